From an optimization exercise on the open Yosys and OpenROAD flow, aimed at small area; shortcuts taken in it are not production practice.
In this exercise RTL edits were held to simulation tests only and were not proved equivalent to the original.
The runs stand in the order in which they began. Some may have run side by side, so a run need not build on the results above it, and the first need not be the original design.
Some runs may be left out. An edit can pass the tests and still lose a function that they never use.

$ cat flow/constraint.sdc
create_clock -name core_clock -period 240.0 [get_ports {clk}]
set_input_delay 48.0000 -clock core_clock [delete_from_list [all_inputs] [get_ports {clk}]]
set_output_delay 48.0000 -clock core_clock [all_outputs]
set_load 0.01 [all_outputs]
$ cat flow/run.sh
#!/bin/bash
# synth_recipe.tcl (not shown) runs the flow's synth.tcl, then flattens the netlist and writes it again
# the make line also repeats each setting of config.mk as NAME=value (left out here)
make -C /OpenROAD-flow-scripts/flow DESIGN_CONFIG=/design/flow/config.mk WORK_HOME=/design/flow/orfs CLKGATE_MAP_FILE= SYNTH_SCRIPT=/design/flow/synth_recipe.tcl finish
$ cat flow/design.v
module diff_word #(
    parameter N = 100   
)(
	input clk,
	input rst,
    input  [2*N-1:0] word_in,   
    output logic [2*N-1:0] word_out   
);
	logic [2*N-1:0] word_tmp;
    integer i;
	always_ff @(posedge clk or posedge rst) begin
		if (rst) begin 
			word_out <=0;
		end
		else begin 
			word_out <=word_tmp;
		end
	end
    always_comb begin 
        word_tmp[2*N-1 -: 2] = word_in[2*N-1 -: 2];   
        for (i = N-2; i >=0 ; i -= 1) begin : diff_loop
            word_tmp[2*i +: 2] = mod4_subtract(word_in[2*i +: 2], word_in[2*(i+1) +: 2]);
		end
    end
    function [1:0] mod4_subtract;
        input [1:0] current;
        input [1:0] previous;
        logic [2:0] diff;
        begin
            diff = {1'b0, current} - {1'b0, previous};   
            case (diff)
                3'b001, 3'b101: mod4_subtract = 2'b01;   
                3'b010, 3'b110: mod4_subtract = 2'b10;   
                3'b011, 3'b111: mod4_subtract = 2'b11;   
                default:        mod4_subtract = 2'b00;   
            endcase
        end
    endfunction
endmodule
module inv_syn #(
    parameter N = 6   
)(
	input clk,
	input rst,
    input  [2*N-1:0] word_in,   
    output logic [13:0] sum_out   
);
	logic [13:0] sum;
    integer i;
	always_ff @(posedge clk or posedge rst) begin
		if (rst) begin 
			sum_out <=0;
		end
		else begin 
			sum_out <=sum;
		end
	end
    always_comb begin 
        sum = 0;   
        for (i = 0; i < N; i = i + 1) begin
			if (word_in[2*i +: 2]==2'b00) begin
				sum = sum + (4 * (i+1));   
			end
			else begin
				sum = sum + (word_in[2*i +: 2] * (i+1));   
			end 
        end
    end
endmodule
module word_sum #(
    parameter N = 4   
)(
	input clk,
	input rst,
    input  [2*N-1:0] word_in,   
    output logic [9:0] sum_out    
);
	logic [9:0] sum;
    integer i;
	always_ff @(posedge clk or posedge rst) begin
		if (rst) sum_out <=0;
		else sum_out <=sum;
	end
    always_comb begin 
        sum = 0;
        for (i = 0; i < N; i++) begin
            if (!word_in[2*i +: 2]) sum=sum+4;
			else sum = sum + word_in[2*i +: 2];
        end
    end
endmodule
module find_index #(
    parameter N=100,
    parameter A=30,
    parameter B=27
)(
    input clk,
    input rst,
    input [2*(N-1)-1:0] word_in,
    input [2*(N-1)-1:0] diff_word,
    input [9:0] diff_word_sum,
    input [13:0] inv_syn,
    input logic reverse_needed,
    output logic [6:0] missing_index,
    output logic [1:0] missing_digit
);
    logic [9:0] sum_yd;
    logic [8:0] deltaj;
    logic [6:0] j;
    logic signed [13:0] delta;
    logic [2:0] gamma;
    integer a, t1, t2, t3, t4, t6, t7, i;
    logic done;
    logic [1:0] diff_val, word_val;
    always_ff @(posedge clk or posedge rst) begin
        if (rst) begin
            missing_index <= 7'b0;
            missing_digit <= 2'b00;
        end 
        else begin
            missing_index <= j;
            missing_digit <= gamma[1:0];
        end
    end
    always_comb begin
        sum_yd = 0;
        deltaj = 0;
        a = 0;
        t4 = 0;
        t6 = 0;
        i = 0;
        done = 0;
        diff_val = 0;
        word_val = 0;
        if (reverse_needed) begin
            t1 = (B - inv_syn) % 4;
            t2 = (B - inv_syn);
            t3 = (t2 % (4*N)) + (4*N);
        end
        else begin
            t1 = (A - inv_syn) % 4;
            t2 = (A - inv_syn);
            t3 = (t2 % (4*N)) + (4*N);
        end
        gamma = t1;
        delta = t3;
        if (gamma == 0) gamma = 3'b100;  
        if (delta < diff_word_sum) begin
            j = N - 2;
            sum_yd = 0;
            done = 0;
            for (int k = 0; k < N; k++) begin
                if (sum_yd >= delta) done = 1;
                if (!done) begin
                diff_val = (k <= N-2) ? ((diff_word >> (2*(N-2-k))) & 2'b11) : 2'b00;
                if (diff_val == 0) 
                    sum_yd = sum_yd + 4;
                else 
                    sum_yd = sum_yd + diff_val;
                j--;
                end
            end
            j = N - j - 3;
        end 
        else if (delta >= diff_word_sum + 4) begin
            sum_yd = diff_word_sum;
            i = N;
            j = 0;
            done = 0;
            for (int k = 0; k < N; k++) begin
                if (i < 2) done = 1;
                if (!done) begin
                word_val = (word_in >> (2*k)) & 2'b11;
                if (word_val == 0) 
                    a = gamma - 4;
                else 
                    a = gamma - word_val;
                if (a <= 0) a += 4;
                t4 = k * 4;
                diff_val = (diff_word >> (2*k)) & 2'b11;
                if (diff_val == 0) 
                    t6 = 4;
                else 
                    t6 = diff_val;
                deltaj = a + sum_yd + t4;
                if (delta == deltaj) done = 1;
                end
                if (!done) begin
                sum_yd -= t6;
                j++;
                i--;
                end
            end
            j = N - j - 1;
        end 
        else begin
            j = N - 1;
        end
    end
endmodule
module insert_digit #(
    parameter N = 6   
)(
	input clk,
	input rst,
    input [2*(N-1)-1:0] word_in,   
    input [6:0] missing_index_ltr,
	input [1:0] missing_digit,
	output logic  [2*N-1:0] word_out  
);
	logic [2*N-1:0] word;
	logic [6:0] missing_index_rtl;
	logic [2*N-1:0] word_up, word_same;
	assign word_up = {word_in, 2'b00};
	assign word_same = {2'b00, word_in};
	integer i;
	always_ff @(posedge clk or posedge rst) begin
		if (rst) 
			word_out <=0;
		else 
			word_out <=word;
	end
	always_comb begin
		missing_index_rtl=N-missing_index_ltr-1;
		for (i=0; i<N; i++) begin
			if (i == missing_index_rtl)
				word[2*i +: 2]=missing_digit;
			else if (i > missing_index_rtl || i == N-1)
				word[2*i +: 2]=word_up[2*i +: 2];
			else
				word[2*i +: 2]=word_same[2*i +: 2];
		end
	end
endmodule
module deletion_restore #(
    parameter N = 98,
	parameter A = 30,	 
	parameter B = 27	 
)(
	input clk,
	input rst,
    input [2*(N-1)-1:0] word_in,
	input reverse_needed,
    output logic [2*N-1:0] word_out
);
	logic [9:0] diff_word_sum;
	logic [2*(N-1)-1:0] diff_word;
	logic [13:0] inv_syn;
	logic [6:0] missing_index;
	logic [1:0] missing_digit;
	logic [2*N-1:0] word;
		diff_word #(.N(N-1)) diff_word0 (
			.clk(clk),
			.rst(rst),
			.word_in(word_in),
			.word_out(diff_word)
		);
		inv_syn #(.N(N-1)) inv_syn0 (
			.clk(clk),
			.rst(rst),
			.word_in(diff_word),
			.sum_out(inv_syn)
		);
		word_sum #(.N(N-1)) word_sum0 (
			.clk(clk),
			.rst(rst),
			.word_in(diff_word),
			.sum_out(diff_word_sum)
		);
		find_index #(.N(N),.A(A),.B(B)) find_index0 (
			.clk(clk),
			.rst(rst),
			.word_in(word_in),
			.diff_word(diff_word),
			.diff_word_sum(diff_word_sum),
			.inv_syn(inv_syn),
			.reverse_needed(reverse_needed),
			.missing_index(missing_index),
			.missing_digit(missing_digit)
		);
		insert_digit #(.N(N)) insert_digit0 (
			.clk(clk),
			.rst(rst),
			.word_in(word_in),
			.missing_digit(missing_digit),
			.missing_index_ltr(missing_index),
			.word_out(word)
		);
		always_ff @(posedge clk or posedge rst) begin
			if (rst) word_out <=0;
			else begin 
				word_out <=word;
			end
		end
endmodule
module dna_deletion_decoder (
	input clk,
	input rst,
	input [61:0] word_in,
	input reverse_needed,
	output [63:0] word_out
);
	deletion_restore #(.N(32),.A(30),.B(50)) deletion_restore0 (
		.clk(clk),
		.rst(rst),
		.word_in(word_in),
		.reverse_needed(reverse_needed),
		.word_out(word_out)
	);
endmodule
$ cat flow/config.mk
export PLATFORM = sky130hd
export DESIGN_NAME = dna_deletion_decoder
export DESIGN_NICKNAME = dna_deletion_decoder
export VERILOG_FILES = /design/flow/design.v
export SDC_FILE = /design/flow/constraint.sdc
export NUM_CORES = 4
export LEC_CHECK = 0
export CAP_MARGIN = 20
export CORE_MARGIN = 2
export CORE_UTILIZATION = 40
export SLEW_MARGIN = 20
==> out/results.tsv, run 1 <==
stage	metric	value	unit
timing	worst_pin_slew	1.123	ns
logic_synthesis	yosys.cell_count.top_type	ha_1	
worst_setup_path	r2r_slack	123.75	ns
clock_network	clkTransAtPathRegs	0.08	ns
floorplanning	io_pins	129	
detailed_routing	vias	82000	
worst_setup_path	crit_path_end	deletion_restore0.find_index0.missing_index[6]$_DFF_PP0_	
worst_setup_path	r2r_end	deletion_restore0.find_index0.missing_index[6]$_DFF_PP0_	
floorplanning	row_count	169	
detailed_routing	wl	312800	um
grt	antenna_found_initial	12	
clock_network	cts_tree	built	
clock_network	root_buffer	clkbuf_16	
timing	clock_skew	0.03487	ns
clock_network	cts_made_buffers	28	
clock_network	cts_resized	0	
logic_synthesis	ys_types	149	
logic_synthesis	yosys.area.top_type_share	0.2081	
worst_setup_path	worstPathMaxFanout	24	
logic_synthesis	synth-async-reset-ratio	1.000	
floorplanning	start_util	0.4028	
timing	setup_violations	0	
worst_setup_path	cp.arrival	163.37	ns
worst_setup_path	startpoint	word_in[1]	
worst_setup_path	r2r_start	deletion_restore0.inv_syn0.sum_out[0]$_DFF_PP0_	
floorplanning	core	0.2121	mm^2
worst_setup_path	cp_common_cell	a21oi_1	
hold_path	hold_class	register to register	
logic_synthesis	yosys.area.top_type	ha_1	
worst_setup_path	r2r.worst_path.cells	489	
timing	hold_viol_final	0	
hold_path	min_from	deletion_restore0.insert_digit0.word_out[57]$_DFF_PP0_	
timing	fmax	0.006141	GHz
worst_setup_path	cp.depth	492	
floorplanning	die_h	466.1	um
logic_synthesis	netlist_instances	11360	
detailed_routing	avgViaCountPerCell	5.783	
clock_network	cts.sink_count	223	
timing	setup_tns	0	ns
status	status	finished clean	
logic_synthesis	ys_seq_elements	223	
timing	maxSlewViolCount	0	
detailed_routing	drc	0	
clock_network	worstSkewPairLatency	0.66	ns
worst_setup_path	cp-start-kind	input pin	
logic_synthesis	yosysWarnings	6	
logic_synthesis	syn_area	0.08542	mm^2
timing	max_slew_margin	0.2321	
detailed_routing	drt-initial-drc-count	6425	
worst_setup_path	crit_buf_inv	43	
detailed_routing	firstDrtPassIters	7	
grt	grt_pass1_wl	476100	um
place	place_hpwl	259300	um
grt	first_global_vias	79140	
hold_path	min_path_cells	0	
timing	finalCriticalPeriod	162.85	ns
logic_synthesis	synth_area_leaders	ha_1 21%, xnor2_1 11%, dfrtp_1 6.5%	
worst_setup_path	crit_family	compound AO/OA/AOI/OAI gates	
place	gp_congestion	0.9532	
layout	syn2layout_area_growth	6.586	%
layout	drive_gt1_frac	0.05462	
worst_setup_path	critPathSlowestCell	nor4_1	
logic_synthesis	synth-edff-count	0	
layout	finalNetCount	13020	
worst_setup_path	cp-end-kind	register	
detailed_routing	wl_per_cell	22.06	um
detailed_routing	postRouteAntennaNets	0	
logic_synthesis	synth_seq_area_share	0.06533	
floorplanning	fp.dieW	466.1	um
timing	rsz0062_at_grt	no	
run	cap_viol_max_count	0	
clock_network	cts_hold_repair.buffers	0	
grt	grt_max_degree	74	
logic_synthesis	ys.flop_type	dfrtp_1	
clock_network	post_cts_buffers	0	
hold_path	min_to	deletion_restore0.word_out[57]$_DFF_PP0_	
logic_synthesis	avgSynthCellArea	7.519	um^2
clock_network	clk_path_buf_depth	3	
logic_synthesis	ys_top_cells_by_count	1421 x ha_1, 1212 x inv_1, 1106 x xnor2_1	
clock_network	htree_num_levels	1	
grt	grt-ovfl-total	0	
floorplanning	die_area	0.2173	mm^2
timing	finalCritPeriodShare	0.6785	
worst_setup_path	criticalPathCategory	input pin to register	
grt	grtUsageTotal	0.2794	
place	io_buffers	128	
worst_setup_path	critPathRequiredTime	240.52	ns
worst_setup_path	max_stage_delay	0.84	ns
layer usage:
metal,vias up,GRT usage,wire (um),share of wire
met5,-,0,0,0
met4,0,0.1047,12540,0.040
met3,434,0.02284,17130,0.055
met2,2410,0.4504,138800,0.44
met1,39420,0.3863,144300,0.46
li1,39730,-,-,-
state kept, by name (all words and copies together), names as in the netlist:
| name | cells |
|---|---|
| deletion_restore0.inv_syn0.sum_out | 14 |
| deletion_restore0.diff_word0.word_out | 62 |
| deletion_restore0.insert_digit0.word_out | 64 |
| deletion_restore0.word_out | 64 |
| deletion_restore0.find_index0.missing_digit | 2 |
| deletion_restore0.find_index0.missing_index | 7 |
| deletion_restore0.word_sum0.sum_out | 10 |
logic make-up (layout without fill, tap and decap cells):
group | after synthesis | count (layout) | share of synthesized area
AND/OR/NAND/NOR | 3505 | 3505 | 0.2042
AO/OA/AOI/OAI | 2586 | 2586 | 0.2003
adder cells (fa/ha/maj) | 1641 | 1641 | 0.2578
buffers and inverters | 1559 | 1546 | 0.06985
XOR/XNOR | 1558 | 1558 | 0.1662
multiplexers | 286 | 286 | 0.03627
flip-flops | 223 | 223 | 0.06533
other | 2 | 12 | 0.00008792
through the flow:
stage | instance area, um^2 | hold slack (ns) | utilization | setup slack [ns] | cells
after floorplan | 85440 | 0.3312 | - | 90.41 | 11360
after global placement | 90030 | 0.3330 | 0.4245 | 80.98 | 14120
final | 91050 | 0.3306 | 0.4293 | 77.15 | 14180
after CTS | 91000 | 0.3349 | 0.4291 | 78.11 | 14170
after detailed placement | 90040 | 0.3347 | 0.4245 | 77.82 | 14120
after global routing | 91040 | 0.3520 | 0.4293 | 67.21 | 14180
worst max-delay path by stage:
stage / depth (start not counted) / slack, ns / end / start
2_1_floorplan: 542 / 90.41 / deletion_restore0.find_index0.missing_index[6]$_DFF_PP0_ / word_in[1]
3_3_place_gp: 485 / 80.98 / deletion_restore0.find_index0.missing_index[6]$_DFF_PP0_ / word_in[1]
3_5_place_dp: 496 / 77.82 / deletion_restore0.find_index0.missing_index[6]$_DFF_PP0_ / word_in[1]
cells in the final DEF (no fill, tap or decap), drive strengths merged, types with 96 or more instances in the layout:
cell type      count
xor2             415
inv             1232
ha              1421
dfrtp            223
and2             103
fa               204
mux2i            107
nor3             220
nor2             840
clkdlybuf4s50    128
and3              96
nor4             113
nor2b            208
nand4            114
a21o             221
nand3            228
mux2             178
a31oi            102
nand2           1007
nand2b           199
xnor2           1116
o21ai            590
a21oi            798
buf              129
cell type report:
type | count | area [um^2]
fill | 21490 | 121000
tap | 2821 | 3530
timing repair buffer | 257 | 2275
inverter | 1238 | 4661
clock inverter | 16 | 202.7
sequential | 223 | 5584
clock buffer | 35 | 758.2
multi-input combinational | 9582 | 74020
antenna | 6 | 15.01
Power of run 1 is not shown: the default activity estimate is doubtful for this run.
==> run 2: too many edits to list; what changed since run 1 <==
flow/design.v: 310 -> 7253 lines; modules unchanged: 0
  cell_a211oi_1: new, 35 lines
  cell_a21o_1: new, 15 lines
  cell_a21oi_1: new, 25 lines
  cell_a221o_1: new, 23 lines
  cell_a221oi_1: new, 61 lines
  cell_a22o_1: new, 19 lines
  cell_a22oi_1: new, 43 lines
  cell_a311oi_1: new, 49 lines
  cell_a31oi_1: new, 35 lines
  cell_a32oi_1: new, 61 lines
  cell_and2_0: new, 11 lines
  cell_and3_1: new, 15 lines
  cell_clkinv_1: new, 9 lines
  cell_fa_1: new, 58 lines
  cell_nand2_1: new, 15 lines
  cell_nand2b_1: new, 13 lines
  cell_nand3_1: new, 21 lines
  cell_nand4_1: new, 27 lines
  cell_nor2_1: new, 15 lines
  cell_nor2b_1: new, 13 lines
  cell_nor3_1: new, 21 lines
  cell_nor3b_1: new, 19 lines
  cell_nor4b_1: new, 25 lines
  cell_o211ai_1: new, 27 lines
  cell_o21a_1: new, 17 lines
  cell_o21ai_0: new, 21 lines
  cell_o21bai_1: new, 19 lines
  cell_o221ai_1: new, 33 lines
  cell_o22a_1: new, 27 lines
  cell_o22ai_1: new, 27 lines
  dna_deletion_decoder: edited, 15 -> 6260 lines, shown in part
  and 8 more new or edited modules, 8 of them shown
  removed: diff_word, inv_syn, word_sum, find_index, insert_digit, deletion_restore
==> module cell_a211oi_1 as of run 2 <==
module cell_a211oi_1(A1, A2, B1, Y, C1);
  input A1;
  wire A1;
  input A2;
  wire A2;
  input B1;
  wire B1;
  output Y;
  wire Y;
  input C1;
  wire C1;
  wire _00_;
  wire _01_;
  wire _02_;
  wire _03_;
  wire _04_;
  wire _05_;
  wire _06_;
  wire _07_;
  wire _08_;
  wire _09_;
  wire _10_;
  assign _06_ = _00_ & _01_;
  assign _07_ = _06_ & _02_;
  assign _08_ = _03_ & _04_;
  assign _09_ = _08_ & _05_;
  assign _10_ = _07_ | _09_;
  assign _00_ = ~A1;
  assign _01_ = ~B1;
  assign _02_ = ~C1;
  assign _03_ = ~A2;
  assign _04_ = ~B1;
  assign _05_ = ~C1;
  assign Y = _10_;
endmodule
==> module cell_a21o_1 as of run 2 <==
module cell_a21o_1(A1, A2, B1, X);
  input A1;
  wire A1;
  input A2;
  wire A2;
  input B1;
  wire B1;
  output X;
  wire X;
  wire _0_;
  wire _1_;
  assign _0_ = A1 & A2;
  assign _1_ = _0_ | B1;
  assign X = _1_;
endmodule
==> module cell_a21oi_1 as of run 2 <==
module cell_a21oi_1(A1, A2, B1, Y);
  input A1;
  wire A1;
  input A2;
  wire A2;
  input B1;
  wire B1;
  output Y;
  wire Y;
  wire _00_;
  wire _01_;
  wire _02_;
  wire _03_;
  wire _04_;
  wire _05_;
  wire _06_;
  assign _04_ = _00_ & _01_;
  assign _05_ = _02_ & _03_;
  assign _06_ = _04_ | _05_;
  assign _00_ = ~A1;
  assign _01_ = ~B1;
  assign _02_ = ~A2;
  assign _03_ = ~B1;
  assign Y = _06_;
endmodule
==> module cell_a221o_1 as of run 2 <==
module cell_a221o_1(A1, A2, B1, B2, X, C1);
  input A1;
  wire A1;
  input A2;
  wire A2;
  input B1;
  wire B1;
  input B2;
  wire B2;
  output X;
  wire X;
  input C1;
  wire C1;
  wire _0_;
  wire _1_;
  wire _2_;
  wire _3_;
  assign _0_ = B1 & B2;
  assign _1_ = A1 & A2;
  assign _2_ = _0_ | _1_;
  assign _3_ = _2_ | C1;
  assign X = _3_;
endmodule
==> module cell_a221oi_1 as of run 2 <==
module cell_a221oi_1(A1, A2, B1, B2, Y, C1);
  input A1;
  wire A1;
  input A2;
  wire A2;
  input B1;
  wire B1;
  input B2;
  wire B2;
  output Y;
  wire Y;
  input C1;
  wire C1;
  wire _00_;
  wire _01_;
  wire _02_;
  wire _03_;
  wire _04_;
  wire _05_;
  wire _06_;
  wire _07_;
  wire _08_;
  wire _09_;
  wire _10_;
  wire _11_;
  wire _12_;
  wire _13_;
  wire _14_;
  wire _15_;
  wire _16_;
  wire _17_;
  wire _18_;
  wire _19_;
  wire _20_;
  wire _21_;
  wire _22_;
  assign _12_ = _00_ & _01_;
  assign _13_ = _12_ & _02_;
  assign _14_ = _03_ & _04_;
  assign _15_ = _14_ & _05_;
  assign _16_ = _06_ & _07_;
  assign _17_ = _16_ & _08_;
  assign _18_ = _09_ & _10_;
  assign _19_ = _18_ & _11_;
  assign _20_ = _13_ | _15_;
  assign _21_ = _20_ | _17_;
  assign _22_ = _21_ | _19_;
  assign _00_ = ~A1;
  assign _01_ = ~B1;
  assign _02_ = ~C1;
  assign _03_ = ~A1;
  assign _04_ = ~B2;
  assign _05_ = ~C1;
  assign _06_ = ~A2;
  assign _07_ = ~B1;
  assign _08_ = ~C1;
  assign _09_ = ~A2;
  assign _10_ = ~B2;
  assign _11_ = ~C1;
  assign Y = _22_;
endmodule
==> module cell_a22o_1 as of run 2 <==
module cell_a22o_1(A1, A2, B1, B2, X);
  input A1;
  wire A1;
  input A2;
  wire A2;
  input B1;
  wire B1;
  input B2;
  wire B2;
  output X;
  wire X;
  wire _0_;
  wire _1_;
  wire _2_;
  assign _0_ = B1 & B2;
  assign _1_ = A1 & A2;
  assign _2_ = _0_ | _1_;
  assign X = _2_;
endmodule
==> module cell_a22oi_1 as of run 2 <==
module cell_a22oi_1(A1, A2, B1, B2, Y);
  input A1;
  wire A1;
  input A2;
  wire A2;
  input B1;
  wire B1;
  input B2;
  wire B2;
  output Y;
  wire Y;
  wire _00_;
  wire _01_;
  wire _02_;
  wire _03_;
  wire _04_;
  wire _05_;
  wire _06_;
  wire _07_;
  wire _08_;
  wire _09_;
  wire _10_;
  wire _11_;
  wire _12_;
  wire _13_;
  wire _14_;
  assign _08_ = _00_ & _01_;
  assign _09_ = _02_ & _03_;
  assign _10_ = _04_ & _05_;
  assign _11_ = _06_ & _07_;
  assign _12_ = _08_ | _09_;
  assign _13_ = _12_ | _10_;
  assign _14_ = _13_ | _11_;
  assign _00_ = ~A1;
  assign _01_ = ~B1;
  assign _02_ = ~A1;
  assign _03_ = ~B2;
  assign _04_ = ~A2;
  assign _05_ = ~B1;
  assign _06_ = ~A2;
  assign _07_ = ~B2;
  assign Y = _14_;
endmodule
==> module cell_a311oi_1 as of run 2 <==
module cell_a311oi_1(A1, A2, A3, B1, Y, C1);
  input A1;
  wire A1;
  input A2;
  wire A2;
  input A3;
  wire A3;
  input B1;
  wire B1;
  output Y;
  wire Y;
  input C1;
  wire C1;
  wire _00_;
  wire _01_;
  wire _02_;
  wire _03_;
  wire _04_;
  wire _05_;
  wire _06_;
  wire _07_;
  wire _08_;
  wire _09_;
  wire _10_;
  wire _11_;
  wire _12_;
  wire _13_;
  wire _14_;
  wire _15_;
  wire _16_;
  assign _09_ = _00_ & _01_;
  assign _10_ = _09_ & _02_;
  assign _11_ = _03_ & _04_;
  assign _12_ = _11_ & _05_;
  assign _13_ = _06_ & _07_;
  assign _14_ = _13_ & _08_;
  assign _15_ = _10_ | _12_;
  assign _16_ = _15_ | _14_;
  assign _00_ = ~A1;
  assign _01_ = ~B1;
  assign _02_ = ~C1;
  assign _03_ = ~A2;
  assign _04_ = ~B1;
  assign _05_ = ~C1;
  assign _06_ = ~A3;
  assign _07_ = ~B1;
  assign _08_ = ~C1;
  assign Y = _16_;
endmodule
==> module cell_a31oi_1 as of run 2 <==
module cell_a31oi_1(A1, A2, A3, B1, Y);
  input A1;
  wire A1;
  input A2;
  wire A2;
  input A3;
  wire A3;
  input B1;
  wire B1;
  output Y;
  wire Y;
  wire _00_;
  wire _01_;
  wire _02_;
  wire _03_;
  wire _04_;
  wire _05_;
  wire _06_;
  wire _07_;
  wire _08_;
  wire _09_;
  wire _10_;
  assign _06_ = _00_ & _01_;
  assign _07_ = _02_ & _03_;
  assign _08_ = _04_ & _05_;
  assign _09_ = _06_ | _07_;
  assign _10_ = _09_ | _08_;
  assign _00_ = ~A1;
  assign _01_ = ~B1;
  assign _02_ = ~A2;
  assign _03_ = ~B1;
  assign _04_ = ~A3;
  assign _05_ = ~B1;
  assign Y = _10_;
endmodule
==> module cell_a32oi_1 as of run 2 <==
module cell_a32oi_1(A1, A2, A3, B1, B2, Y);
  input A1;
  wire A1;
  input A2;
  wire A2;
  input A3;
  wire A3;
  input B1;
  wire B1;
  input B2;
  wire B2;
  output Y;
  wire Y;
  wire _00_;
  wire _01_;
  wire _02_;
  wire _03_;
  wire _04_;
  wire _05_;
  wire _06_;
  wire _07_;
  wire _08_;
  wire _09_;
  wire _10_;
  wire _11_;
  wire _12_;
  wire _13_;
  wire _14_;
  wire _15_;
  wire _16_;
  wire _17_;
  wire _18_;
  wire _19_;
  wire _20_;
  wire _21_;
  wire _22_;
  assign _12_ = _00_ & _01_;
  assign _13_ = _02_ & _03_;
  assign _14_ = _04_ & _05_;
  assign _15_ = _06_ & _07_;
  assign _16_ = _08_ & _09_;
  assign _17_ = _10_ & _11_;
  assign _18_ = _12_ | _13_;
  assign _19_ = _18_ | _14_;
  assign _20_ = _19_ | _15_;
  assign _21_ = _20_ | _16_;
  assign _22_ = _21_ | _17_;
  assign _00_ = ~A1;
  assign _01_ = ~B1;
  assign _02_ = ~A1;
  assign _03_ = ~B2;
  assign _04_ = ~A2;
  assign _05_ = ~B1;
  assign _06_ = ~A3;
  assign _07_ = ~B1;
  assign _08_ = ~A2;
  assign _09_ = ~B2;
  assign _10_ = ~A3;
  assign _11_ = ~B2;
  assign Y = _22_;
endmodule
==> module cell_and2_0 as of run 2 <==
module cell_and2_0(A, B, X);
  input A;
  wire A;
  input B;
  wire B;
  output X;
  wire X;
  wire _0_;
  assign _0_ = A & B;
  assign X = _0_;
endmodule
==> module cell_and3_1 as of run 2 <==
module cell_and3_1(A, B, C, X);
  input A;
  wire A;
  input B;
  wire B;
  input C;
  wire C;
  output X;
  wire X;
  wire _0_;
  wire _1_;
  assign _0_ = A & B;
  assign _1_ = _0_ & C;
  assign X = _1_;
endmodule
==> module cell_clkinv_1 as of run 2 <==
module cell_clkinv_1(A, Y);
  input A;
  wire A;
  output Y;
  wire Y;
  wire _0_;
  assign _0_ = ~A;
  assign Y = _0_;
endmodule
==> module cell_fa_1 as of run 2 <==
module cell_fa_1(A, B, CIN, COUT, SUM);
  input A;
  wire A;
  input B;
  wire B;
  input CIN;
  wire CIN;
  output COUT;
  wire COUT;
  output SUM;
  wire SUM;
  wire _00_;
  wire _01_;
  wire _02_;
  wire _03_;
  wire _04_;
  wire _05_;
  wire _06_;
  wire _07_;
  wire _08_;
  wire _09_;
  wire _10_;
  wire _11_;
  wire _12_;
  wire _13_;
  wire _14_;
  wire _15_;
  wire _16_;
  wire _17_;
  wire _18_;
  wire _19_;
  wire _20_;
  wire _21_;
  assign _06_ = A & B;
  assign _07_ = A & CIN;
  assign _08_ = B & CIN;
  assign _09_ = A & _00_;
  assign _10_ = _09_ & _01_;
  assign _11_ = _02_ & B;
  assign _12_ = _11_ & _03_;
  assign _13_ = _04_ & _05_;
  assign _14_ = _13_ & CIN;
  assign _15_ = A & B;
  assign _16_ = _15_ & CIN;
  assign _17_ = _06_ | _07_;
  assign _18_ = _17_ | _08_;
  assign _19_ = _10_ | _12_;
  assign _20_ = _19_ | _14_;
  assign _21_ = _20_ | _16_;
  assign _00_ = ~B;
  assign _01_ = ~CIN;
  assign _02_ = ~A;
  assign _03_ = ~CIN;
  assign _04_ = ~A;
  assign _05_ = ~B;
  assign COUT = _18_;
  assign SUM = _21_;
endmodule
==> module cell_nand2_1 as of run 2 <==
module cell_nand2_1(A, B, Y);
  input A;
  wire A;
  input B;
  wire B;
  output Y;
  wire Y;
  wire _0_;
  wire _1_;
  wire _2_;
  assign _2_ = _0_ | _1_;
  assign _0_ = ~A;
  assign _1_ = ~B;
  assign Y = _2_;
endmodule
==> module cell_nand2b_1 as of run 2 <==
module cell_nand2b_1(B, Y, A_N);
  input B;
  wire B;
  output Y;
  wire Y;
  input A_N;
  wire A_N;
  wire _0_;
  wire _1_;
  assign _1_ = A_N | _0_;
  assign _0_ = ~B;
  assign Y = _1_;
endmodule
==> module cell_nand3_1 as of run 2 <==
module cell_nand3_1(A, B, C, Y);
  input A;
  wire A;
  input B;
  wire B;
  input C;
  wire C;
  output Y;
  wire Y;
  wire _0_;
  wire _1_;
  wire _2_;
  wire _3_;
  wire _4_;
  assign _3_ = _0_ | _1_;
  assign _4_ = _3_ | _2_;
  assign _0_ = ~A;
  assign _1_ = ~B;
  assign _2_ = ~C;
  assign Y = _4_;
endmodule
==> module cell_nand4_1 as of run 2 <==
module cell_nand4_1(A, B, C, D, Y);
  input A;
  wire A;
  input B;
  wire B;
  input C;
  wire C;
  input D;
  wire D;
  output Y;
  wire Y;
  wire _00_;
  wire _01_;
  wire _02_;
  wire _03_;
  wire _04_;
  wire _05_;
  wire _06_;
  assign _04_ = _00_ | _01_;
  assign _05_ = _04_ | _02_;
  assign _06_ = _05_ | _03_;
  assign _00_ = ~A;
  assign _01_ = ~B;
  assign _02_ = ~C;
  assign _03_ = ~D;
  assign Y = _06_;
endmodule
==> module cell_nor2_1 as of run 2 <==
module cell_nor2_1(A, B, Y);
  input A;
  wire A;
  input B;
  wire B;
  output Y;
  wire Y;
  wire _0_;
  wire _1_;
  wire _2_;
  assign _2_ = _0_ & _1_;
  assign _0_ = ~A;
  assign _1_ = ~B;
  assign Y = _2_;
endmodule
==> module cell_nor2b_1 as of run 2 <==
module cell_nor2b_1(A, Y, B_N);
  input A;
  wire A;
  output Y;
  wire Y;
  input B_N;
  wire B_N;
  wire _0_;
  wire _1_;
  assign _1_ = _0_ & B_N;
  assign _0_ = ~A;
  assign Y = _1_;
endmodule
==> module cell_nor3_1 as of run 2 <==
module cell_nor3_1(A, B, C, Y);
  input A;
  wire A;
  input B;
  wire B;
  input C;
  wire C;
  output Y;
  wire Y;
  wire _0_;
  wire _1_;
  wire _2_;
  wire _3_;
  wire _4_;
  assign _3_ = _0_ & _1_;
  assign _4_ = _3_ & _2_;
  assign _0_ = ~A;
  assign _1_ = ~B;
  assign _2_ = ~C;
  assign Y = _4_;
endmodule
==> module cell_nor3b_1 as of run 2 <==
module cell_nor3b_1(A, B, Y, C_N);
  input A;
  wire A;
  input B;
  wire B;
  output Y;
  wire Y;
  input C_N;
  wire C_N;
  wire _0_;
  wire _1_;
  wire _2_;
  wire _3_;
  assign _2_ = _0_ & _1_;
  assign _3_ = _2_ & C_N;
  assign _0_ = ~A;
  assign _1_ = ~B;
  assign Y = _3_;
endmodule
==> module cell_nor4b_1 as of run 2 <==
module cell_nor4b_1(A, B, C, Y, D_N);
  input A;
  wire A;
  input B;
  wire B;
  input C;
  wire C;
  output Y;
  wire Y;
  input D_N;
  wire D_N;
  wire _00_;
  wire _01_;
  wire _02_;
  wire _03_;
  wire _04_;
  wire _05_;
  assign _03_ = _00_ & _01_;
  assign _04_ = _03_ & _02_;
  assign _05_ = _04_ & D_N;
  assign _00_ = ~A;
  assign _01_ = ~B;
  assign _02_ = ~C;
  assign Y = _05_;
endmodule
==> module cell_o211ai_1 as of run 2 <==
module cell_o211ai_1(A1, A2, B1, Y, C1);
  input A1;
  wire A1;
  input A2;
  wire A2;
  input B1;
  wire B1;
  output Y;
  wire Y;
  input C1;
  wire C1;
  wire _00_;
  wire _01_;
  wire _02_;
  wire _03_;
  wire _04_;
  wire _05_;
  wire _06_;
  assign _04_ = _00_ & _01_;
  assign _05_ = _04_ | _02_;
  assign _06_ = _05_ | _03_;
  assign _00_ = ~A1;
  assign _01_ = ~A2;
  assign _02_ = ~B1;
  assign _03_ = ~C1;
  assign Y = _06_;
endmodule
==> module cell_o21a_1 as of run 2 <==
module cell_o21a_1(A1, A2, B1, X);
  input A1;
  wire A1;
  input A2;
  wire A2;
  input B1;
  wire B1;
  output X;
  wire X;
  wire _0_;
  wire _1_;
  wire _2_;
  assign _0_ = A1 & B1;
  assign _1_ = A2 & B1;
  assign _2_ = _0_ | _1_;
  assign X = _2_;
endmodule
==> module cell_o21ai_0 as of run 2 <==
module cell_o21ai_0(A1, A2, B1, Y);
  input A1;
  wire A1;
  input A2;
  wire A2;
  input B1;
  wire B1;
  output Y;
  wire Y;
  wire _0_;
  wire _1_;
  wire _2_;
  wire _3_;
  wire _4_;
  assign _3_ = _0_ & _1_;
  assign _4_ = _3_ | _2_;
  assign _0_ = ~A1;
  assign _1_ = ~A2;
  assign _2_ = ~B1;
  assign Y = _4_;
endmodule
==> module cell_o21bai_1 as of run 2 <==
module cell_o21bai_1(A1, A2, Y, B1_N);
  input A1;
  wire A1;
  input A2;
  wire A2;
  output Y;
  wire Y;
  input B1_N;
  wire B1_N;
  wire _0_;
  wire _1_;
  wire _2_;
  wire _3_;
  assign _2_ = _0_ & _1_;
  assign _3_ = _2_ | B1_N;
  assign _0_ = ~A1;
  assign _1_ = ~A2;
  assign Y = _3_;
endmodule
==> module cell_o221ai_1 as of run 2 <==
module cell_o221ai_1(A1, A2, B1, B2, Y, C1);
  input A1;
  wire A1;
  input A2;
  wire A2;
  input B1;
  wire B1;
  input B2;
  wire B2;
  output Y;
  wire Y;
  input C1;
  wire C1;
  wire _00_;
  wire _01_;
  wire _02_;
  wire _03_;
  wire _04_;
  wire _05_;
  wire _06_;
  wire _07_;
  wire _08_;
  assign _05_ = _00_ & _01_;
  assign _06_ = _02_ & _03_;
  assign _07_ = _05_ | _06_;
  assign _08_ = _07_ | _04_;
  assign _00_ = ~B1;
  assign _01_ = ~B2;
  assign _02_ = ~A1;
  assign _03_ = ~A2;
  assign _04_ = ~C1;
  assign Y = _08_;
endmodule
==> module cell_o22a_1 as of run 2 <==
module cell_o22a_1(A1, A2, B1, B2, X);
  input A1;
  wire A1;
  input A2;
  wire A2;
  input B1;
  wire B1;
  input B2;
  wire B2;
  output X;
  wire X;
  wire _00_;
  wire _01_;
  wire _02_;
  wire _03_;
  wire _04_;
  wire _05_;
  wire _06_;
  assign _00_ = A1 & B1;
  assign _01_ = A2 & B1;
  assign _02_ = A1 & B2;
  assign _03_ = A2 & B2;
  assign _04_ = _00_ | _01_;
  assign _05_ = _04_ | _02_;
  assign _06_ = _05_ | _03_;
  assign X = _06_;
endmodule
==> module cell_o22ai_1 as of run 2 <==
module cell_o22ai_1(A1, A2, B1, B2, Y);
  input A1;
  wire A1;
  input A2;
  wire A2;
  input B1;
  wire B1;
  input B2;
  wire B2;
  output Y;
  wire Y;
  wire _00_;
  wire _01_;
  wire _02_;
  wire _03_;
  wire _04_;
  wire _05_;
  wire _06_;
  assign _04_ = _00_ & _01_;
  assign _05_ = _02_ & _03_;
  assign _06_ = _04_ | _05_;
  assign _00_ = ~B1;
  assign _01_ = ~B2;
  assign _02_ = ~A1;
  assign _03_ = ~A2;
  assign Y = _06_;
endmodule
==> module cell_o31ai_1 as of run 2 <==
module cell_o31ai_1(A1, A2, A3, B1, Y);
  input A1;
  wire A1;
  input A2;
  wire A2;
  input A3;
  wire A3;
  input B1;
  wire B1;
  output Y;
  wire Y;
  wire _00_;
  wire _01_;
  wire _02_;
  wire _03_;
  wire _04_;
  wire _05_;
  wire _06_;
  assign _04_ = _00_ & _01_;
  assign _05_ = _04_ & _02_;
  assign _06_ = _05_ | _03_;
  assign _00_ = ~A1;
  assign _01_ = ~A2;
  assign _02_ = ~A3;
  assign _03_ = ~B1;
  assign Y = _06_;
endmodule
==> module cell_o32a_1 as of run 2 <==
module cell_o32a_1(A1, A2, A3, B1, B2, X);
  input A1;
  wire A1;
  input A2;
  wire A2;
  input A3;
  wire A3;
  input B1;
  wire B1;
  input B2;
  wire B2;
  output X;
  wire X;
  wire _00_;
  wire _01_;
  wire _02_;
  wire _03_;
  wire _04_;
  wire _05_;
  wire _06_;
  wire _07_;
  wire _08_;
  wire _09_;
  wire _10_;
  assign _00_ = A1 & B1;
  assign _01_ = A1 & B2;
  assign _02_ = A2 & B1;
  assign _03_ = A3 & B1;
  assign _04_ = A2 & B2;
  assign _05_ = A3 & B2;
  assign _06_ = _00_ | _01_;
  assign _07_ = _06_ | _02_;
  assign _08_ = _07_ | _03_;
  assign _09_ = _08_ | _04_;
  assign _10_ = _09_ | _05_;
  assign X = _10_;
endmodule
==> module cell_o32ai_1 as of run 2 <==
module cell_o32ai_1(A1, A2, A3, B1, B2, Y);
  input A1;
  wire A1;
  input A2;
  wire A2;
  input A3;
  wire A3;
  input B1;
  wire B1;
  input B2;
  wire B2;
  output Y;
  wire Y;
  wire _00_;
  wire _01_;
  wire _02_;
  wire _03_;
  wire _04_;
  wire _05_;
  wire _06_;
  wire _07_;
  wire _08_;
  assign _05_ = _00_ & _01_;
  assign _06_ = _05_ & _02_;
  assign _07_ = _03_ & _04_;
  assign _08_ = _06_ | _07_;
  assign _00_ = ~A1;
  assign _01_ = ~A2;
  assign _02_ = ~A3;
  assign _03_ = ~B1;
  assign _04_ = ~B2;
  assign Y = _08_;
endmodule
==> module cell_o41ai_1 as of run 2 <==
module cell_o41ai_1(A1, A2, A3, A4, B1, Y);
  input A1;
  wire A1;
  input A2;
  wire A2;
  input A3;
  wire A3;
  input A4;
  wire A4;
  input B1;
  wire B1;
  output Y;
  wire Y;
  wire _00_;
  wire _01_;
  wire _02_;
  wire _03_;
  wire _04_;
  wire _05_;
  wire _06_;
  wire _07_;
  wire _08_;
  assign _05_ = _00_ & _01_;
  assign _06_ = _05_ & _02_;
  assign _07_ = _06_ & _03_;
  assign _08_ = _07_ | _04_;
  assign _00_ = ~A1;
  assign _01_ = ~A2;
  assign _02_ = ~A3;
  assign _03_ = ~A4;
  assign _04_ = ~B1;
  assign Y = _08_;
endmodule
==> module cell_or2_0 as of run 2 <==
module cell_or2_0(A, B, X);
  input A;
  wire A;
  input B;
  wire B;
  output X;
  wire X;
  wire _0_;
  assign _0_ = A | B;
  assign X = _0_;
endmodule
==> module cell_or3_1 as of run 2 <==
module cell_or3_1(A, B, C, X);
  input A;
  wire A;
  input B;
  wire B;
  input C;
  wire C;
  output X;
  wire X;
  wire _0_;
  wire _1_;
  assign _0_ = A | B;
  assign _1_ = _0_ | C;
  assign X = _1_;
endmodule
==> module cell_xnor2_1 as of run 2 <==
module cell_xnor2_1(A, B, Y);
  input A;
  wire A;
  input B;
  wire B;
  output Y;
  wire Y;
  wire _0_;
  wire _1_;
  wire _2_;
  wire _3_;
  wire _4_;
  assign _2_ = _0_ & _1_;
  assign _3_ = A & B;
  assign _4_ = _2_ | _3_;
  assign _0_ = ~A;
  assign _1_ = ~B;
  assign Y = _4_;
endmodule
==> module cell_xor2_1 as of run 2 <==
module cell_xor2_1(A, B, X);
  input A;
  wire A;
  input B;
  wire B;
  output X;
  wire X;
  wire _0_;
  wire _1_;
  wire _2_;
  wire _3_;
  wire _4_;
  assign _2_ = A & _0_;
  assign _3_ = _1_ & B;
  assign _4_ = _2_ | _3_;
  assign _0_ = ~B;
  assign _1_ = ~A;
  assign X = _4_;
endmodule
==> module dna_deletion_decoder, changes in run 2, first 100 of 6275 lines <==
@@ -1,15 +1,6260 @@
-module dna_deletion_decoder (
-	input clk,
-	input rst,
-	input [61:0] word_in,
-	input reverse_needed,
-	output [63:0] word_out
-);
-	deletion_restore #(.N(32),.A(30),.B(50)) deletion_restore0 (
-		.clk(clk),
-		.rst(rst),
-		.word_in(word_in),
-		.reverse_needed(reverse_needed),
-		.word_out(word_out)
-	);
+module dna_deletion_decoder(clk, rst, word_in, reverse_needed, word_out);
+  input clk;
+  wire clk;
+  input rst;
+  wire rst;
+  input [61:0] word_in;
+  wire [61:0] word_in;
+  input reverse_needed;
+  wire reverse_needed;
+  output [63:0] word_out;
+  wire [63:0] word_out;
+  wire _0000_;
+  wire _0001_;
+  wire _0002_;
+  wire _0003_;
+  wire _0004_;
+  wire _0005_;
+  wire _0006_;
+  wire _0007_;
+  wire _0008_;
+  wire _0009_;
+  wire _0010_;
+  wire _0011_;
+  wire _0012_;
+  wire _0013_;
+  wire _0014_;
+  wire _0015_;
+  wire _0016_;
+  wire _0017_;
+  wire _0018_;
+  wire _0019_;
+  wire _0020_;
+  wire _0021_;
+  wire _0022_;
+  wire _0023_;
+  wire _0024_;
+  wire _0025_;
+  wire _0026_;
+  wire _0027_;
+  wire _0028_;
+  wire _0029_;
+  wire _0030_;
+  wire _0031_;
+  wire _0032_;
+  wire _0033_;
+  wire _0034_;
+  wire _0035_;
+  wire _0036_;
+  wire _0037_;
+  wire _0038_;
+  wire _0039_;
+  wire _0040_;
+  wire _0041_;
+  wire _0042_;
+  wire _0043_;
+  wire _0044_;
+  wire _0045_;
+  wire _0046_;
+  wire _0047_;
+  wire _0048_;
+  wire _0049_;
+  wire _0050_;
+  wire _0051_;
+  wire _0052_;
+  wire _0053_;
+  wire _0054_;
+  wire _0055_;
+  wire _0056_;
+  wire _0057_;
+  wire _0058_;
+  wire _0059_;
+  wire _0060_;
+  wire _0061_;
+  wire _0062_;
+  wire _0063_;
+  wire _0064_;
+  wire _0065_;
+  wire _0066_;
+  wire _0067_;
+  wire _0068_;
+  wire _0069_;
+  wire _0070_;
+  wire _0071_;
+  wire _0072_;
+  wire _0073_;
removed: flow/run.sh
==> flow/flow/run.sh (new file) <==
#!/bin/bash
set -euo pipefail
cd "$(dirname "$0")/.."
W=$PWD
RES=$W/orfs/results/${FLOW_PLATFORM:-sky130hd}/dna_deletion_decoder/base
YOSYS=yosys
if [[ -x $FLOW_HOME/../tools/install/yosys/bin/yosys ]]; then
  YOSYS=$FLOW_HOME/../tools/install/yosys/bin/yosys
fi

# 1. the standard synthesis (kept for reference)
bash standard.sh synth > flow_1_standard_synth.log 2>&1
cp "$RES/1_2_yosys.v" flow_standard_netlist.v

# 2. the RTL's cells as the platform's cells
$YOSYS -c flow/netlist.tcl > flow_2_netlist.log 2>&1
if grep -oE '\\[^ ]+' netlist.v | grep -q '[/:]'; then
  echo "netlist has names with / or :" >&2
  exit 1
fi
cp netlist.v "$RES/1_2_yosys.v"
rm -f "$RES/1_synth.odb"
bash standard.sh synth > flow_3_synth_odb.log 2>&1

# 3. the standard layout, port buffers of buf_1
bash standard.sh "BUFFER_PORTS_ARGS=-buffer_cell sky130_fd_sc_hd__buf_1" finish > flow_4_layout.log 2>&1
test -s out/final.def
==> flow/flow/netlist.tcl (new file) <==
# Reads the RTL (a netlist of cell_X modules) and makes every cell_X
# instance the platform cell sky130_fd_sc_hd__X, whose function cell_X
# copies.  Writes netlist.v.
yosys -import
set lib $::env(FLOW_HOME)/platforms/sky130hd/lib/sky130_fd_sc_hd__tt_025C_1v80.lib
set top $::env(FLOW_TOP)
read_liberty -lib $lib
read_verilog -sv $::env(FLOW_DESIGN)
hierarchy -check -top $top
set f [open $::env(FLOW_DESIGN) r]
set text [read $f]
close $f
foreach m [lsort -unique [regexp -all -inline {\mcell_[A-Za-z0-9_]+} $text]] {
  set c [string range $m 5 end]
  chtype -map $m sky130_fd_sc_hd__$c
}
hierarchy -top $top
opt_clean
check -assert -mapped
tee -o netlist_stat.txt stat -liberty $lib
write_verilog -noattr -nohex -nodec netlist.v
==> flow/standard.sh (new file) <==
#!/bin/bash
# synth_recipe.tcl (not shown) runs the flow's synth.tcl, then flattens the netlist and writes it again
# the make line also repeats each setting of config.mk as NAME=value (left out here)
make -C /OpenROAD-flow-scripts/flow DESIGN_CONFIG=/design/flow/config.mk WORK_HOME=/design/flow/orfs CLKGATE_MAP_FILE= SYNTH_SCRIPT=/design/flow/synth_recipe.tcl "${@:-finish}"
--- a/flow/config.mk
+++ b/flow/config.mk
@@ -10,2 +10,3 @@
 export CORE_UTILIZATION = 40
+export GPL_TIMING_DRIVEN = 0
 export SLEW_MARGIN = 20
==> out/results.tsv, run 2 <==
stage	metric	value	unit	change
timing	fmax	0.008470	GHz	was 0.006141 GHz
layout	finalNetCount	1243		was 13020
grt	grt_pass1_wl	33550	um	was 476100 um
logic_synthesis	netlist_instances	922		was 11360
timing	setup_slack	121.93	ns	was 77.15 ns
floorplanning	die_h	130.5	um	was 466.1 um
detailed_routing	wl_per_cell	16.74	um	was 22.06 um
timing	setup_violations	0		unchanged
worst_setup_path	critPathRequiredTime	192.00	ns	was 240.52 ns
layout	regArea	0	um^2	was 0.005584 mm^2
timing	rsz0062_at_grt	no		unchanged
worst_setup_path	max_stage_delay	1.05	ns	was 0.84 ns
status	status	finished clean		unchanged
layout	final_cell_mix	146 x clkinv_1, 146 x nor2_1, 135 x o21ai_0, 127 x buf_1, 123 x fa_1		was 1419 x ha_1, 1209 x inv_1, 1105 x xnor2_1, 1004 x nand2_1, 836 x nor2_1
worst_setup_path	crit_buf_inv	14		was 43
worst_setup_path	critPathSlowestCell	clkinv_1		was nor4_1
detailed_routing	firstDrtPassIters	7		unchanged
grt	grt_max_degree	33		was 74
grt	grt-ovfl-total	0		unchanged
detailed_routing	drc	0		unchanged
timing	worst_pin_slew	1.087	ns	was 1.123 ns
timing	setup_tns	0	ns	unchanged
layout	fill_cells	1761		was 21490
clock_network	post_cts_buffers	0		unchanged
layout	clkbuf_count	0		was 35
hold_path	min_from	word_in[4]		was deletion_restore0.insert_digit0.word_out[57]$_DFF_PP0_
worst_setup_path	startpoint	word_in[2]		was word_in[1]
place	gp_congestion	0.9170		was 0.9532
clock_network	cts_resized	0		unchanged
detailed_routing	vias	6973		was 82000
layout	drive_gt1_frac	0.005709		was 0.05462
timing	maxSlewViolCount	0		unchanged
detailed_routing	drt-initial-drc-count	437		was 6425
floorplanning	io_pins	129		unchanged
worst_setup_path	cp-end-kind	output pin		was register
grt	grtUsageTotal	0.2504		was 0.2794
detailed_routing	wl	21220	um	was 312800 um
place	post-place-ws	122.11	ns	was 77.82 ns
floorplanning	die_area	0.01703	mm^2	was 0.2173 mm^2
place	place_hpwl	18090	um	was 259300 um
layout	syn2layout_area_growth	12.36	%	was 6.586%
place	io_buffers	127		was 128
worst_setup_path	crit_family	adder cells		was compound AO/OA/AOI/OAI gates
timing	max_slew_margin	0.2676		was 0.2321
floorplanning	row_count	46		was 169
logic_synthesis	syn_area	0.006400	mm^2	was 0.08542 mm^2
logic_synthesis	avgSynthCellArea	6.941	um^2	was 7.519 um^2
floorplanning	core	0.01577	mm^2	was 0.2121 mm^2
run	cap_viol_max_count	0		unchanged
hold_path	hold_class	input pin to output pin		was register to register
timing	finalCriticalPeriod	118.07	ns	was 162.85 ns
worst_setup_path	cp-start-kind	input pin		unchanged
grt	antenna_found_initial	0		was 12
timing	hold_viol_final	0		unchanged
logic_synthesis	yosysWarnings	0		was 6
worst_setup_path	cp.arrival	70.07	ns	was 163.37 ns
timing	finalCritPeriodShare	0.4919		was 0.6785
grt	first_global_vias	6367		was 79140
detailed_routing	postRouteAntennaNets	0		unchanged
floorplanning	fp.dieW	130.5	um	was 466.1 um
worst_setup_path	worstPathMaxFanout	32		was 24
floorplanning	start_util	0.4058		was 0.4028
clock_network	cts_hold_repair.buffers	0		unchanged
layout	diodes	0		was 6
layout	design.seq.count	0		was 223
worst_setup_path	cp_common_cell	nor2_1		was a21oi_1
worst_setup_path	criticalPathCategory	input pin to output pin		was input pin to register
detailed_routing	avgViaCountPerCell	5.504		was 5.783
[run 2: cell count changes in the layout (fill, tap and decap cells not counted), moves of 222 or more]
cell	change
xor2_1	-403
nand2_1	-909
dfrtp_1	-222
ha_1	-1419
inv_1	-1209
xnor2_1	-1104
o21ai_0	-415
a21oi_1	-719
nor2_1	-690
[run 2: final cells by class]
type / count / area, um^2 / area share
Inverter: 146 / 548.0 / 0.07621
Tap cell: 216 / 270.3 / 0.03758
Multi-Input combinational cell: 776 / 5863 / 0.8154
Timing Repair Buffer: 129 / 509.2 / 0.07082
[run 2: per-layer routing]
metal | track usage | vias up | share of wire
li1 | - | 3506 | -
met1 | 0.3852 | 3267 | 0.48
met2 | 0.4072 | 192 | 0.46
met3 | 0.01751 | 8 | 0.055
met4 | 0.01690 | 0 | 0.0040
met5 | 0 | - | 0
[run 2: worst paths after layout]
check | cells after the start | to
worst max-delay path | 78 | word_out[62]
worst min-delay path | 4 | word_out[4]
[run 2: through the flow]
stage	util	cell area (um^2)	std cells	hold slack [ns]
after floorplan	-	6400	922	96.13
after detailed placement	0.4556	7186	1266	96.40
after global routing	0.4560	7191	1267	96.44
after CTS	0.4556	7186	1266	96.40
after global placement	0.4532	7147	1265	96.40
final	0.4560	7191	1267	96.40
Power of run 2 is not shown: default switching activity piles up to over one toggle a cycle in this logic, so the estimate is an artifact.
## Run 3: large edit since run 2, in outline
flow/design.v: 7253 -> 7096 lines; modules unchanged: 32
  cell_a2111oi_0: new, 45 lines
  cell_a222oi_1: new, 111 lines
  cell_nor4_1: new, 27 lines
  cell_nor4bb_1: new, 23 lines
  cell_o221a_1: new, 37 lines
  dna_deletion_decoder: edited, 6260 -> 5988 lines, shown in part
  removed: cell_a22o_1, cell_nor3b_1, cell_nor4b_1, cell_o21bai_1, cell_o22a_1, cell_xor2_1
==> module cell_a2111oi_0 as of run 3 <==
module cell_a2111oi_0(A1, A2, B1, Y, C1, D1);
  input A1;
  wire A1;
  input A2;
  wire A2;
  input B1;
  wire B1;
  output Y;
  wire Y;
  input C1;
  wire C1;
  input D1;
  wire D1;
  wire _00_;
  wire _01_;
  wire _02_;
  wire _03_;
  wire _04_;
  wire _05_;
  wire _06_;
  wire _07_;
  wire _08_;
  wire _09_;
  wire _10_;
  wire _11_;
  wire _12_;
  wire _13_;
  wire _14_;
  assign _08_ = _00_ & _01_;
  assign _09_ = _08_ & _02_;
  assign _10_ = _09_ & _03_;
  assign _11_ = _04_ & _05_;
  assign _12_ = _11_ & _06_;
  assign _13_ = _12_ & _07_;
  assign _14_ = _10_ | _13_;
  assign _00_ = ~A1;
  assign _01_ = ~B1;
  assign _02_ = ~C1;
  assign _03_ = ~D1;
  assign _04_ = ~A2;
  assign _05_ = ~B1;
  assign _06_ = ~C1;
  assign _07_ = ~D1;
  assign Y = _14_;
endmodule
==> module cell_a222oi_1 as of run 3 <==
module cell_a222oi_1(A1, A2, B1, B2, Y, C1, C2);
  input A1;
  wire A1;
  input A2;
  wire A2;
  input B1;
  wire B1;
  input B2;
  wire B2;
  output Y;
  wire Y;
  input C1;
  wire C1;
  input C2;
  wire C2;
  wire _00_;
  wire _01_;
  wire _02_;
  wire _03_;
  wire _04_;
  wire _05_;
  wire _06_;
  wire _07_;
  wire _08_;
  wire _09_;
  wire _10_;
  wire _11_;
  wire _12_;
  wire _13_;
  wire _14_;
  wire _15_;
  wire _16_;
  wire _17_;
  wire _18_;
  wire _19_;
  wire _20_;
  wire _21_;
  wire _22_;
  wire _23_;
  wire _24_;
  wire _25_;
  wire _26_;
  wire _27_;
  wire _28_;
  wire _29_;
  wire _30_;
  wire _31_;
  wire _32_;
  wire _33_;
  wire _34_;
  wire _35_;
  wire _36_;
  wire _37_;
  wire _38_;
  wire _39_;
  wire _40_;
  wire _41_;
  wire _42_;
  wire _43_;
  wire _44_;
  wire _45_;
  wire _46_;
  assign _24_ = _00_ & _01_;
  assign _25_ = _24_ & _02_;
  assign _26_ = _03_ & _04_;
  assign _27_ = _26_ & _05_;
  assign _28_ = _06_ & _07_;
  assign _29_ = _28_ & _08_;
  assign _30_ = _09_ & _10_;
  assign _31_ = _30_ & _11_;
  assign _32_ = _12_ & _13_;
  assign _33_ = _32_ & _14_;
  assign _34_ = _15_ & _16_;
  assign _35_ = _34_ & _17_;
  assign _36_ = _18_ & _19_;
  assign _37_ = _36_ & _20_;
  assign _38_ = _21_ & _22_;
  assign _39_ = _38_ & _23_;
  assign _40_ = _25_ | _27_;
  assign _41_ = _40_ | _29_;
  assign _42_ = _41_ | _31_;
  assign _43_ = _42_ | _33_;
  assign _44_ = _43_ | _35_;
  assign _45_ = _44_ | _37_;
  assign _46_ = _45_ | _39_;
  assign _00_ = ~A1;
  assign _01_ = ~B1;
  assign _02_ = ~C1;
  assign _03_ = ~A1;
  assign _04_ = ~B1;
  assign _05_ = ~C2;
  assign _06_ = ~A1;
  assign _07_ = ~B2;
  assign _08_ = ~C1;
  assign _09_ = ~A2;
  assign _10_ = ~B1;
  assign _11_ = ~C1;
  assign _12_ = ~A1;
  assign _13_ = ~B2;
  assign _14_ = ~C2;
  assign _15_ = ~A2;
  assign _16_ = ~B1;
  assign _17_ = ~C2;
  assign _18_ = ~A2;
  assign _19_ = ~B2;
  assign _20_ = ~C1;
  assign _21_ = ~A2;
  assign _22_ = ~B2;
  assign _23_ = ~C2;
  assign Y = _46_;
endmodule
==> module cell_nor4_1 as of run 3 <==
module cell_nor4_1(A, B, C, D, Y);
  input A;
  wire A;
  input B;
  wire B;
  input C;
  wire C;
  input D;
  wire D;
  output Y;
  wire Y;
  wire _00_;
  wire _01_;
  wire _02_;
  wire _03_;
  wire _04_;
  wire _05_;
  wire _06_;
  assign _04_ = _00_ & _01_;
  assign _05_ = _04_ & _02_;
  assign _06_ = _05_ & _03_;
  assign _00_ = ~A;
  assign _01_ = ~B;
  assign _02_ = ~C;
  assign _03_ = ~D;
  assign Y = _06_;
endmodule
==> module cell_nor4bb_1 as of run 3 <==
module cell_nor4bb_1(A, B, Y, C_N, D_N);
  input A;
  wire A;
  input B;
  wire B;
  output Y;
  wire Y;
  input C_N;
  wire C_N;
  input D_N;
  wire D_N;
  wire _0_;
  wire _1_;
  wire _2_;
  wire _3_;
  wire _4_;
  assign _2_ = _0_ & _1_;
  assign _3_ = _2_ & C_N;
  assign _4_ = _3_ & D_N;
  assign _0_ = ~A;
  assign _1_ = ~B;
  assign Y = _4_;
endmodule
==> module cell_o221a_1 as of run 3 <==
module cell_o221a_1(A1, A2, B1, B2, X, C1);
  input A1;
  wire A1;
  input A2;
  wire A2;
  input B1;
  wire B1;
  input B2;
  wire B2;
  output X;
  wire X;
  input C1;
  wire C1;
  wire _00_;
  wire _01_;
  wire _02_;
  wire _03_;
  wire _04_;
  wire _05_;
  wire _06_;
  wire _07_;
  wire _08_;
  wire _09_;
  wire _10_;
  assign _00_ = A1 & B1;
  assign _01_ = _00_ & C1;
  assign _02_ = A2 & B1;
  assign _03_ = _02_ & C1;
  assign _04_ = A1 & B2;
  assign _05_ = _04_ & C1;
  assign _06_ = A2 & B2;
  assign _07_ = _06_ & C1;
  assign _08_ = _01_ | _03_;
  assign _09_ = _08_ | _05_;
  assign _10_ = _09_ | _07_;
  assign X = _10_;
endmodule
==> module dna_deletion_decoder, changes in run 3, first 101 of 7214 lines <==
@@ -645,62 +645,2 @@
   wire _0633_;
-  wire _0634_;
-  wire _0635_;
-  wire _0636_;
-  wire _0637_;
-  wire _0638_;
-  wire _0639_;
-  wire _0640_;
-  wire _0641_;
-  wire _0642_;
-  wire _0643_;
-  wire _0644_;
-  wire _0645_;
-  wire _0646_;
-  wire _0647_;
-  wire _0648_;
-  wire _0649_;
-  wire _0650_;
-  wire _0651_;
-  wire _0652_;
-  wire _0653_;
-  wire _0654_;
-  wire _0655_;
-  wire _0656_;
-  wire _0657_;
-  wire _0658_;
-  wire _0659_;
-  wire _0660_;
-  wire _0661_;
-  wire _0662_;
-  wire _0663_;
-  wire _0664_;
-  wire _0665_;
-  wire _0666_;
-  wire _0667_;
-  wire _0668_;
-  wire _0669_;
-  wire _0670_;
-  wire _0671_;
-  wire _0672_;
-  wire _0673_;
-  wire _0674_;
-  wire _0675_;
-  wire _0676_;
-  wire _0677_;
-  wire _0678_;
-  wire _0679_;
-  wire _0680_;
-  wire _0681_;
-  wire _0682_;
-  wire _0683_;
-  wire _0684_;
-  wire _0685_;
-  wire _0686_;
-  wire _0687_;
-  wire _0688_;
-  wire _0689_;
-  wire _0690_;
-  wire _0691_;
-  wire _0692_;
-  wire _0693_;
   wire n_deletion_restore0_c_0_ ;
@@ -994,343 +934,337 @@
   wire n_deletion_restore0_word_sum0_pc_s90 ;
-  cell_clkinv_1 _0694_ (
+  cell_clkinv_1 _0634_ (
     .A(word_in[23]),
-    .Y(_0008_)
+    .Y(_0007_)
   );
-  cell_clkinv_1 _0695_ (
+  cell_clkinv_1 _0635_ (
     .A(word_in[21]),
-    .Y(_0009_)
+    .Y(_0008_)
   );
-  cell_clkinv_1 _0696_ (
+  cell_clkinv_1 _0636_ (
     .A(word_in[20]),
-    .Y(_0010_)
+    .Y(_0009_)
   );
-  cell_o22ai_1 _0697_ (
+  cell_o22ai_1 _0637_ (
     .A1(word_in[23]),
-    .A2(_0009_),
-    .B1(_0010_),
+    .A2(_0008_),
+    .B1(_0009_),
     .B2(word_in[22]),
-    .Y(_0011_)
+    .Y(_0010_)
   );
-  cell_o21ai_0 _0698_ (
-    .A1(_0008_),
+  cell_o21ai_0 _0638_ (
+    .A1(_0007_),
     .A2(word_in[21]),
-    .B1(_0011_),
+    .B1(_0010_),
==> out/results.tsv, run 3 <==
stage	metric	value	unit	change
worst_setup_path	critPathRequiredTime	192.00	ns	about the same
timing	setup_violations	0		unchanged
worst_setup_path	critPathSlowestCell	clkinv_1		unchanged
worst_setup_path	max_stage_delay	0.74	ns	was 1.05 ns
grt	antenna_found_initial	0		unchanged
layout	finalNetCount	1184		was 1243
layout	mostFrequentLayoutCell	clkinv_1		
layout	drive_gt1_frac	0.006048		was 0.005709
grt	grt_max_degree	32		was 33
logic_synthesis	yosysWarnings	0		unchanged
detailed_routing	avgViaCountPerCell	5.839		was 5.504
hold_path	hold_class	input pin to output pin		unchanged
place	placed_cells	1208		was 1266
timing	hold_viol_final	0		unchanged
hold_path	min_from	word_in[48]		was word_in[4]
worst_setup_path	worstPathMaxFanout	27		was 32
timing	max_slew_margin	0.2855		was 0.2676
layout	fill_cells	1679		was 1761
floorplanning	start_util	0.4040		was 0.4058
timing	maxSlewViolCount	0		unchanged
timing	setup_tns	0	ns	unchanged
grt	grtUsageTotal	0.2589		was 0.2504
worst_setup_path	cp_common_cell	nor2_1		unchanged
worst_setup_path	criticalPathCategory	input pin to output pin		unchanged
detailed_routing	postRouteAntennaNets	0		unchanged
worst_setup_path	crit_buf_inv	13		was 14
grt	grt_pass1_wl	34100	um	was 33550 um
status	status	finished clean		unchanged
layout	fin_area	0.007168	mm^2	was 0.007191 mm^2
layout	final_cell_mix	148 x clkinv_1, 130 x nor2_1, 127 x buf_1, 123 x fa_1, 82 x o21ai_0		was 146 x clkinv_1, 146 x nor2_1, 135 x o21ai_0, 127 x buf_1, 123 x fa_1
hold_path	min_to	word_out[50]		was word_out[4]
layout	multi_input_area	0.005806	mm^2	was 0.005863 mm^2
logic_synthesis	netlist_instances	862		was 922
detailed_routing	vias	7054		was 6973
logic_synthesis	syn_area	0.006347	mm^2	was 0.006400 mm^2
floorplanning	die_h	130.0	um	was 130.5 um
timing	worst_pin_slew	1.060	ns	was 1.087 ns
floorplanning	row_count	46		unchanged
floorplanning	die_area	0.01689	mm^2	was 0.01703 mm^2
timing	fmax	0.008468	GHz	was 0.008470 GHz
timing	finalCriticalPeriod	118.09	ns	was 118.07 ns
layout	syn2layout_area_growth	12.93	%	was 12.36%
layout	design.seq.count	0		unchanged
detailed_routing	wl_per_cell	18.19	um	was 16.74 um
logic_synthesis	avgSynthCellArea	7.364	um^2	was 6.941 um^2
clock_network	cts_hold_repair.buffers	0		unchanged
worst_setup_path	cp.arrival	70.09	ns	was 70.07 ns
layout	clkbuf_count	0		unchanged
detailed_routing	drt-initial-drc-count	649		was 437
grt	first_global_vias	6209		was 6367
clock_network	cts_resized	0		unchanged
place	gp_congestion	0.9365		was 0.9170
worst_setup_path	cp-end-kind	output pin		unchanged
grt	grt-ovfl-total	0		unchanged
worst_setup_path	crit_family	adder cells		unchanged
detailed_routing	wl	21970	um	was 21220 um
detailed_routing	drc	0		unchanged
floorplanning	fp.dieW	130.0	um	was 130.5 um
run	cap_viol_max_count	0		unchanged
worst_setup_path	cp-start-kind	input pin		unchanged
floorplanning	io_pins	129		unchanged
place	place_hpwl	18710	um	was 18090 um
floorplanning	core	0.01571	mm^2	was 0.01577 mm^2
place	io_buffers	127		unchanged
timing	finalCritPeriodShare	0.4920		was 0.4919
timing	rsz0062_at_grt	no		unchanged
layout	fin_cells	1208		was 1267
clock_network	post_cts_buffers	0		unchanged
layout	diodes	0		unchanged
layout	regArea	0	um^2	unchanged
place	place_area	0.007167	mm^2	was 0.007186 mm^2
hold_path	min_path_cells	4		unchanged
detailed_routing	firstDrtPassIters	6		was 7
-- run 3: cell types whose count changed in the layout (fill, tap and decap cells not counted), moves of 5 or more --
cell / delta
a211oi_1: -5
a21oi_1: -14
a221oi_1: -6
a222oi_1: +44
a22oi_1: -5
nand2_1: -34
nor2_1: -16
nor2b_1: +22
o21ai_0: -53
o22ai_1: +8
-- run 3: worst max path at each step --
stage | startpoint | end | slack [ns] | cells after the start
finish | word_in[2] | word_out[60] | 121.91 | 83
global route | word_in[2] | word_out[61] | 119.97 | 83
CTS | word_in[2] | word_out[60] | 122.05 | 83
detailed placement | word_in[2] | word_out[60] | 122.10 | 83
global placement | word_in[2] | word_out[60] | 120.13 | 80
floorplan | word_in[2] | word_out[62] | 124.65 | 80
-- run 3: layer usage --
metal / vias up / track usage / share of wire
met5: - / 0 / 0
met4: 0 / 0.04491 / 0.020
met3: 22 / 0.02173 / 0.057
met2: 238 / 0.4078 / 0.45
met1: 3369 / 0.3946 / 0.47
li1: 3425 / - / -
-- run 3: final cells by class --
| cell class | count | area share |
|---|---|---|
| multi-input cells | 714 | 0.8099 |
| inverters | 148 | 0.07750 |
| repair buffers | 130 | 0.07488 |
| well taps | 216 | 0.03770 |
-- run 3: worst min-delay path, cell delays in order --
cell	delay, ns
buf_1	0.11
clkinv_1	0.09
a222oi_1	0.06
buf_1	0.13
-- run 3: through the flow --
stage	setup WS (ns)	util	hold WS [ns]
final	121.91	0.4562	96.39
after global routing	119.97	0.4562	96.42
after floorplan	124.65	-	96.12
after CTS	122.05	0.4561	96.38
after detailed placement	122.10	0.4561	96.38
after global placement	120.13	0.4515	96.39
Power of run 3 is left out for the same reason.
==> run 4: changes to the inputs <==
--- a/flow/config.mk
+++ b/flow/config.mk
@@ -7,3 +7,3 @@
 export LEC_CHECK = 0
-export CAP_MARGIN = 20
+export CAP_MARGIN = 0
 export CORE_MARGIN = 2
@@ -11,2 +11,2 @@
 export GPL_TIMING_DRIVEN = 0
-export SLEW_MARGIN = 20
+export SLEW_MARGIN = 0
==> out/results.tsv, run 4 <==
stage	metric	value	unit	change
status	status	finished clean		unchanged
logic_synthesis	avgSynthCellArea	7.364	um^2	unchanged
timing	setup_tns	0	ns	unchanged
grt	first_global_vias	6225		was 6209
hold_path	hold_class	input pin to output pin		unchanged
grt	grt_pass1_wl	34030	um	was 34100 um
floorplanning	io_pins	129		unchanged
worst_setup_path	criticalPathCategory	input pin to output pin		unchanged
timing	finalCriticalPeriod	118.22	ns	was 118.09 ns
grt	antenna_found_initial	0		unchanged
detailed_routing	wl_per_cell	18.22	um	was 18.19 um
place	place_area	0.007114	mm^2	was 0.007167 mm^2
grt	grt_max_degree	35		was 32
worst_setup_path	critPathRequiredTime	192.00	ns	about the same
timing	max_slew_margin	0.1001		was 0.2855
timing	hold_viol_final	0		unchanged
timing	rsz0062_at_grt	no		unchanged
worst_setup_path	startpoint	word_in[2]		unchanged
layout	design.seq.count	0		unchanged
detailed_routing	firstDrtPassIters	6		unchanged
worst_setup_path	cp.arrival	70.22	ns	was 70.09 ns
place	io_buffers	127		unchanged
timing	worst_pin_slew	1.336	ns	was 1.060 ns
floorplanning	die_area	0.01689	mm^2	unchanged
run	cap_viol_max_count	0		unchanged
place	place_hpwl	18580	um	was 18710 um
grt	grt-ovfl-total	0		unchanged
detailed_routing	drc	0		unchanged
layout	syn2layout_area_growth	12.12	%	was 12.93%
detailed_routing	postRouteAntennaNets	0		unchanged
floorplanning	core	0.01571	mm^2	unchanged
worst_setup_path	max_stage_delay	0.73	ns	was 0.74 ns
hold_path	min_to	word_out[50]		unchanged
worst_setup_path	worstPathMaxFanout	27		unchanged
floorplanning	die_h	130.0	um	unchanged
layout	mostFrequentLayoutCell	clkinv_1		unchanged
logic_synthesis	yosysWarnings	0		unchanged
timing	finalCritPeriodShare	0.4926		was 0.4920
detailed_routing	drt-initial-drc-count	565		was 649
clock_network	cts_resized	0		unchanged
clock_network	cts_hold_repair.buffers	0		unchanged
layout	diodes	0		unchanged
worst_setup_path	cp-start-kind	input pin		unchanged
floorplanning	fp.dieW	130.0	um	unchanged
grt	grtUsageTotal	0.2580		was 0.2589
layout	regArea	0	um^2	unchanged
clock_network	post_cts_buffers	0		unchanged
timing	whs	96.38	ns	was 96.39 ns
floorplanning	start_util	0.4040		unchanged
timing	setup_violations	0		unchanged
layout	multi_input_area	0.005799	mm^2	was 0.005806 mm^2
layout	fin_area	0.007117	mm^2	was 0.007168 mm^2
detailed_routing	vias	6972		was 7054
layout	final_cell_mix	148 x clkinv_1, 130 x nor2_1, 127 x buf_1, 123 x fa_1, 93 x o21ai_0		was 148 x clkinv_1, 130 x nor2_1, 127 x buf_1, 123 x fa_1, 82 x o21ai_0
detailed_routing	avgViaCountPerCell	5.781		was 5.839
hold_path	min_from	word_in[48]		unchanged
place	placed_cells	1206		was 1208
logic_synthesis	syn_area	0.006347	mm^2	unchanged
timing	maxSlewViolCount	0		unchanged
layout	fill_cells	1672		was 1679
hold_path	min_path_cells	4		unchanged
layout	finalNetCount	1182		was 1184
worst_setup_path	cp-end-kind	output pin		unchanged
place	gp_congestion	0.9365		unchanged
layout	drive_gt1_frac	0.004040		was 0.006048
timing	fmax	0.008459	GHz	was 0.008468 GHz
floorplanning	row_count	46		unchanged
detailed_routing	wl	21970	um	about the same
layout	clkbuf_count	0		unchanged
logic_synthesis	netlist_instances	862		unchanged
worst_setup_path	critPathSlowestCell	clkinv_1		unchanged
worst_setup_path	cp_common_cell	nor2_1		unchanged
layout	fin_cells	1206		was 1208
run 4: routing by layer:
| metal | vias to the layer above | global-route usage | part of all wire |
|---|---|---|---|
| met3 | 17 | 0.02829 | 0.061 |
| li1 | 3419 | - | - |
| met2 | 239 | 0.4115 | 0.46 |
| met1 | 3297 | 0.3873 | 0.47 |
| met5 | - | 0 | 0 |
| met4 | 0 | 0.03858 | 0.017 |
run 4: worst max path at each step:
stage                   end  slack (ns)  cells after the start
6_report       word_out[60]      121.78                     83
4_1_cts        word_out[60]      121.78                     83
3_5_place_dp   word_out[60]      121.84                     83
2_1_floorplan  word_out[62]      124.65                     80
5_1_grt        word_out[61]      119.68                     83
3_3_place_gp   word_out[60]      120.13                     80
run 4: worst max-delay path: cells and delay by family:
| kind | cells | cell delay (ns) |
|---|---|---|
| fa+ha+maj | 18 | 8.76 |
| simple gates | 38 | 8.36 |
| compound gates | 13 | 2.48 |
| xor+xnor | 1 | 0.10 |
| buf+inv | 13 | 2.51 |
run 4: area by class of cell:
| type | instances | area share |
|---|---|---|
| multi-input combinational | 714 | 0.8149 |
| inverter | 148 | 0.07806 |
| timing repair buffer | 128 | 0.06909 |
| tap | 216 | 0.03797 |
run 4: metrics by stage:
| step | worst slack, ns | utilization |
|---|---|---|
| 2_1_floorplan | 124.65 | - |
| 3_3_place_gp | 120.13 | 0.4515 |
| 3_5_place_dp | 121.84 | 0.4528 |
| 4_1_cts | 121.78 | 0.4528 |
| 5_1_grt | 119.68 | 0.4529 |
| 6_report | 121.78 | 0.4529 |
Power of run 4 is left out for the same reason.
--- run 5: outline of the changes from run 4 ---
flow/design.v: 7096 -> 6960 lines; modules unchanged: 34
  cell_nor3b_1: new, 19 lines
  cell_o21bai_1: new, 19 lines
  cell_o22a_1: new, 27 lines
  cell_xor2_1: new, 19 lines
  dna_deletion_decoder: edited, 5988 -> 5847 lines, shown in part
  removed: cell_a221o_1, cell_o221a_1, cell_xnor2_1
==> module cell_nor3b_1 as of run 5 <==
module cell_nor3b_1(A, B, Y, C_N);
  input A;
  wire A;
  input B;
  wire B;
  output Y;
  wire Y;
  input C_N;
  wire C_N;
  wire _0_;
  wire _1_;
  wire _2_;
  wire _3_;
  assign _2_ = _0_ & _1_;
  assign _3_ = _2_ & C_N;
  assign _0_ = ~A;
  assign _1_ = ~B;
  assign Y = _3_;
endmodule
==> module cell_o21bai_1 as of run 5 <==
module cell_o21bai_1(A1, A2, Y, B1_N);
  input A1;
  wire A1;
  input A2;
  wire A2;
  output Y;
  wire Y;
  input B1_N;
  wire B1_N;
  wire _0_;
  wire _1_;
  wire _2_;
  wire _3_;
  assign _2_ = _0_ & _1_;
  assign _3_ = _2_ | B1_N;
  assign _0_ = ~A1;
  assign _1_ = ~A2;
  assign Y = _3_;
endmodule
==> module cell_o22a_1 as of run 5 <==
module cell_o22a_1(A1, A2, B1, B2, X);
  input A1;
  wire A1;
  input A2;
  wire A2;
  input B1;
  wire B1;
  input B2;
  wire B2;
  output X;
  wire X;
  wire _00_;
  wire _01_;
  wire _02_;
  wire _03_;
  wire _04_;
  wire _05_;
  wire _06_;
  assign _00_ = A1 & B1;
  assign _01_ = A2 & B1;
  assign _02_ = A1 & B2;
  assign _03_ = A2 & B2;
  assign _04_ = _00_ | _01_;
  assign _05_ = _04_ | _02_;
  assign _06_ = _05_ | _03_;
  assign X = _06_;
endmodule
==> module cell_xor2_1 as of run 5 <==
module cell_xor2_1(A, B, X);
  input A;
  wire A;
  input B;
  wire B;
  output X;
  wire X;
  wire _0_;
  wire _1_;
  wire _2_;
  wire _3_;
  wire _4_;
  assign _2_ = A & _0_;
  assign _3_ = _1_ & B;
  assign _4_ = _2_ | _3_;
  assign _0_ = ~B;
  assign _1_ = ~A;
  assign X = _4_;
endmodule
==> module dna_deletion_decoder, changes in run 5, first 93 of 6739 lines <==
@@ -620,27 +620,2 @@
   wire _0608_;
-  wire _0609_;
-  wire _0610_;
-  wire _0611_;
-  wire _0612_;
-  wire _0613_;
-  wire _0614_;
-  wire _0615_;
-  wire _0616_;
-  wire _0617_;
-  wire _0618_;
-  wire _0619_;
-  wire _0620_;
-  wire _0621_;
-  wire _0622_;
-  wire _0623_;
-  wire _0624_;
-  wire _0625_;
-  wire _0626_;
-  wire _0627_;
-  wire _0628_;
-  wire _0629_;
-  wire _0630_;
-  wire _0631_;
-  wire _0632_;
-  wire _0633_;
   wire n_deletion_restore0_c_0_ ;
@@ -934,3 +909,3 @@
   wire n_deletion_restore0_word_sum0_pc_s90 ;
-  cell_clkinv_1 _0634_ (
+  cell_clkinv_1 _0609_ (
     .A(word_in[23]),
@@ -938,3 +913,3 @@
   );
-  cell_clkinv_1 _0635_ (
+  cell_clkinv_1 _0610_ (
     .A(word_in[21]),
@@ -942,3 +917,3 @@
   );
-  cell_clkinv_1 _0636_ (
+  cell_clkinv_1 _0611_ (
     .A(word_in[20]),
@@ -946,3 +921,3 @@
   );
-  cell_o22ai_1 _0637_ (
+  cell_o22ai_1 _0612_ (
     .A1(word_in[23]),
@@ -953,3 +928,3 @@
   );
-  cell_o21ai_0 _0638_ (
+  cell_o21ai_0 _0613_ (
     .A1(_0007_),
@@ -959,3 +934,3 @@
   );
-  cell_clkinv_1 _0639_ (
+  cell_clkinv_1 _0614_ (
     .A(word_in[25]),
@@ -963,3 +938,3 @@
   );
-  cell_clkinv_1 _0640_ (
+  cell_clkinv_1 _0615_ (
     .A(word_in[22]),
@@ -967,3 +942,3 @@
   );
-  cell_o22ai_1 _0641_ (
+  cell_o22ai_1 _0616_ (
     .A1(_0007_),
@@ -974,3 +949,3 @@
   );
-  cell_o21ai_0 _0642_ (
+  cell_o21ai_0 _0617_ (
     .A1(word_in[23]),
@@ -980,3 +955,3 @@
   );
-  cell_clkinv_1 _0643_ (
+  cell_clkinv_1 _0618_ (
     .A(word_in[27]),
@@ -984,3 +959,3 @@
   );
-  cell_clkinv_1 _0644_ (
+  cell_clkinv_1 _0619_ (
     .A(word_in[24]),
@@ -988,3 +963,3 @@
   );
-  cell_o22ai_1 _0645_ (
+  cell_o22ai_1 _0620_ (
     .A1(_0011_),
@@ -995,3 +970,3 @@
   );
-  cell_o21ai_0 _0646_ (
+  cell_o21ai_0 _0621_ (
     .A1(word_in[25]),
==> out/results.tsv, run 5 <==
stage	metric	value	unit	change
status	status	finished clean		unchanged
detailed_routing	vias	7014		was 6972
timing	finalCriticalPeriod	117.73	ns	was 118.22 ns
timing	max_slew_margin	0.04158		was 0.1001
detailed_routing	drc	0		unchanged
place	io_buffers	127		unchanged
floorplanning	start_util	0.4096		was 0.4040
logic_synthesis	netlist_instances	837		was 862
worst_setup_path	worstPathMaxFanout	13		was 27
worst_setup_path	critPathSlowestCell	o41ai_1		was clkinv_1
timing	maxSlewViolCount	0		unchanged
detailed_routing	drt-initial-drc-count	998		was 565
floorplanning	die_h	129.0	um	was 130.0 um
detailed_routing	wl	23060	um	was 21970 um
floorplanning	die_area	0.01664	mm^2	was 0.01689 mm^2
grt	antenna_found_initial	0		unchanged
worst_setup_path	critPathRequiredTime	192.00	ns	about the same
layout	finalNetCount	1159		was 1182
logic_synthesis	syn_area	0.006250	mm^2	was 0.006347 mm^2
grt	grt_pass1_wl	35480	um	was 34030 um
floorplanning	fp.dieW	129.0	um	was 130.0 um
layout	diodes	0		unchanged
layout	design.seq.count	0		unchanged
timing	hold_viol_final	0		unchanged
detailed_routing	firstDrtPassIters	7		was 6
worst_setup_path	cp.arrival	69.73	ns	was 70.22 ns
layout	clkbuf_count	0		unchanged
clock_network	post_cts_buffers	0		unchanged
place	gp_congestion	0.9339		was 0.9365
timing	rsz0062_at_grt	no		unchanged
worst_setup_path	cp-start-kind	input pin		unchanged
timing	setup_slack	122.27	ns	was 121.78 ns
place	post-place-ws	122.60	ns	was 121.84 ns
floorplanning	row_count	45		was 46
layout	fill_cells	1564		was 1672
grt	first_global_vias	6354		was 6225
logic_synthesis	avgSynthCellArea	7.467	um^2	was 7.364 um^2
floorplanning	io_pins	129		unchanged
timing	setup_violations	0		unchanged
layout	syn2layout_area_growth	12.41	%	was 12.12%
worst_setup_path	crit_family	adder cells		unchanged
grt	grt-ovfl-total	0		unchanged
logic_synthesis	yosysWarnings	0		unchanged
layout	final_cell_mix	153 x clkinv_1, 127 x buf_1, 123 x fa_1, 119 x nor2_1, 89 x o21ai_0		was 148 x clkinv_1, 130 x nor2_1, 127 x buf_1, 123 x fa_1, 93 x o21ai_0
hold_path	hold_class	input pin to output pin		unchanged
worst_setup_path	max_stage_delay	1.12	ns	was 0.73 ns
worst_setup_path	criticalPathCategory	input pin to output pin		unchanged
timing	setup_tns	0	ns	unchanged
worst_setup_path	crit_buf_inv	19		was 13
grt	grtUsageTotal	0.2769		was 0.2580
layout	mostFrequentLayoutCell	clkinv_1		unchanged
place	place_hpwl	19700	um	was 18580 um
timing	worst_pin_slew	1.423	ns	was 1.336 ns
layout	regArea	0	um^2	unchanged
detailed_routing	avgViaCountPerCell	5.954		was 5.781
worst_setup_path	cp-end-kind	output pin		unchanged
run	cap_viol_max_count	0		unchanged
timing	fmax	0.008494	GHz	was 0.008459 GHz
clock_network	cts_hold_repair.buffers	0		unchanged
timing	finalCritPeriodShare	0.4905		was 0.4926
clock_network	cts_resized	0		unchanged
floorplanning	core	0.01526	mm^2	was 0.01571 mm^2
detailed_routing	postRouteAntennaNets	0		unchanged
layout	fin_util	0.4604		was 0.4529
grt	grt_max_degree	38		was 35
detailed_routing	wl_per_cell	19.57	um	was 18.22 um
layout	drive_gt1_frac	0.006205		was 0.004040
==> run 5: cell count changes in the layout (fill, tap and decap cells not counted), moves of 4 or more <==
cell	delta
a222oi_1	+12
a21oi_1	-5
o221ai_1	-8
o211ai_1	+4
nor2_1	-11
nand2_1	-7
o21ai_0	-4
nor2b_1	-11
clkinv_1	+5
o22ai_1	+6
==> run 5: area by class of cell <==
cell class                 count  area (um^2)  share of cell area
timing repair buffer         130        504.2             0.07177
tap                          211        264.0             0.03758
multi-input combinational    684         5683              0.8089
inverter                     153        574.3             0.08175
==> run 5: worst paths after layout <==
kind	start	end	depth (start not counted)	slack [ns]
min	word_in[54]	word_out[56]	4	96.40
max	word_in[28]	word_out[60]	78	122.27
==> run 5: through the flow <==
| stage | cells | cell area [um^2] | hold slack, ns |
|---|---|---|---|
| after CTS | 1177 | 7020 | 96.40 |
| after detailed placement | 1177 | 7020 | 96.39 |
| after floorplan | 837 | 6250 | 96.12 |
| after global placement | 1175 | 6990 | 96.40 |
| final | 1178 | 7025 | 96.40 |
| after global routing | 1178 | 7025 | 96.42 |
==> run 5: worst min-delay path, delay by kind of cell <==
kind | cells | cell delay [ns]
buf+inv | 3 | 0.33
compound gates | 1 | 0.06
==> run 5: per-layer routing <==
layer / GRT usage / up-vias / routed length, um
met2: 0.4407 / 284 / 10590
met3: 0.03410 / 18 / 1772
met1: 0.4164 / 3368 / 10340
met5: 0 / - / 0
met4: 0.03708 / 0 / 351
li1: - / 3344 / -
Power of run 5 is left out for the same reason.

## static timing again, ports no longer ideal
In the flow no input, the clock included, has a driving cell. The finished layout below was timed again as built, in two steps.
Step 1 sets driving cells, clkbuf_16 on the clock port and buf_2 on the other inputs (assumed; they add their load-dependent delay and slew).
Step 2 moves the port delays by t, midway between the first and last clock arrival at a register: inputs arrive t later, outputs are due t later. That takes back most of the time a late clock gives input paths.
Three values: ideal, step 1, step 2; two values: the first two.
run: run 1
shift t [ns]: 0.717
setup WS [ns]: 77.150 / 77.061 / 76.344
worst slew at a driven data input, ns: 0.29
After both steps setup and hold are still met in run 1. The setup slack of run 1 moves by -0.089 ns with the drivers and by -0.806 ns with both steps.
